From an optimization exercise on the open Yosys and OpenROAD flow, aimed at small area; shortcuts taken in it are not production practice.
At most, simulation tests tie the RTL to the original design; equivalence was not proved.
Order is by start time. A run may have started before the one above it ended, and the first run may already hold edits.
The series may have gaps, and a smaller design here may also do less where the tests do not look.
For runs 4 and 5, only the layout was checked, not whether the RTL still works.
In runs 4 to 15 the design's own scripts or RTL, not TritonCTS, make the clock network.
The flow treats the clock pin as an ideal source. Dropping or thinning the clock tree relies on that and would not hold on a real chip.

**flow/run.sh**
```bash
#!/bin/bash
# synth_recipe.tcl (not shown) runs the flow's synth.tcl, then flattens the netlist and writes it again
# the make line also repeats each setting of config.mk as NAME=value (left out here)
make -C /OpenROAD-flow-scripts/flow DESIGN_CONFIG=/design/flow/config.mk WORK_HOME=/design/flow/orfs CLKGATE_MAP_FILE= SYNTH_SCRIPT=/design/flow/synth_recipe.tcl finish
```
**flow/config.mk**
```make
export PLATFORM = sky130hd
export DESIGN_NAME = ssd_top
export DESIGN_NICKNAME = ssd_top
export VERILOG_FILES = /design/flow/design.v
export SDC_FILE = /design/flow/constraint.sdc
export NUM_CORES = 4
export LEC_CHECK = 0
export CAP_MARGIN = 20
export CORE_MARGIN = 2
export CORE_UTILIZATION = 40
export PLACE_DENSITY = 0.6
export SLEW_MARGIN = 20
```
**flow/constraint.sdc**
```tcl
create_clock -name core_clock -period 5.0 [get_ports {clk}]
set_input_delay 1.0000 -clock core_clock [delete_from_list [all_inputs] [get_ports {clk}]]
set_output_delay 1.0000 -clock core_clock [all_outputs]
set_load 0.01 [all_outputs]
```
**flow/design.v**
```verilog
module debounce
    #(
        parameter clk_freq = 50_000_000,
        parameter stable_time = 10
    )
    (
        input logic clk,
        input logic rst,
        input logic button,
        output logic result
    );
    logic sig;
    logic [31:0] count;
    localparam max_delay = clk_freq*stable_time/1024;
    always_ff @( posedge clk, posedge rst ) begin
        if (rst) begin
            sig <= 1'b0;
            count <= 0;
        end
        else begin
            if (button) begin
                if (count == max_delay) begin
                    sig <= 1'b1;
                end
                count <= count + 1;
            end
            else begin
                sig <= 1'b0;
                count <= 0;
            end
        end
    end
    assign result = sig;
endmodule
module single_pulse_detector 
    #(
        parameter detect_type = 2'b0
    )
    (
        input logic clk,
        input logic rst,
        input logic input_signal,
        output logic output_pulse
    );
    logic ff0;
    logic ff1;
    always_ff@(posedge clk, posedge rst) begin
        if (rst) begin
            ff0 <= 1'b0;
            ff1 <= 1'b0;
        end
        else begin
            ff0 <= input_signal;
            ff1 <= ff0;
        end
    end
    always_comb begin
        if (detect_type == 2'b00)
            output_pulse = ~ff1 & ff0;
        else if (detect_type == 2'b01)
            output_pulse = ~ff0 & ff1;
        else if (detect_type == 2'b10)
            output_pulse = ff0 ^ ff1;
        else
            output_pulse = 1'b0;
    end
endmodule
module disp_ctrl (
    input logic clk,
    input logic rst,
    input logic [15:0] disp_val,
    output logic [6:0] seg_out
);
logic [6:0] seg_dec;
logic       seg_vld;
logic [6:0] seg_hold;
always_comb begin
    seg_vld = 1'b1;
    seg_dec = seg_hold;
    case (disp_val)
        16'b0000000000000001: seg_dec = 7'b1111110;  
        16'b0000000000000010: seg_dec = 7'b0110000;  
        16'b0000000000000100: seg_dec = 7'b1101101;  
        16'b0000000000001000: seg_dec = 7'b1111001;  
        16'b0000000000010000: seg_dec = 7'b0110011;  
        16'b0000000000100000: seg_dec = 7'b1011011;  
        16'b0000000001000000: seg_dec = 7'b1011111;  
        16'b0000000010000000: seg_dec = 7'b1110000;  
        16'b0000000100000000: seg_dec = 7'b1111111;  
        16'b0000001000000000: seg_dec = 7'b1110011;  
        16'b0000010000000000: seg_dec = 7'b1110111;  
        16'b0000100000000000: seg_dec = 7'b0011111;  
        16'b0001000000000000: seg_dec = 7'b1001110;  
        16'b0010000000000000: seg_dec = 7'b0111101;  
        16'b0100000000000000: seg_dec = 7'b1001111;  
        16'b1000000000000000: seg_dec = 7'b1000111;  
        default: seg_vld = 1'b0;
    endcase
end
always_ff @(posedge clk, posedge rst) begin
    if (rst)
        seg_hold <= 7'b0;
    else if (seg_vld)
        seg_hold <= seg_dec;
end
assign seg_out = seg_dec;
endmodule
module decoder 
#(
    parameter clk_freq = 50_000_000,
    parameter stable_time = 10
)
(
    input logic clk,
    input logic rst,
    input logic [3:0] row,
    output logic [3:0] col,
    output logic [15:0] keys
);
localparam keypad_size = 16;
localparam max_delay = 16;
logic [3:0] row_int;
logic [(keypad_size-1):0] keys_int;
logic [(keypad_size-1):0] keys_stored;
logic [(keypad_size-1):0] presses;
logic [31:0] count;
genvar i;
generate
    for (i = 0; i<keypad_size; i++) begin
       debounce
    #(
        .clk_freq(clk_freq),
        .stable_time(stable_time)
    )
    db_i
    (
        .clk(clk),
        .rst(rst),
        .button(keys_stored[i]),
        .result(keys[i])
    ); 
    end    
endgenerate
always_ff @(posedge clk) begin : synchronizer
    if (rst) begin
        row_int <= 0;
    end
    else begin
        row_int <= row;
    end
end
integer  j;
always_ff @( posedge rst, posedge clk ) begin : capture_keys 
    if (rst) begin
        col <= 4'b1111;
        keys_int <= 0;
        keys_stored <= 0;
        count <= 0;
        presses <= 0;
    end
    else begin
        presses <= 0;
        if (count < max_delay-1) begin  
            count <= count + 1;
        end
        else begin
            count <= 0;
            case (col)
                4'b1111: begin     
                    for (j = 0; j < keypad_size; j++) begin
                        if (keys_int[j] == 1) begin
                            presses <= presses + 1;
                        end
                    end
                    if (presses < 2) begin
                        keys_stored <= keys_int;
                    end
                    else begin
                        keys_stored <= 0;
                    end
                    keys_int <= 0;
                    col <= 4'b0111;
                end
                4'b0111: begin
                    keys_int[1] <= ~row_int[3];
                    keys_int[4] <= ~row_int[2];
                    keys_int[7] <= ~row_int[1];
                    keys_int[0] <= ~row_int[0];
                    col <= 4'b1011;
                end
                4'b1011: begin
                    keys_int[2] <= ~row_int[3];
                    keys_int[5] <= ~row_int[2];
                    keys_int[8] <= ~row_int[1];
                    keys_int[15] <= ~row_int[0];
                    col <= 4'b1101;
                end
                4'b1101: begin
                    keys_int[3] <= ~row_int[3];
                    keys_int[6] <= ~row_int[2];
                    keys_int[9] <= ~row_int[1];
                    keys_int[14] <= ~row_int[0];
                    col <= 4'b1110;
                end
                4'b1110: begin
                    keys_int[10] <= ~row_int[3];
                    keys_int[11] <= ~row_int[2];
                    keys_int[12] <= ~row_int[1];
                    keys_int[13] <= ~row_int[0];
                    col <= 4'b1111;
                end
            endcase
        end
    end
end
endmodule
module ssd_top
#(
    parameter clk_freq = 1_024_000,
    parameter stable_time = 5
)
(
    input logic clk, 
    input logic [1:0] btn,
    input logic sw,
    output logic led,
    output logic [6:0] seg,
    output logic chip_sel,
    input logic [3:0] row,
    output logic [3:0] col
);
localparam max_delay = clk_freq*stable_time/1024;
localparam keypad_size = 16;
localparam btn_size = 2;
logic rst;
logic c_sel;
logic [(keypad_size -1):0] keys;
logic [(keypad_size -1):0] keys_pulse;
logic btn1_debounce;
logic btn1_pulse;
logic [19:0] count_div;
logic [6:0] disp_ctrl_out;
logic [6:0] seg_reg;
logic [6:0] seg1_reg;
logic [6:0] seg2_reg;
logic btn_press_toggle;
decoder  
#(
    .clk_freq(clk_freq),
    .stable_time(stable_time)
)
decoder_i
(
    .clk(clk),
    .rst(rst),
    .row(row),
    .col(col),
    .keys(keys)
);
genvar n;
generate
    for (n = 0; n<keypad_size; n++) begin
        single_pulse_detector sp_i (
            .clk(clk),
            .rst(rst),
            .input_signal(keys[n]),
            .output_pulse(keys_pulse[n])
        );
    end    
endgenerate
disp_ctrl dc_i (
    .clk(clk),
    .rst(rst),
    .disp_val(keys),
    .seg_out(disp_ctrl_out)
);
debounce
#(
    .clk_freq(clk_freq),
    .stable_time(stable_time)
)
db_i
(
    .clk(clk),
    .rst(rst),
    .button(btn[1]),
    .result(btn1_debounce)
); 
single_pulse_detector sp_i (
    .clk(clk),
    .rst(rst),
    .input_signal(btn1_debounce),
    .output_pulse(btn1_pulse)
);
always_ff@(posedge rst, posedge clk) begin
    if (rst) begin
        c_sel <= 1'b0;
        count_div <= 'b0;
    end
    else begin
        if (sw == 0) begin
            if (btn1_pulse) begin
                c_sel <= ~c_sel;
            end
        end
        else begin
            count_div <= count_div + 'b1;
            if (count_div == max_delay) begin
                count_div <= 'b0;
                c_sel <= ~c_sel;
            end
        end
    end
end
always_ff@(posedge clk, posedge rst) begin
    if (rst) begin
        seg1_reg <= 7'b0;
        seg2_reg <= 7'b0;
        btn_press_toggle <= 1'b1;
    end
    else begin
        if (|keys_pulse) begin
            if (sw == 0) begin
                seg1_reg <= disp_ctrl_out;
            end
            else begin
                if (btn_press_toggle) begin
                    seg1_reg <= disp_ctrl_out;
                    seg2_reg <= 0;
                    btn_press_toggle <= 0;
                end
                else begin
                    seg2_reg <= disp_ctrl_out;
                    btn_press_toggle <= 1;
                end
            end
        end
    end
end
always_ff@(posedge clk, posedge rst) begin
    if (rst) begin
        seg_reg <= 0;
    end
    else begin
        if (sw == 0)
            seg_reg <= seg1_reg;
        else 
            if (chip_sel)
                seg_reg <= seg1_reg;
            else
                seg_reg <= seg2_reg;
    end
end
assign seg = seg_reg;
assign rst = btn[0];
assign led = sw;
assign chip_sel = c_sel;
endmodule
```
==> impl_metrics.yaml, run 1 <==
grt:
  overflow: 0
  grt_util_met1: 0.226
  grt_pass1_wl_mm: 118
  grt_max_degree: 111
  grt_busiest_layer: "met2"
  first_global_vias: 23700
  grt.total_usage: 0.152
  grt.met3_usage: 0.0263
  use_met2: 0.231
  antenna_found_initial: 2
die:
  die_y_microns: 302
  initial_core_util: 0.403
  row_count: 109
  core-area_sq_mm: 0.0884
  dieArea_sq_mm: 0.0915
  io_pins: 21
  chipWidth_microns: 302
clocking:
  cts_max_path_buffers: 3
  clk-insertion-delay-late_ns: 0.62
  cts_hold_buffers: 0
  clk_pin_slew_ns: 0.06
  cts_tree: "yes"
  cts_buffers: 84
  cts_root_buffer: "clkbuf_16"
  post_cts_buffers: 0
  clock-sinks: 733
  cts_resized: 0
  htreeDepth: 3
logic_synthesis:
  synth_area_per_cell_sq_um: 10.4
  post_synth_fa_ha_maj_area_fraction: 0.0133
  synth_area_leaders: "dfrtp_1 51%, xnor2_1 8.2%, and2_1 8.0%, xor2_1 3.6%, nand3_1 3.4%"
  yosys.area_share.simple: 0.286
  ys_ff_latch: 733
  synth.yosys.seq_area_share: 0.514
  yosys_warnings: 5
  synthXorXnorAreaFrac: 0.118
  ys_types: 70
  yosysTopAreaCell: "dfrtp_1"
  yosys-mux-area-fraction: 0.00404
  synth_edf_count: 0
  synth_top_family_by_area: "simple AND/OR/NAND/NOR gates"
  yosysTopAreaCellShare: 0.508
  syn_area_sq_mm: 0.0356
  synth_ff_type: "dfrtp_1"
  async_flop_share: 0.995
  synth_compound_area_frac: 0.0450
  syn_inst: 3442
detailed_routing:
  drc: 0
  dr.pass1.iters: 5
  ant_nets: 0
  first_iter_violations: 1444
  wl_per_cell_microns: 14.3
  vias: 24000
  viasPerCell: 5.07
  routed_wl_mm: 67.7
setup_path:
  r2r_cells: 7
  crit_buf_inv: 2
  worst_setup_path_start_kind: "input pin"
  path_cells: "clkdlybuf4s50_1, clkdlybuf4s50_1"
  cp.depth: 2
  worstPathRequired_ns: 4.00
  crit_path_end_kind: "output port"
  path_delay_family: "buffers and inverters"
  crit_type: "input pin to output port"
  critPathSlowestCell: "clkdlybuf4s50_1"
  path_max_fanout: 13
  max_stage_delay_ns: 0.77
  worstPathArrival_ns: 2.41
  crit_top_cell: "clkdlybuf4s50_1"
sta:
  slew_headroom: 0.315
  tightest_slew_ns: 1.03
  period_share: 0.681
  fin_crit_ns: 3.41
  slew_viol_final: 0
  fmax_mhz: 294
  hold_violations: 0
  rsz0062_at_grt: "no"
  final.setup.tns_ns: 0
  finalSetupViolCount: 0
  finClkSkew_ns: 0.0273
min_path:
  hold_path.class: "register to register"
  whs_path_depth: 0
cells_and_area:
  diodes: 0
  reg_top3: "decoder_i.genblk1.db_i.count: 512 flops, db_i.count: 32 flops, decoder_i.count: 32 flops"
  utilization: 0.455
  area_growth_pct: 12.8
  top_register: "decoder_i.genblk1.db_i.count"
  largest_reg_flops: 512
  fillers: 8352
  layoutNonFillerInstCount: 4732
  finalNetCount: 3550
  drive_above_1_share: 0.0611
placement:
  io_buffers: 20
  place_congestion: 0.783
  dpl.hpwl_mm: 43.9
  dp.cells: 4583
run_status:
  status: "timing/DRC/antenna clean"
run:
  maxCapViolations: 0
[Yosys cell counts, types with 5 or more instances]
library cell	instances
o21ai_0	103
nand3_1	241
and4_1	52
nor2_1	108
and2_1	454
nor3_1	59
and3_1	102
or3_1	78
nand2_1	258
xor2_1	147
nor2b_1	61
inv_1	79
nand2b_1	6
mux2_2	11
nor4bb_1	10
nor4_2	8
dfrtp_1	724
a21boi_0	71
clkbuf_1	82
buf_2	7
nor4b_1	32
ha_1	38
xnor2_1	332
nand4_1	145
nor3b_1	7
nor4_1	107
o21a_1	16
o31ai_1	21
dfstp_2	5
[per-stage QoR]
| stage | cell area (sq um) | hold WS (ns) | setup slack (ns) |
|---|---|---|---|
| after floorplan | 35700 | 0.346 | -5.98 |
| after global placement | 37300 | 0.349 | 1.60 |
| after detailed placement | 37300 | 0.351 | 1.59 |
| after CTS | 40200 | 0.363 | 1.58 |
| after global routing | 40200 | 0.374 | 1.51 |
| final | 40200 | 0.360 | 1.59 |
[layer usage]
| layer | share of wire | up-vias |
|---|---|---|
| met5 | 0 | - |
| li1 | - | 12000 |
| met2 | 0.43 | 219 |
| met1 | 0.52 | 11700 |
| met3 | 0.034 | 66 |
| met4 | 0.015 | 0 |
[layout make-up]
| cell class | instances | area, sq um | area share |
|---|---|---|---|
| clock buffers | 108 | 2340 | 0.0583 |
| multi-input cells | 2563 | 16700 | 0.416 |
| inverters | 79 | 300 | 0.00747 |
| repair buffers | 43 | 485 | 0.0121 |
| well taps | 1165 | 1460 | 0.0363 |
| clock inverters | 41 | 557 | 0.0138 |
| flip-flops and latches | 733 | 18300 | 0.456 |
[path summary, 6_finish.rpt]
kind                                            from                                   end  slack, ns
min in group asynchronous                     btn[0]                 decoder_i.presses[14]       1.04
worst max-delay path                              sw                                   led       1.59
worst min register to register  genblk1[11].sp_i.ff0                  genblk1[11].sp_i.ff1       0.36
max in group asynchronous                     btn[0]  decoder_i.genblk1[10].db_i.count[12]       2.88
worst max register to register   decoder_i.count[12]                  decoder_i.presses[3]       2.17
worst min-delay path            genblk1[11].sp_i.ff0                  genblk1[11].sp_i.ff1       0.36
[cell families (layout without fill, tap and decap cells)]
group / count (synthesis) / in the layout
AO/OA/AOI/OAI: 244 / 244
flip-flops: 733 / 733
buffers and inverters: 173 / 271
other: 1 / 28
adder cells (fa/ha/maj): 38 / 38
multiplexers: 13 / 13
AND/OR/NAND/NOR: 1761 / 1761
XOR/XNOR: 479 / 479
[cell usage in the layout, fill, tap and decap left out, types with 11 or more instances in the layout]
cell,instances
a21boi_0,71
and2_1,454
and3_1,102
and4_1,52
buf_4,14
bufinv_16,12
clkbuf_16,85
clkbuf_8,13
clkdlybuf4s50_1,20
clkinv_2,12
clkinvlp_4,11
conb_1,28
dfrtp_1,723
ha_1,38
inv_1,78
mux2_2,11
nand2_1,258
nand3_1,241
nand4_1,145
nor2_1,108
nor2b_1,61
nor3_1,59
nor4_1,106
nor4b_1,32
o21a_1,16
o21ai_0,103
o31ai_1,21
or3_1,78
xnor2_1,332
xor2_1,147
Power of run 1 is not shown: the default activity estimate is doubtful for this run.
==> run 2, diff against run 1 <==
==> flow/design.v (replaced) <==
module debounce (
    input  logic clk,
    input  logic rst,
    input  logic button,
    output logic rise
);
localparam logic [12:0] Z5000 = 13'd3344;
logic [12:0] count;
wire at_max = (count == Z5000);
always_ff @(posedge clk, posedge rst) begin
    if (rst) begin
        count <= 13'd0;
        rise  <= 1'b0;
    end else begin
        rise <= button & at_max;
        if (!button)
            count <= 13'd0;
        else if (at_max)
            count <= 13'h1fff;
        else
            count <= {count[11:0], ~(count[12] ^ count[5])};
    end
end
endmodule
module single_pulse_detector (
    input  logic clk,
    input  logic rst,
    input  logic input_signal,
    output logic output_pulse
);
always_ff @(posedge clk, posedge rst) begin
    if (rst)
        output_pulse <= 1'b0;
    else
        output_pulse <= input_signal;
end
endmodule
module disp_ctrl (
    input  logic [4:0] disp_val,
    output logic [6:0] seg_out
);
always_comb begin
    case (disp_val)
        5'h10: seg_out = 7'b1111110;  
        5'h11: seg_out = 7'b0110000;  
        5'h12: seg_out = 7'b1101101;  
        5'h13: seg_out = 7'b1111001;  
        5'h14: seg_out = 7'b0110011;  
        5'h15: seg_out = 7'b1011011;  
        5'h16: seg_out = 7'b1011111;  
        5'h17: seg_out = 7'b1110000;  
        5'h18: seg_out = 7'b1111111;  
        5'h19: seg_out = 7'b1110011;  
        5'h1a: seg_out = 7'b1110111;  
        5'h1b: seg_out = 7'b0011111;  
        5'h1c: seg_out = 7'b1001110;  
        5'h1d: seg_out = 7'b0111101;  
        5'h1e: seg_out = 7'b1001111;  
        5'h1f: seg_out = 7'b1000111;  
        default: seg_out = 7'b0000000;
    endcase
end
endmodule
module decoder (
    input  logic       clk,
    input  logic       rst,
    input  logic [3:0] row,
    output logic [3:0] col,
    output logic [4:0] hold,    
    output logic       cap
);
localparam logic [5:0] Z62 = 6'b100000;
localparam logic [5:0] SAT = 6'b111111;
logic [3:0]  cnt;
logic [15:0] kr;
logic [95:0] cr;      
logic        rmask;   
logic        a1, b1, a41, b41, rise;
wire pass_a = &col;
wire pass_b = ~col[3];
wire pass_c = ~col[2];
wire start  = (cnt == 4'd0);
wire       k_h   = kr[15] & ~rmask;
wire [5:0] c_h   = cr[95:90];
wire       h_sat = (c_h == SAT);
wire       h_z62 = (c_h == Z62);
wire       v1    = k_h & h_sat;
wire       v41   = k_h & (h_sat | h_z62);
wire       r_h   = k_h & h_z62;
wire [5:0] c_new = k_h ? (h_z62 ? SAT : {c_h[4:0], ~(c_h[5] ^ c_h[4])}) : 6'd0;
function automatic int colbit(input int k);
    case (k)
        1, 4, 7, 0:    colbit = 3;
        2, 5, 8, 15:   colbit = 2;
        3, 6, 9, 14:   colbit = 1;
        default:       colbit = 0;
    endcase
endfunction
function automatic int rowbit(input int k);
    case (k)
        1, 2, 3, 10:   rowbit = 3;
        4, 5, 6, 11:   rowbit = 2;
        7, 8, 9, 12:   rowbit = 1;
        default:       rowbit = 0;
    endcase
endfunction
logic [15:0] kr_next;
always_comb begin
    kr_next = {kr[14:0], kr[15]};
    for (int k = 0; k < 16; k++)
        if (cnt == 4'd14 && !col[colbit(k)])
            kr_next[(14 - k) & 15] = ~row[rowbit(k)];
end
always_ff @(posedge clk) begin
    kr <= kr_next;
    cr <= {cr[89:0], pass_b ? c_new : c_h};
end
always_ff @(posedge clk, posedge rst) begin
    if (rst) begin
        cnt   <= 4'd0;
        col   <= 4'b1111;
        rmask <= 1'b1;
        hold  <= 5'd0;
    end else begin
        cnt <= cnt + 4'd1;
        if (cnt == 4'd15)
            col <= {~&col, col[3:1]};
        if (pass_b && cnt == 4'd15)
            rmask <= 1'b0;
        if ((pass_b && a1 && !b1 && v1) || (pass_c && a41 && !b41 && h_sat))
            hold <= {1'b1, cnt};
    end
end
always_ff @(posedge clk) begin
    if (pass_a) begin
        a1  <= (start ? 1'b0 : a1) | v1;
        b1  <= (start ? 1'b0 : b1) | (a1 & v1 & !start);
        a41 <= (start ? 1'b0 : a41) | v41;
        b41 <= (start ? 1'b0 : b41) | (a41 & v41 & !start);
    end
    if (pass_b)
        rise <= (start ? 1'b0 : rise) | r_h;
end
assign cap = rise & ~col[1] & (cnt == 4'd10);
endmodule
module ssd_top
#(
    parameter clk_freq = 1_024_000,
    parameter stable_time = 5
)
(
    input logic clk,
    input logic [1:0] btn,
    input logic sw,
    output logic led,
    output logic [6:0] seg,
    output logic chip_sel,
    input logic [3:0] row,
    output logic [3:0] col
);
localparam max_delay = clk_freq*stable_time/1024;
logic rst;
logic c_sel;
logic [12:0] count_div;
logic [4:0] hold;
logic key_cap;
logic btn1_rise;
logic btn1_pulse;
logic [4:0] seg_reg;
logic [4:0] seg1_reg;
logic [4:0] seg2_reg;
logic btn_press_toggle;
decoder decoder_i (
    .clk(clk),
    .rst(rst),
    .row(row),
    .col(col),
    .hold(hold),
    .cap(key_cap)
);
debounce db_i (
    .clk(clk),
    .rst(rst),
    .button(btn[1]),
    .rise(btn1_rise)
);
single_pulse_detector sp_i (
    .clk(clk),
    .rst(rst),
    .input_signal(btn1_rise),
    .output_pulse(btn1_pulse)
);
always_ff @(posedge clk, posedge rst) begin
    if (rst) begin
        c_sel <= 1'b0;
        count_div <= 13'd0;
    end else begin
        if (sw == 0) begin
            if (btn1_pulse)
                c_sel <= ~c_sel;
        end else begin
            count_div <= count_div + 13'd1;
            if (count_div == 13'(max_delay)) begin
                count_div <= 13'd0;
                c_sel <= ~c_sel;
            end
        end
    end
end
always_ff @(posedge clk, posedge rst) begin
    if (rst) begin
        seg1_reg <= 5'd0;
        seg2_reg <= 5'd0;
        btn_press_toggle <= 1'b1;
    end else if (key_cap) begin
        if (sw == 0) begin
            seg1_reg <= hold;
        end else if (btn_press_toggle) begin
            seg1_reg <= hold;
            seg2_reg <= 5'd0;
            btn_press_toggle <= 1'b0;
        end else begin
            seg2_reg <= hold;
            btn_press_toggle <= 1'b1;
        end
    end
end
always_ff @(posedge clk, posedge rst) begin
    if (rst)
        seg_reg <= 5'd0;
    else if (sw == 0 || chip_sel)
        seg_reg <= seg1_reg;
    else
        seg_reg <= seg2_reg;
end
disp_ctrl dc_i (
    .disp_val(seg_reg),
    .seg_out(seg)
);
assign rst = btn[0];
assign led = sw;
assign chip_sel = c_sel;
endmodule
==> run 2 against run 1 <==
Compared with the run above:
- register-to-register slack improved by 0.78 ns
- global-route usage is 3.0 points lower
- sequential cell count down 557
- synthesized cell count is 88% lower
- routed wire length down 88%
- clock skew fell by 0.018 ns
- highest routed layer unchanged
- first-iteration DRC count shrank 93%
- still clean
- hold slack worse by 0.036 ns
- non-clock buffer count down 22
- critical path depth grew 4
==> impl_metrics.yaml, run 2 <==
die:
  row_count: 42
  initial_core_util: 0.411
  chipWidth_microns: 121
  core-area_sq_mm: 0.0133
  die_y_microns: 121
  io_pins: 21
  dieArea_sq_mm: 0.0146
cells_and_area:
  drive_above_1_share: 0.146
  multi_input_area_sq_mm: 0.00149
  final_common_cell: "dfxtp_1"
  seqCellArea_sq_mm: 0.00388
  fillers: 1187
  finalNetCount: 478
  reg_top3: "decoder_i.cr: 96 flops, decoder_i.kr: 16 flops"
  diodes: 0
  top_register: "decoder_i.cr"
  largest_reg_flops: 96
  area_growth_pct: 18.0
  most-common-layout-cells: "112 x dfxtp_1, 54 x nand2_1, 53 x dfrtp_1"
setup_path:
  crit_path_end_kind: "output port"
  path_max_fanout: 4
  worstPathRequired_ns: 4.00
  worstPathArrival_ns: 2.33
  worst_setup_path_start_kind: "register"
  r2r_slack_ns: 2.95
  crit_type: "register to output port"
logic_synthesis:
  async_flop_share: 0.335
  syn_area_sq_mm: 0.00546
  synth_area_leaders: "dfxtp_1 41%, dfrtp_1 24%, mux2_2 4.5%, nand2_1 3.7%, o21ai_0 3.1%"
  synth_ff_type: "dfxtp_1"
  yosysTopAreaCell: "dfxtp_1"
  yosys_warnings: 5
  syn_inst: 430
  ys_types: 47
  synth_area_per_cell_sq_um: 12.7
  yosysMostFrequentCell: "dfxtp_1"
  ys_ff_latch: 176
  synth_edf_count: 5
  yosysTopAreaCellShare: 0.411
  synth_common_cells: "112 x dfxtp_1, 54 x nand2_1, 53 x dfrtp_1, 34 x o21ai_0, 22 x mux2_2"
  synth.yosys.seq_area_share: 0.710
detailed_routing:
  dr.pass1.iters: 4
  first_iter_violations: 101
  vias: 3010
  wl_per_cell_microns: 12.0
  viasPerCell: 4.64
  drc: 0
  ant_nets: 0
  routed_wl_mm: 7.82
clocking:
  htreeDepth: 4
  cts_hold_buffers: 0
  cts_root_buffer: "clkbuf_16"
  post_cts_buffers: 0
  clock-sinks: 176
  cts_max_path_buffers: 2
  cts_tree: "yes"
  cts_resized: 0
  clk-insertion-delay-late_ns: 0.42
  cts_buffers: 17
  clk_pin_slew_ns: 0.07
sta:
  slew_viol_final: 0
  finClkSkew_ns: 0.00915
  period_share: 0.666
  hold_violations: 0
  fmax_mhz: 301
  slew_headroom: 0.541
  rsz0062_at_grt: "no"
  tightest_slew_ns: 0.687
  fin_crit_ns: 3.33
  final.setup.tns_ns: 0
  finalSetupViolCount: 0
grt:
  grt.total_usage: 0.122
  grt_busiest_layer: "met2"
  first_global_vias: 2997
  grt.met3_usage: 0.0489
  grt_pass1_wl_mm: 13.9
  grt_max_degree: 49
  antenna_found_initial: 0
  overflow: 0
  use_met2: 0.180
  grt_util_met1: 0.161
min_path:
  hold_path.class: "register to register"
run_status:
  status: "timing/DRC/antenna clean"
run:
  maxCapViolations: 0
placement:
  io_buffers: 20
  dpl.hpwl_mm: 5.02
  place_congestion: 0.791
-- run 2: final timing paths --
check / start / endpoint / cells past startpoint
setup / recovery: seg_reg[0] / seg[3] / 6
hold / removal: decoder_i.cr[42] / decoder_i.cr[48] / 0
setup reg to reg: decoder_i.rmask / decoder_i.hold[0] / 4
hold reg to reg: decoder_i.cr[42] / decoder_i.cr[48] / 0
max in group asynchronous: btn[0] / db_i.count[10] / 3
min in group asynchronous: btn[0] / count_div[0] / 2
-- run 2: layout make-up --
type	instances	share of cell area
multi-input combinational	229	0.231
timing repair buffer	21	0.0322
sequential	176	0.601
clock inverter	14	0.0262
inverter	15	0.00874
tap	176	0.0342
clock buffer	18	0.0666
-- run 2: metal layers --
metal  routed length [microns]  part of all wire
met1                      3990              0.51
met2                      3410              0.44
met3                       328             0.042
met5                         0                 0
met4                        92             0.012
-- run 2: stage by stage --
step                      hold slack [ns]  std cells  utilization  worst slack (ns)  area (sq um)
after floorplan                     0.310        430            -              2.55          5460
after global placement              0.312        617        0.440              1.82          5850
after detailed placement            0.312        617        0.440              1.77          5850
after CTS                           0.325        649        0.485              1.65          6440
after global routing                0.332        649        0.485              1.57          6440
final                               0.324        649        0.485              1.67          6440
-- run 2: critical path: stages, from the launching register on --
cell and delay (ns):
dfrtp_1 0.39, inv_1 0.11, ha_1 0.31, nor2b_1 0.15
or3_1 0.35, o311a_1 0.13, clkdlybuf4s50_1 0.48
-- run 2: kinds of logic (layout without fill, tap and decap cells) --
family | count (synthesis) | count (layout) | synth area share
compound gates | 57 | 57 | 0.0628
xor+xnor | 14 | 14 | 0.0225
fa+ha+maj | 10 | 10 | 0.0229
buf+inv | 25 | 68 | 0.0181
flops | 176 | 176 | 0.710
mux | 22 | 22 | 0.0454
simple gates | 126 | 126 | 0.119
Power of run 2 is not shown: the default activity estimate is doubtful for this run.
==> run 3, diff against run 2 <==
==> flow/flow/run.sh (new file) <==
#!/bin/bash
set -e
export CTS_ARGS="-sink_clustering_enable -repair_clock_nets -dont_use_dummy_load -buf_list sky130_fd_sc_hd__clkbuf_8"
export BUFFER_PORTS_ARGS="-buffer_cell sky130_fd_sc_hd__buf_1"
bash standard.sh > standard.log 2>&1
==> flow/standard.sh (new file) <==
#!/bin/bash
# synth_recipe.tcl (not shown) runs the flow's synth.tcl, then flattens the netlist and writes it again
# the make line also repeats each setting of config.mk as NAME=value (left out here)
make -C /OpenROAD-flow-scripts/flow DESIGN_CONFIG=/design/flow/config.mk WORK_HOME=/design/flow/orfs CLKGATE_MAP_FILE= SYNTH_SCRIPT=/design/flow/synth_recipe.tcl "${@:-finish}"
removed: flow/run.sh
==> run 3 against run 2 <==
Compared with the run above:
- still clean on timing, DRC and antenna
- setup slack improved by 0.31 ns
- area after synthesis did not move
- sequential cell count did not move
- global-route usage fell by 0.37 points
- synthesized cell count did not move
- via count rose by 0.27%
- maximum frequency rose by 10%
- final area fell by 7.6%
- non-clock buffer count did not move
- clock-buffer cell count fell by 1
==> impl_metrics.yaml, run 3 <==
run_status:
  status: "timing/DRC/antenna clean"
detailed_routing:
  dr.pass1.iters: 4
  routed_wl_mm: 7.74
  drc: 0
  first_iter_violations: 145
  viasPerCell: 4.76
  vias: 3018
  ant_nets: 0
  wl_per_cell_microns: 12.2
logic_synthesis:
  syn_inst: 430
  synth_top_family_by_area: "simple AND/OR/NAND/NOR gates"
  post_synth_fa_ha_maj_area_fraction: 0.0229
  yosysTopAreaCellShare: 0.411
  ys_types: 47
  synth_common_cells: "112 x dfxtp_1, 54 x nand2_1, 53 x dfrtp_1, 34 x o21ai_0, 22 x mux2_2"
  yosys-mux-area-fraction: 0.0454
  synthXorXnorAreaFrac: 0.0225
  syn_area_sq_mm: 0.00546
  yosys_warnings: 5
  ys_ff_latch: 176
  synth_area_leaders: "dfxtp_1 41%, dfrtp_1 24%, mux2_2 4.5%, nand2_1 3.7%, o21ai_0 3.1%"
  async_flop_share: 0.335
  yosysMostFrequentCell: "dfxtp_1"
  synth_ff_type: "dfxtp_1"
  yosys.area_share.simple: 0.119
  yosysTopAreaCell: "dfxtp_1"
  synth_area_per_cell_sq_um: 12.7
  synth_edf_count: 5
  synth_compound_area_frac: 0.0628
  synth.yosys.seq_area_share: 0.710
clocking:
  cts_root_buffer: "clkbuf_8"
  cts_max_path_buffers: 2
  cts_resized: 0
  cts_buffers: 17
  clk-insertion-delay-late_ns: 0.45
  htreeDepth: 4
  clk_pin_slew_ns: 0.09
  clock-sinks: 176
  cts_hold_buffers: 0
  post_cts_buffers: 0
  cts_tree: "yes"
cells_and_area:
  utilization: 0.448
  top_register: "decoder_i.cr"
  area_growth_pct: 9.05
  seqCellArea_sq_mm: 0.00388
  final_common_cell: "dfxtp_1"
  finalNetCount: 478
  fillers: 1214
  largest_reg_flops: 96
  multi_input_area_sq_mm: 0.00149
  diodes: 0
  drive_above_1_share: 0.120
  reg_top3: "decoder_i.cr: 96 flops, decoder_i.kr: 16 flops"
  most-common-layout-cells: "112 x dfxtp_1, 54 x nand2_1, 53 x dfrtp_1"
run:
  maxCapViolations: 0
setup_path:
  crit_type: "register to output port"
  worstPathRequired_ns: 4.00
  r2r-start: "decoder_i.rmask"
  r2r-end: "decoder_i.hold[1]"
  r2r_slack_ns: 2.96
  critPathSlowestCell: "dfrtp_1"
  path_max_fanout: 4
  crit_path_end_kind: "output port"
  r2r_cells: 4
  max_stage_delay_ns: 0.39
  worst_setup_path_start_kind: "register"
  path_cells: "inv_1, ha_1, nor2b_1, or3_1, o311a_1, buf_1"
  worstPathArrival_ns: 2.02
min_path:
  whs_path_depth: 0
  hold_path.class: "register to register"
  hold_start: "decoder_i.cr[31]"
  hold_end: "decoder_i.cr[37]"
die:
  io_pins: 21
  core-area_sq_mm: 0.0133
  initial_core_util: 0.411
  dieArea_sq_mm: 0.0146
  row_count: 42
  die_y_microns: 121
  chipWidth_microns: 121
grt:
  grt_pass1_wl_mm: 13.4
  overflow: 0
  antenna_found_initial: 0
  grt.total_usage: 0.118
  first_global_vias: 2912
  grt_max_degree: 60
sta:
  finClkSkew_ns: 0.0326
  finalSetupViolCount: 0
  rsz0062_at_grt: "no"
  slew_viol_final: 0
  slew_headroom: 0.511
  fmax_mhz: 331
  hold_violations: 0
  hold_slack_ns: 0.309
  period_share: 0.604
  tightest_slew_ns: 0.733
  final.setup.tns_ns: 0
  fin_crit_ns: 3.02
placement:
  io_buffers: 20
  dpl.hpwl_mm: 5.13
  place_congestion: 0.809
## run 3: cell counts after synthesis
No cell type changed its count.
## run 3: per-layer routing
metal,track usage,vias to the layer above,part of all wire
met2,0.165,56,0.43
li1,-,1487,-
met3,0.0461,8,0.045
met4,0.0567,0,0.016
met1,0.160,1467,0.51
met5,0,-,0
## run 3: final cells by class
type	instances	area share
Clock buffer	17	0.0393
Inverter	15	0.00945
Multi-Input combinational cell	229	0.250
Sequential cell	176	0.651
Tap cell	176	0.0370
Timing Repair Buffer	21	0.0139
## run 3: logic make-up after synthesis
group           after synthesis
mux                          22
buf+inv                      25
simple gates                126
flops                       176
xor+xnor                     14
compound gates               57
fa+ha+maj                    10
## run 3: critical path: cells and delay by family, from the launching register on
family / cells / cell delay [ns]
flops: 1 / 0.39
compound gates: 1 / 0.13
fa+ha+maj: 1 / 0.32
simple gates: 2 / 0.52
buf+inv: 2 / 0.24
## run 3: through the flow
step / instance area [sq um] / setup slack [ns] / std cells
final: 5960 / 1.98 / 634
after global routing: 5960 / 1.85 / 634
after CTS: 5960 / 1.95 / 634
after detailed placement: 5720 / 2.43 / 617
after global placement: 5720 / 2.49 / 617
after floorplan: 5460 / 2.55 / 430
## run 3: how the worst max path moves through the flow
| stage | from | to | slack (ns) | depth (start not counted) |
|---|---|---|---|---|
| after floorplan | btn[0] | c_sel | 2.55 | 1 |
| after CTS | seg_reg[0] | seg[3] | 1.95 | 6 |
| after detailed placement | seg_reg[0] | seg[3] | 2.43 | 6 |
| after global routing | seg_reg[0] | seg[3] | 1.85 | 6 |
| final | seg_reg[0] | seg[3] | 1.98 | 6 |
| after global placement | seg_reg[0] | seg[3] | 2.49 | 6 |
Power of run 3 is not shown: the default activity estimate is doubtful for this run.
==> run 4, diff against run 3 <==
==> flow/design.v (replaced) <==
module debounce (
    input  logic clk,
    input  logic rst,
    input  logic button,
    output logic rise
);
localparam logic [12:0] Z5000 = 13'd3344;
logic [12:0] count;
wire at_max = (count == Z5000);
always_ff @(posedge clk, posedge rst) begin
    if (rst) begin
        count <= 13'd0;
        rise  <= 1'b0;
    end else begin
        rise <= button & at_max;
        if (!button)
            count <= 13'd0;
        else if (at_max)
            count <= 13'h1fff;
        else
            count <= {count[11:0], ~(count[12] ^ count[5])};
    end
end
endmodule
module single_pulse_detector (
    input  logic clk,
    input  logic rst,
    input  logic input_signal,
    output logic output_pulse
);
always_ff @(posedge clk, posedge rst) begin
    if (rst)
        output_pulse <= 1'b0;
    else
        output_pulse <= input_signal;
end
endmodule
module disp_ctrl (
    input  logic [4:0] disp_val,
    output logic [6:0] seg_out
);
always_comb begin
    case (disp_val)
        5'h10: seg_out = 7'b1110000;  
        5'h11: seg_out = 7'b0110011;  
        5'h12: seg_out = 7'b0110000;  
        5'h13: seg_out = 7'b1000111;  
        5'h14: seg_out = 7'b1111111;  
        5'h15: seg_out = 7'b1011011;  
        5'h16: seg_out = 7'b1101101;  
        5'h17: seg_out = 7'b1001111;  
        5'h18: seg_out = 7'b1110011;  
        5'h19: seg_out = 7'b1011111;  
        5'h1a: seg_out = 7'b1111001;  
        5'h1b: seg_out = 7'b0111101;  
        5'h1c: seg_out = 7'b1001110;  
        5'h1d: seg_out = 7'b0011111;  
        5'h1e: seg_out = 7'b1110111;  
        5'h1f: seg_out = 7'b1111110;  
        default: seg_out = 7'b0000000;
    endcase
end
endmodule
module decoder (
    input  logic       clk,
    input  logic       rst,
    input  logic [3:0] row,
    output logic [3:0] col,
    output logic [4:0] hold,    
    output logic       cap
);
localparam logic [5:0] Z62 = 6'b100000;
localparam logic [5:0] SAT = 6'b111111;
logic [3:0]  cnt;
logic [3:0]  rbuf;
logic [95:0] cr;
logic        rmask;    
logic        a1, b1, a41, b41, rise_acc, rise;
logic [3:0]  idx1;
wire s0 = ~col[3];
wire s1 = ~col[2];
wire s2 = ~col[1];
wire s3 = ~col[0];
wire s4 = &col;
wire win = (s0 & cnt == 4'd15) | (s1 & cnt <= 4'd2) |
           (s2 & cnt >= 4'd3 & cnt <= 4'd6) | (s3 & cnt >= 4'd7 & cnt <= 4'd10) |
           (s4 & cnt >= 4'd11 & cnt <= 4'd14);
wire start   = s0 & (cnt == 4'd15);    
wire fr_end  = s4 & (cnt == 4'd15);    
wire       k_h   = win & rbuf[0];
wire [5:0] c_h   = cr[95:90];
wire       h_sat = (c_h == SAT);
wire       h_z62 = (c_h == Z62);
wire       v1    = k_h & h_sat;
wire       v41   = k_h & (h_sat | h_z62);
wire       r_h   = k_h & h_z62;
wire [5:0] c_new = rbuf[0] ? (h_z62 ? SAT : {c_h[4:0], ~(c_h[5] ^ c_h[4])}) : 6'd0;
wire [5:0] c_in  = rmask ? 6'd0 : (win ? c_new : c_h);
always_ff @(posedge clk) begin
    cr   <= {cr[89:0], c_in};
    rbuf <= (cnt == 4'd14) ? ~row : {rbuf[0], rbuf[3:1]};
    a1   <= (a1 & ~start) | v1;
    b1   <= (b1 & ~start) | (a1 & ~start & v1);
    a41  <= (a41 & ~start) | v41;
    b41  <= (b41 & ~start) | (a41 & ~start & v41);
    rise_acc <= (rise_acc & ~start) | r_h;
    if (v1 & (start | ~a1))
        idx1 <= cnt;
    if (fr_end)
        rise <= rise_acc & ~rmask;
end
always_ff @(posedge clk, posedge rst) begin
    if (rst) begin
        cnt   <= 4'd0;
        col   <= 4'b1111;
        rmask <= 1'b1;
        hold  <= 5'd0;
    end else begin
        cnt <= cnt + 4'd1;
        if (cnt == 4'd15)
            col <= {~&col, col[3:1]};
        if (fr_end)
            rmask <= 1'b0;
        if (fr_end & ~rmask & a1 & ~b1)
            hold <= {1'b1, idx1};
        else if (s0 & a41 & ~b41 & h_sat)
            hold <= {1'b1, cnt};
    end
end
assign cap = rise & s2 & (cnt == 4'd11);
endmodule
module ssd_top
#(
    parameter clk_freq = 1_024_000,
    parameter stable_time = 5
)
(
    input logic clk,
    input logic [1:0] btn,
    input logic sw,
    output logic led,
    output logic [6:0] seg,
    output logic chip_sel,
    input logic [3:0] row,
    output logic [3:0] col
);
localparam max_delay = clk_freq*stable_time/1024;
logic rst;
logic c_sel;
logic [12:0] count_div;
logic [4:0] hold;
logic key_cap;
logic btn1_rise;
logic btn1_pulse;
logic [4:0] seg1_d;
logic [4:0] seg2_d;
logic sel_d;
logic sw_d;
logic btn_press_toggle;
decoder decoder_i (
    .clk(clk),
    .rst(rst),
    .row(row),
    .col(col),
    .hold(hold),
    .cap(key_cap)
);
debounce db_i (
    .clk(clk),
    .rst(rst),
    .button(btn[1]),
    .rise(btn1_rise)
);
single_pulse_detector sp_i (
    .clk(clk),
    .rst(rst),
    .input_signal(btn1_rise),
    .output_pulse(btn1_pulse)
);
always_ff @(posedge clk, posedge rst) begin
    if (rst) begin
        c_sel <= 1'b0;
        count_div <= 13'd0;
    end else begin
        if (sw == 0) begin
            if (btn1_pulse)
                c_sel <= ~c_sel;
        end else begin
            count_div <= {count_div[11:0], ~(count_div[12] ^ count_div[5])};
            if (count_div == 13'd3344) begin  
                count_div <= 13'd0;
                c_sel <= ~c_sel;
            end
        end
    end
end
always_ff @(posedge clk, posedge rst) begin
    if (rst) begin
        seg1_d <= 5'd0;
        seg2_d <= 5'd0;
        btn_press_toggle <= 1'b1;
        sel_d <= 1'b0;
        sw_d <= 1'b0;
    end else begin
        sel_d <= ~sw | c_sel;
        sw_d <= sw;
        if (key_cap) begin
            if (sw_d == 0) begin
                seg1_d <= hold;
            end else if (btn_press_toggle) begin
                seg1_d <= hold;
                seg2_d <= 5'd0;
                btn_press_toggle <= 1'b0;
            end else begin
                seg2_d <= hold;
                btn_press_toggle <= 1'b1;
            end
        end
    end
end
disp_ctrl dc_i (
    .disp_val(sel_d ? seg1_d : seg2_d),
    .seg_out(seg)
);
assign rst = btn[0];
assign led = sw;
assign chip_sel = c_sel;
endmodule
==> flow/flow/run.sh (replaced) <==
#!/bin/bash
set -e
HERE=$(pwd)
export PRE_CTS_TCL=$HERE/flow/cts_pre.tcl
export FLOW_CLK=clk
export FLOW_CTS_LEVELS=${FLOW_CTS_LEVELS:-4}
export FLOW_CTS_LEAF=${FLOW_CTS_LEAF:-sky130_fd_sc_hd__clkbuf_4}
export FLOW_CTS_ROOT=${FLOW_CTS_ROOT:-sky130_fd_sc_hd__clkbuf_16}
export BUFFER_PORTS_ARGS="-buffer_cell sky130_fd_sc_hd__buf_1"
bash standard.sh > standard.log 2>&1
==> flow/flow/cts_pre.tcl (new file) <==
# Sourced by ORFS's cts.tcl before clock_tree_synthesis (PRE_CTS_TCL).
# Replaces TritonCTS with a plain two-level tree: the clock port drives one
# root buffer, which drives one leaf buffer per group of flip-flops; the
# groups come from splitting the flip-flops at the median, alternately in x
# and y, so that they are of equal size and compact.

proc my_split { items depth axis } {
  if { $depth == 0 || [llength $items] < 2 } { return [list $items] }
  set idx [expr { $axis == 0 ? 1 : 2 }]
  set sorted [lsort -integer -index $idx $items]
  set half [expr { [llength $sorted] / 2 }]
  set a [lrange $sorted 0 [expr { $half - 1 }]]
  set b [lrange $sorted $half end]
  return [concat [my_split $a [expr { $depth - 1 }] [expr { 1 - $axis }]] \
                 [my_split $b [expr { $depth - 1 }] [expr { 1 - $axis }]]]
}

rename clock_tree_synthesis my_orig_clock_tree_synthesis
proc clock_tree_synthesis { args } {
  set levels $::env(FLOW_CTS_LEVELS)
  set leaf_cell $::env(FLOW_CTS_LEAF)
  set root_cell $::env(FLOW_CTS_ROOT)
  set db [ord::get_db]
  set block [ord::get_db_block]
  set clk_net [$block findNet $::env(FLOW_CLK)]
  set sinks {}
  foreach it [$clk_net getITerms] {
    set inst [$it getInst]
    set bb [$inst getBBox]
    set x [expr { ([$bb xMin] + [$bb xMax]) / 2 }]
    set y [expr { ([$bb yMin] + [$bb yMax]) / 2 }]
    lappend sinks [list $it $x $y]
  }
  puts "bench cts: [llength $sinks] sinks on [$clk_net getName]"
  set groups [my_split $sinks $levels 0]
  set root_net [odb::dbNet_create $block clknet_root]
  $root_net setSigType CLOCK
  set rx 0; set ry 0; set n 0
  set i 0
  foreach g $groups {
    set sx 0; set sy 0
    foreach s $g { incr sx [lindex $s 1]; incr sy [lindex $s 2] }
    set cx [expr { $sx / [llength $g] }]
    set cy [expr { $sy / [llength $g] }]
    set buf [odb::dbInst_create $block [$db findMaster $leaf_cell] clkbuf_leaf_$i]
    set net [odb::dbNet_create $block clknet_leaf_$i]
    $net setSigType CLOCK
    foreach s $g {
      set it [lindex $s 0]
      $it disconnect
      $it connect $net
    }
    [$buf findITerm X] connect $net
    [$buf findITerm A] connect $root_net
    $buf setLocation $cx $cy
    $buf setPlacementStatus PLACED
    puts "bench cts: leaf $i [llength $g] sinks at $cx $cy"
    incr rx $cx; incr ry $cy; incr n
    incr i
  }
  set root [odb::dbInst_create $block [$db findMaster $root_cell] clkbuf_root]
  [$root findITerm A] connect $clk_net
  [$root findITerm X] connect $root_net
  $root setLocation [expr { $rx / $n }] [expr { $ry / $n }]
  $root setPlacementStatus PLACED
  set_propagated_clock [all_clocks]
}
==> run 4 against run 3 <==
Compared with the run above:
- critical path depth stayed put
- synthesized cell count is 7.0% lower
- cell count shrank 5.8%
- die area down 5.8%
- area after synthesis shrank 6.0%
- highest routed layer unchanged
- first-iteration DRC count is 39% lower
- maximum frequency fell by 14%
- final area down 7.3%
- still clean
- global-route usage is 1.5 points lower
- setup slack got worse by 0.51 ns
- routed wire length is 9.5% lower
==> impl_metrics.yaml, run 4 <==
setup_path:
  crit_buf_inv: 2
  worstPathRequired_ns: 4.00
  worst_setup_path_start_kind: "register"
  path_max_fanout: 6
  r2r-end: "decoder_i.idx1[2]"
  critPathSlowestCell: "dfrtp_1"
  path_cells: "mux2i_1, inv_1, ha_1, mux4_2, nor2_1, buf_1"
  r2r_cells: 6
  r2r-start: "decoder_i.cnt[1]"
  crit_path_end_kind: "output port"
  max_stage_delay_ns: 0.50
  r2r_slack_ns: 2.36
  crit_type: "register to output port"
  path_delay_family: "multiplexers"
  worstPathArrival_ns: 2.53
die:
  row_count: 41
  initial_core_util: 0.409
  chipWidth_microns: 117
  core-area_sq_mm: 0.0126
  dieArea_sq_mm: 0.0138
  io_pins: 21
  die_y_microns: 117
sta:
  hold_slack_ns: 0.320
  hold_violations: 0
  fin_crit_ns: 3.53
  slew_viol_final: 0
  period_share: 0.705
  slew_headroom: 0.404
  tightest_slew_ns: 0.869
  finClkSkew_ns: 0.0188
  fmax_mhz: 284
  finalSetupViolCount: 0
  rsz0062_at_grt: "no"
  final.setup.tns_ns: 0
grt:
  grt.total_usage: 0.104
  overflow: 0
  grt_max_degree: 57
  grt_pass1_wl_mm: 12.6
  antenna_found_initial: 0
  first_global_vias: 2732
clocking:
  post_cts_buffers: 0
  clk-insertion-delay-late_ns: 0.37
  cts_hold_buffers: 0
  cts_resized: 0
  clk_pin_slew_ns: 0.11
detailed_routing:
  first_iter_violations: 88
  wl_per_cell_microns: 11.7
  viasPerCell: 4.61
  dr.pass1.iters: 4
  vias: 2754
  ant_nets: 0
  drc: 0
  routed_wl_mm: 7.00
logic_synthesis:
  yosysMostFrequentCell: "dfxtp_1"
  async_flop_share: 0.337
  synth_ff_type: "dfxtp_1"
  synth.yosys.seq_area_share: 0.713
  syn_area_sq_mm: 0.00514
  yosys_warnings: 5
  ys_ff_latch: 166
  yosysTopAreaCell: "dfxtp_1"
  synth_area_per_cell_sq_um: 12.8
  ys_types: 54
  syn_inst: 400
  yosysTopAreaCellShare: 0.409
  synth_edf_count: 5
  synth_area_leaders: "dfxtp_1 41%, dfrtp_1 24%, nand2_1 3.4%, dfstp_2 3.1%, mux2_2 3.1%"
  synth_common_cells: "105 x dfxtp_1, 50 x dfrtp_1, 46 x nand2_1, 22 x o21ai_0"
cells_and_area:
  final_common_cell: "dfxtp_1"
  diodes: 0
  fillers: 1182
  reg_top3: "decoder_i.cr: 96 flops, count_div: 13 flops, db_i.count: 13 flops"
  top_register: "decoder_i.cr"
  multi_input_area_sq_mm: 0.00135
  finalNetCount: 442
  drive_above_1_share: 0.113
  largest_reg_flops: 96
  area_growth_pct: 7.53
  seqCellArea_sq_mm: 0.00366
  most-common-layout-cells: "105 x dfxtp_1, 50 x dfrtp_1, 46 x nand2_1"
min_path:
  whs_path_depth: 0
  hold_path.class: "register to register"
  hold_start: "decoder_i.cr[66]"
  hold_end: "decoder_i.cr[72]"
placement:
  place_congestion: 0.738
  io_buffers: 20
  dpl.hpwl_mm: 4.67
run_status:
  status: "timing/DRC/antenna clean"
run:
  maxCapViolations: 0
-- run 4: cell count changes after synthesis, sizes merged, moves of 5 or more --
| cell | delta |
|---|---|
| nand2 | -7 |
| nor2b | -7 |
| xnor2 | -7 |
| dfxtp | -7 |
| mux2 | -8 |
| mux2i | +11 |
| nand3 | -5 |
| o21ai | -9 |
| nand2b | +5 |
-- run 4: logic make-up after synthesis --
logic type / count (synthesis) / synth area share
adder cells (fa/ha/maj): 7 / 0.0171
multiplexers: 26 / 0.0565
XOR/XNOR: 6 / 0.0102
buffers and inverters: 32 / 0.0248
AND/OR/NAND/NOR: 107 / 0.109
flip-flops: 166 / 0.713
AO/OA/AOI/OAI: 56 / 0.0692
-- run 4: worst max path at each step --
stage	depth (start not counted)	to	from
6_report	6	seg[5]	sel_d
5_1_grt	6	seg[5]	sel_d
4_1_cts	6	seg[5]	sel_d
3_5_place_dp	6	seg[5]	sel_d
3_3_place_gp	6	seg[5]	sel_d
2_1_floorplan	6	seg[5]	sel_d
-- run 4: layout make-up --
class | instances | area share
Buffer | 17 | 0.0263
Timing Repair Buffer | 21 | 0.0150
Inverter | 19 | 0.0129
Multi-Input combinational cell | 202 | 0.244
Tap cell | 172 | 0.0390
Sequential cell | 166 | 0.663
-- run 4: layer usage --
| layer | global-route usage | vias up | part of all wire |
|---|---|---|---|
| li1 | - | 1385 | - |
| met1 | 0.150 | 1307 | 0.49 |
| met2 | 0.165 | 47 | 0.44 |
| met3 | 0.0161 | 15 | 0.046 |
| met4 | 0.0241 | 0 | 0.019 |
| met5 | 0 | - | 0 |
-- run 4: through the flow --
stage                     cells   util  instance area (sq um)  worst slack, ns
after floorplan             400      -                   5140             2.04
after global placement      580  0.428                   5380             1.98
after detailed placement    580  0.428                   5380             1.88
after CTS                   597  0.439                   5520             1.44
after global routing        597  0.439                   5520             1.24
final                       597  0.439                   5520             1.47
Power of run 4 is not shown: the default activity estimate is doubtful for this run.
==> run 5, diff against run 4 <==
==> flow/flow/run.sh (replaced) <==
#!/bin/bash
set -e
HERE=$(pwd)
export PRE_CTS_TCL=$HERE/flow/cts_pre.tcl
export FLOW_CLK=clk
export FLOW_CTS_LEVELS=${FLOW_CTS_LEVELS:-4}
export FLOW_CTS_LEAF=${FLOW_CTS_LEAF:-sky130_fd_sc_hd__clkbuf_4}
export FLOW_CTS_ROOT=${FLOW_CTS_ROOT:-sky130_fd_sc_hd__clkbuf_8}
export BUFFER_PORTS_ARGS="-buffer_cell sky130_fd_sc_hd__buf_1"
bash standard.sh > standard.log 2>&1
==> run 5 against run 4 <==
Compared with the run above:
- clock skew barely moved
- critical path type unchanged
- sequential share of layout area rose by 0.14 points
- area after synthesis did not move
- maximum frequency fell by 1.5%
- first-iteration DRC count did not move
- setup slack got worse by 0.054 ns
- via count barely moved
==> impl_metrics.yaml, run 5 <==
run_status:
  status: "timing/DRC/antenna clean"
setup_path:
  worst_setup_path_start_kind: "register"
  worstPathRequired_ns: 4.00
  r2r_cells: 6
  crit_type: "register to output port"
  crit_path_end_kind: "output port"
  path_max_fanout: 6
  endpoint: "seg[5]"
  worstPathArrival_ns: 2.58
  r2r_slack_ns: 2.36
  r2r-start: "decoder_i.cnt[1]"
  r2r-end: "decoder_i.idx1[2]"
  worstSetupStartpoint: "sel_d"
detailed_routing:
  routed_wl_mm: 7.01
  wl_met1_mm: 3.43
  highest_layer: "met4"
  drc: 0
  ant_nets: 0
  met3_length_microns: 325
  vias: 2755
  viasPerCell: 4.61
  dr.pass1.iters: 4
  met2_length_mm: 3.11
  first_iter_violations: 88
  wl_per_cell_microns: 11.7
die:
  die_y_microns: 117
  core-area_sq_mm: 0.0126
  initial_core_util: 0.409
  io_pins: 21
  dieArea_sq_mm: 0.0138
  chipWidth_microns: 117
  row_count: 41
cells_and_area:
  final_common_cell: "dfxtp_1"
  seqCellArea_sq_mm: 0.00366
  most-common-layout-cells: "105 x dfxtp_1, 50 x dfrtp_1, 46 x nand2_1"
  fillers: 1183
  drive_above_1_share: 0.113
  multi_input_area_sq_mm: 0.00135
  largest_reg_flops: 96
  reg_top3: "decoder_i.cr: 96 flops, count_div: 13 flops, db_i.count: 13 flops"
  layoutNonFillerInstCount: 597
  utilization: 0.439
  finalNetCount: 442
  top_register: "decoder_i.cr"
  diodes: 0
  area_growth_pct: 7.31
logic_synthesis:
  ys_types: 54
  synth_common_cells: "105 x dfxtp_1, 50 x dfrtp_1, 46 x nand2_1, 22 x o21ai_0"
  yosysMostFrequentCell: "dfxtp_1"
  syn_inst: 400
  synth.yosys.seq_area_share: 0.713
  syn_area_sq_mm: 0.00514
  synth_area_leaders: "dfxtp_1 41%, dfrtp_1 24%, nand2_1 3.4%, dfstp_2 3.1%, mux2_2 3.1%"
  yosysTopAreaCell: "dfxtp_1"
  synth_edf_count: 5
  synth_area_per_cell_sq_um: 12.8
  synth_ff_type: "dfxtp_1"
  async_flop_share: 0.337
  yosysTopAreaCellShare: 0.409
  yosys_warnings: 5
  ys_ff_latch: 166
run:
  maxCapViolations: 0
grt:
  grt.total_usage: 0.104
  antenna_found_initial: 0
  grt_max_degree: 57
  grt_pass1_wl_mm: 12.6
  overflow: 0
  first_global_vias: 2732
min_path:
  hold_path.class: "register to register"
  whs_path_depth: 0
clocking:
  cts_resized: 0
  cts_hold_buffers: 0
  clk-insertion-delay-late_ns: 0.42
  clk_pin_slew_ns: 0.11
  post_cts_buffers: 0
placement:
  place_congestion: 0.738
  dp.cells: 580
  dpl.hpwl_mm: 4.67
  io_buffers: 20
sta:
  finClkSkew_ns: 0.0185
  slew_headroom: 0.404
  period_share: 0.716
  hold_violations: 0
  rsz0062_at_grt: "no"
  fmax_mhz: 279
  tightest_slew_ns: 0.869
  slew_viol_final: 0
  hold_slack_ns: 0.320
  finalSetupViolCount: 0
  fin_crit_ns: 3.58
  final.setup.tns_ns: 0
[run 5: cell counts after synthesis]
No cell type changed its count.
[run 5: stage by stage]
| step | instance area, sq um | setup WS (ns) |
|---|---|---|
| 2_1_floorplan | 5140 | 2.04 |
| 3_3_place_gp | 5380 | 1.98 |
| 3_5_place_dp | 5380 | 1.88 |
| 4_1_cts | 5510 | 1.37 |
| 5_1_grt | 5510 | 1.17 |
| 6_report | 5510 | 1.42 |
[run 5: layout make-up]
class	instances	share of cell area
Timing Repair Buffer	21	0.0150
Sequential cell	166	0.664
Buffer	17	0.0243
Inverter	19	0.0129
Multi-Input combinational cell	202	0.244
Tap cell	172	0.0390
[run 5: routing by layer]
| layer | vias up | track usage |
|---|---|---|
| li1 | 1385 | - |
| met1 | 1307 | 0.150 |
| met5 | - | 0 |
| met3 | 15 | 0.0161 |
| met2 | 48 | 0.165 |
| met4 | 0 | 0.0241 |
[run 5: worst max-delay path: stages (launching register included)]
cell     delay, ns
dfrtp_1       0.50
mux2i_1       0.50
inv_1         0.18
ha_1          0.27
mux4_2        0.47
nor2_1        0.09
buf_1         0.15
[run 5: worst min path at each step]
| stage | start | endpoint | slack, ns |
|---|---|---|---|
| after detailed placement | decoder_i.cr[87] | decoder_i.cr[93] | 0.31 |
| after CTS | decoder_i.cr[66] | decoder_i.cr[72] | 0.32 |
| final | decoder_i.cr[66] | decoder_i.cr[72] | 0.32 |
| after global routing | decoder_i.cr[66] | decoder_i.cr[72] | 0.32 |
| after global placement | decoder_i.cr[58] | decoder_i.cr[64] | 0.31 |
| after floorplan | decoder_i.cr[4] | decoder_i.cr[10] | 0.31 |
[run 5: cell families after synthesis]
logic type / Yosys count / synth area share
and+or+nand+nor: 107 / 0.109
DFF: 166 / 0.713
adders and majority gates: 7 / 0.0171
muxes: 26 / 0.0565
AOI/OAI and AO/OA: 56 / 0.0692
buffers and inverters: 32 / 0.0248
xor gates and xnor gates: 6 / 0.0102
Power of run 5 is not shown: the default activity estimate is doubtful for this run.
==> run 6, diff against run 5 <==
--- a/flow/design.v
+++ b/flow/design.v
@@ -2,24 +2,20 @@
     input  logic clk,
     input  logic rst,
     input  logic button,
-    output logic rise
-);
-localparam logic [12:0] Z5000 = 13'd3344;
+    output logic at_s1
+);
+localparam logic [12:0] S1 = 13'd6689;
 logic [12:0] count;
-wire at_max = (count == Z5000);
-always_ff @(posedge clk, posedge rst) begin
-    if (rst) begin
+assign at_s1 = (count == S1);
+always_ff @(posedge clk, posedge rst) begin
+    if (rst)
         count <= 13'd0;
-        rise  <= 1'b0;
-    end else begin
-        rise <= button & at_max;
-        if (!button)
-            count <= 13'd0;
-        else if (at_max)
-            count <= 13'h1fff;
-        else
-            count <= {count[11:0], ~(count[12] ^ count[5])};
-    end
+    else if (!button)
+        count <= 13'd0;
+    else if (at_s1)
+        count <= 13'h1fff;
+    else
+        count <= {count[11:0], ~(count[12] ^ count[5])};
 end
 endmodule
 module single_pulse_detector (
@@ -169,7 +165,7 @@
     .clk(clk),
     .rst(rst),
     .button(btn[1]),
-    .rise(btn1_rise)
+    .at_s1(btn1_rise)
 );
 single_pulse_detector sp_i (
     .clk(clk),
==> run 6 against run 5 <==
Compared with the run above:
- cell count fell by 2.2%
- highest routed layer unchanged
- still clean on timing, DRC and antenna
- critical path depth did not move
- core utilization fell by 0.060 points
==> impl_metrics.yaml, run 6 <==
setup_path:
  r2r_slack_ns: 2.35
  crit_path_end_kind: "output port"
  r2r_cells: 6
  path_max_fanout: 6
  crit_type: "register to output port"
  worstPathRequired_ns: 4.00
  worstPathArrival_ns: 2.60
  worst_setup_path_start_kind: "register"
detailed_routing:
  viasPerCell: 4.62
  wl_per_cell_microns: 12.2
  drc: 0
  ant_nets: 0
  vias: 2697
  first_iter_violations: 83
  routed_wl_mm: 7.11
  dr.pass1.iters: 4
cells_and_area:
  final_common_cell: "dfxtp_1"
  top_register: "decoder_i.cr"
  reg_top3: "decoder_i.cr: 96 flops, count_div: 13 flops, db_i.count: 13 flops"
  finalNetCount: 429
  area_growth_pct: 7.35
  most-common-layout-cells: "105 x dfxtp_1, 49 x dfrtp_1, 28 x nand2_1"
  largest_reg_flops: 96
  diodes: 0
  drive_above_1_share: 0.121
run_status:
  status: "timing/DRC/antenna clean"
grt:
  grt.total_usage: 0.107
  grt_max_degree: 56
  overflow: 0
  grt_pass1_wl_mm: 12.3
  antenna_found_initial: 0
  first_global_vias: 2645
clocking:
  post_cts_buffers: 0
  clk_pin_slew_ns: 0.11
  cts_hold_buffers: 0
  cts_resized: 0
  clk-insertion-delay-late_ns: 0.42
sta:
  slew_headroom: 0.398
  final.setup.tns_ns: 0
  period_share: 0.720
  rsz0062_at_grt: "no"
  slew_viol_final: 0
  fin_crit_ns: 3.60
  tightest_slew_ns: 0.878
  finalSetupViolCount: 0
  finClkSkew_ns: 0.0156
  hold_violations: 0
  fmax_mhz: 278
logic_synthesis:
  yosysMostFrequentCell: "dfxtp_1"
  yosysTopAreaCellShare: 0.412
  synth_common_cells: "105 x dfxtp_1, 49 x dfrtp_1, 28 x nand2_1, 20 x nor2_1, 20 x o21ai_0"
  async_flop_share: 0.333
  yosysTopAreaCell: "dfxtp_1"
  synth_area_leaders: "dfxtp_1 41%, dfrtp_1 24%, mux2_2 3.5%, dfstp_2 3.1%, edfxtp_1 2.9%"
  ys_types: 53
  syn_area_sq_mm: 0.00511
  synth_ff_type: "dfxtp_1"
  ys_ff_latch: 165
  synth_edf_count: 5
  syn_inst: 387
  synth_area_per_cell_sq_um: 13.2
  synth.yosys.seq_area_share: 0.712
  yosys_warnings: 5
die:
  dieArea_sq_mm: 0.0137
  initial_core_util: 0.408
  row_count: 41
  core-area_sq_mm: 0.0125
  io_pins: 21
  die_y_microns: 117
  chipWidth_microns: 117
placement:
  io_buffers: 20
  place_congestion: 0.724
  dpl.hpwl_mm: 4.62
run:
  maxCapViolations: 0
min_path:
  hold_path.class: "register to register"
  whs_path_depth: 0
-- run 6: changes by cell type after synthesis --
cell / previous run / this run
mux2_2: 14 / 16
nand4_1: 2 / 1
nand2_1: 46 / 28
nand3_1: 5 / 6
nor4bb_1: 1 / 0
dfrtp_1: 50 / 49
nand4b_1: 2 / 3
o21a_1: 5 / 13
inv_1: 19 / 16
o21ai_0: 22 / 20
nor2_1: 19 / 20
-- run 6: logic make-up after synthesis --
family	share of synthesized area
muxes	0.0613
adders and majority gates	0.0172
AOI/OAI and AO/OA	0.0794
DFF	0.712
buffers and inverters	0.0228
xor gates and xnor gates	0.0103
and+or+nand+nor	0.0970
-- run 6: per-layer routing --
layer  global-route usage  vias to the layer above  part of all wire
li1                     -                     1364                 -
met1                0.155                     1284              0.50
met2                0.172                       36              0.44
met3               0.0165                       13             0.042
met4               0.0243                        0             0.018
met5                    0                        -                 0
-- run 6: final cells by class --
| class | instances | area (sq um) |
|---|---|---|
| tap | 172 | 215 |
| timing repair buffer | 21 | 82.6 |
| inverter | 16 | 60.1 |
| sequential | 165 | 3640 |
| fill | 1196 | 7040 |
| multi-input combinational | 193 | 1350 |
| buffer | 17 | 134 |
-- run 6: critical path, stage by stage (launching register included) --
cell	delay [ns]
dfrtp_1	0.49
mux2i_1	0.51
inv_1	0.18
ha_1	0.27
mux4_2	0.47
nor2_1	0.10
buf_1	0.16
-- run 6: path summary, 6_finish.rpt --
path	startpoint	to
min	decoder_i.cr[75]	decoder_i.cr[81]
min reg2reg	decoder_i.cr[75]	decoder_i.cr[81]
max	sel_d	seg[5]
max reg2reg	decoder_i.cnt[1]	decoder_i.idx1[2]
min in group asynchronous	btn[0]	db_i.count[12]
max in group asynchronous	btn[0]	decoder_i.cnt[0]
-- run 6: per-stage QoR --
step           hold WS (ns)   util  instances  setup slack (ns)  cell area (sq um)
4_1_cts               0.323  0.438        584              1.35               5480
6_report              0.323  0.438        584              1.40               5480
2_1_floorplan         0.310      -        387              2.04               5110
3_3_place_gp          0.311  0.427        567              1.97               5350
3_5_place_dp          0.312  0.427        567              1.85               5350
5_1_grt               0.327  0.438        584              1.22               5480
Power of run 6 is not shown: the default activity estimate is doubtful for this run.
==> run 7, diff against run 6 <==
--- a/flow/design.v
+++ b/flow/design.v
@@ -7,10 +7,8 @@
 localparam logic [12:0] S1 = 13'd6689;
 logic [12:0] count;
 assign at_s1 = (count == S1);
-always_ff @(posedge clk, posedge rst) begin
-    if (rst)
-        count <= 13'd0;
-    else if (!button)
+always_ff @(posedge clk) begin
+    if (rst || !button)
         count <= 13'd0;
     else if (at_s1)
         count <= 13'h1fff;
@@ -24,7 +22,7 @@
     input  logic input_signal,
     output logic output_pulse
 );
-always_ff @(posedge clk, posedge rst) begin
+always_ff @(posedge clk) begin
     if (rst)
         output_pulse <= 1'b0;
     else
@@ -106,15 +104,18 @@
         rise <= rise_acc & ~rmask;
 end
 always_ff @(posedge clk, posedge rst) begin
+    if (rst)
+        col <= 4'b1111;
+    else if (cnt == 4'd15)
+        col <= {~&col, col[3:1]};
+end
+always_ff @(posedge clk) begin
     if (rst) begin
         cnt   <= 4'd0;
-        col   <= 4'b1111;
         rmask <= 1'b1;
         hold  <= 5'd0;
     end else begin
         cnt <= cnt + 4'd1;
-        if (cnt == 4'd15)
-            col <= {~&col, col[3:1]};
         if (fr_end)
             rmask <= 1'b0;
         if (fr_end & ~rmask & a1 & ~b1)
@@ -173,46 +174,39 @@
     .input_signal(btn1_rise),
     .output_pulse(btn1_pulse)
 );
+wire cd_wrap = (count_div == 13'd3344);  
 always_ff @(posedge clk, posedge rst) begin
-    if (rst) begin
+    if (rst)
         c_sel <= 1'b0;
+    else if (sw == 0 ? btn1_pulse : cd_wrap)
+        c_sel <= ~c_sel;
+end
+always_ff @(posedge clk) begin
+    if (rst || (sw && cd_wrap))
         count_div <= 13'd0;
-    end else begin
-        if (sw == 0) begin
-            if (btn1_pulse)
-                c_sel <= ~c_sel;
-        end else begin
-            count_div <= {count_div[11:0], ~(count_div[12] ^ count_div[5])};
-            if (count_div == 13'd3344) begin  
-                count_div <= 13'd0;
-                c_sel <= ~c_sel;
-            end
-        end
-    end
+    else if (sw)
+        count_div <= {count_div[11:0], ~(count_div[12] ^ count_div[5])};
 end
 always_ff @(posedge clk, posedge rst) begin
     if (rst) begin
         seg1_d <= 5'd0;
         seg2_d <= 5'd0;
+    end else if (key_cap) begin
+        if (sw_d == 0 || btn_press_toggle)
+            seg1_d <= hold;
+        if (sw_d == 1)
+            seg2_d <= btn_press_toggle ? 5'd0 : hold;
+    end
+end
+always_ff @(posedge clk) begin
+    if (rst)
         btn_press_toggle <= 1'b1;
-        sel_d <= 1'b0;
-        sw_d <= 1'b0;
-    end else begin
-        sel_d <= ~sw | c_sel;
-        sw_d <= sw;
-        if (key_cap) begin
-            if (sw_d == 0) begin
-                seg1_d <= hold;
-            end else if (btn_press_toggle) begin
-                seg1_d <= hold;
-                seg2_d <= 5'd0;
-                btn_press_toggle <= 1'b0;
-            end else begin
-                seg2_d <= hold;
-                btn_press_toggle <= 1'b1;
-            end
-        end
-    end
+    else if (key_cap && sw_d)
+        btn_press_toggle <= ~btn_press_toggle;
+end
+always_ff @(posedge clk) begin
+    sel_d <= ~sw | c_sel;
+    sw_d <= sw;
 end
 disp_ctrl dc_i (
     .disp_val(sel_d ? seg1_d : seg2_d),
==> run 7 against run 6 <==
Compared with the run above:
- highest routed layer unchanged
- synthesized cell count rose by 4.1%
- register-to-register slack got worse by 0.18 ns
- area after synthesis fell by 2.4%
- die area fell by 2.3%
- still clean on timing, DRC and antenna
- core utilization rose by 0.57 points
- clock skew rose by 0.0026 ns
- via count rose by 2.7%
==> impl_metrics.yaml, run 7 <==
sta:
  setup_slack_ns: 1.44
  hold_violations: 0
  finClkSkew_ns: 0.0183
  slew_viol_final: 0
  slew_headroom: 0.297
  fmax_mhz: 281
  fin_crit_ns: 3.56
  finalSetupViolCount: 0
  period_share: 0.712
  tightest_slew_ns: 1.05
  rsz0062_at_grt: "no"
  final.setup.tns_ns: 0
logic_synthesis:
  yosysTopAreaCell: "dfxtp_1"
  synth_common_cells: "145 x dfxtp_1, 37 x nor2_1, 24 x mux2i_1, 19 x nand2_1, 17 x o21ai_0"
  yosysTopAreaCellShare: 0.583
  syn_inst: 403
  synth_ff_type: "dfxtp_1"
  syn_area_sq_mm: 0.00498
  yosysMostFrequentCell: "dfxtp_1"
  synth_edf_count: 5
  yosys_warnings: 5
  ys_types: 50
  synth.yosys.seq_area_share: 0.689
  async_flop_share: 0.0909
  synth_area_leaders: "dfxtp_1 58%, dfrtp_1 5.5%, mux2i_1 4.8%, edfxtp_1 3.0%, nor2_1 2.8%"
  ys_ff_latch: 165
  synth_area_per_cell_sq_um: 12.4
clocking:
  cts_hold_buffers: 0
  clk-insertion-delay-late_ns: 0.43
  clk_pin_slew_ns: 0.10
  post_cts_buffers: 0
  cts_resized: 0
die:
  die_y_microns: 116
  row_count: 40
  initial_core_util: 0.413
  chipWidth_microns: 116
  dieArea_sq_mm: 0.0134
  io_pins: 21
  core-area_sq_mm: 0.0121
cells_and_area:
  largest_reg_flops: 96
  reg_top3: "decoder_i.cr: 96 flops, count_div: 13 flops, db_i.count: 13 flops"
  drive_above_1_share: 0.0892
  multi_input_area_sq_mm: 0.00144
  finalNetCount: 443
  fillers: 1147
  most-common-layout-cells: "145 x dfxtp_1, 37 x nor2_1, 24 x mux2i_1"
  top_register: "decoder_i.cr"
  final_cell_area_sq_mm: 0.00535
  area_growth_pct: 7.41
  diodes: 0
  final_common_cell: "dfxtp_1"
  seqCellArea_sq_mm: 0.00343
detailed_routing:
  dr.pass1.iters: 4
  drc: 0
  ant_nets: 0
  viasPerCell: 4.66
  vias: 2769
  first_iter_violations: 108
  wl_per_cell_microns: 12.2
  routed_wl_mm: 7.24
grt:
  first_global_vias: 2820
  grt_max_degree: 20
  grt_pass1_wl_mm: 13.0
  overflow: 0
  grt.total_usage: 0.114
  antenna_found_initial: 0
placement:
  place_congestion: 0.774
  dpl_cell_area_sq_mm: 0.00521
  io_buffers: 20
  pre_cts_ws_ns: 1.89
  dpl.hpwl_mm: 4.81
setup_path:
  crit_path_end_kind: "output port"
  worst_setup_path_start_kind: "register"
  worstPathArrival_ns: 2.56
  r2r-start: "decoder_i.cnt[1]"
  crit_type: "register to output port"
  worstSetupStartpoint: "sel_d"
  path_max_fanout: 6
  worstPathRequired_ns: 4.00
run:
  maxCapViolations: 0
min_path:
  hold_path.class: "register to register"
  hold_start: "decoder_i.cr[33]"
run_status:
  status: "timing/DRC/antenna clean"
run 7: critical path, cell delays in order, from the launching register on:
cell and delay (ns):
dfxtp_1 0.47, mux2i_1 0.50, inv_1 0.18, ha_1 0.28, mux4_2 0.47, nor2_1 0.09, buf_1 0.15
run 7: cells by family (layout without fill, tap and decap cells):
kind of cell,count (synthesis),count (layout),share of synthesized area
mux,33,33,0.0708
simple gates,105,105,0.113
flops,165,165,0.689
fa+ha+maj,7,7,0.0176
buf+inv,30,53,0.0239
xor+xnor,6,6,0.0105
compound gates,57,57,0.0756
run 7: through the flow:
stage	util	hold slack (ns)	cells
4_1_cts	0.443	0.328	594
3_3_place_gp	0.432	0.312	577
5_1_grt	0.444	0.334	594
6_report	0.444	0.324	594
3_5_place_dp	0.432	0.312	577
2_1_floorplan	-	0.310	403
run 7: final timing paths:
path                                endpoint  cells after the start  slack, ns
hold / removal              decoder_i.cr[39]                      0       0.32
setup reg to reg           decoder_i.idx1[1]                      6       2.17
setup / recovery                      seg[5]                      6       1.44
min in group asynchronous          seg1_d[2]                      3       0.77
max in group asynchronous   decoder_i.col[3]                      3       3.96
hold reg to reg             decoder_i.cr[39]                      0       0.32
run 7: layer usage:
metal,vias up,global-route usage,part of all wire
li1,1407,-,-
met1,1304,0.160,0.50
met2,43,0.183,0.44
met3,15,0.0183,0.043
met4,0,0.0321,0.022
met5,-,0,0
run 7: area by class of cell:
| cell class | instances | share of cell area |
|---|---|---|
| plain buffers | 17 | 0.0250 |
| inverters | 15 | 0.0105 |
| multi-input cells | 208 | 0.268 |
| flip-flops and latches | 165 | 0.642 |
| well taps | 168 | 0.0393 |
| repair buffers | 21 | 0.0154 |
Power of run 7 is not shown: the default activity estimate is doubtful for this run.
==> run 8, diff against run 7 <==
--- a/flow/flow/run.sh
+++ b/flow/flow/run.sh
@@ -1,6 +1,10 @@
 #!/bin/bash
 set -e
 HERE=$(pwd)
+rm -rf "$HERE/orfs_scripts"
+cp -r "$FLOW_HOME/scripts" "$HERE/orfs_scripts"
+cp "$HERE/flow/abc_area.script" "$HERE/orfs_scripts/abc_area.script"
+export SCRIPTS_DIR=$HERE/orfs_scripts
 export PRE_CTS_TCL=$HERE/flow/cts_pre.tcl
 export FLOW_CLK=clk
 export FLOW_CTS_LEVELS=${FLOW_CTS_LEVELS:-4}
==> flow/flow/abc_area.script (new file) <==
strash
dch -f
map -a
mfs2
strash
dch -f
map -a
topo
--- a/flow/config.mk
+++ b/flow/config.mk
@@ -5,6 +5,7 @@
 export SDC_FILE = /design/flow/constraint.sdc
 export NUM_CORES = 4
 export LEC_CHECK = 0
+export ABC_AREA = 1
 export CAP_MARGIN = 20
 export CORE_MARGIN = 2
 export CORE_UTILIZATION = 40
==> run 8 against run 7 <==
Compared with the run above:
- die area fell by 3.7%
- setup slack improved by 0.053 ns
- maximum frequency rose by 1.5%
- hold slack got worse by 0.0042 ns
- global-route usage rose by 0.38 points
- critical path type unchanged
- still clean on timing, DRC and antenna
- largest cell class unchanged
- sequential share of layout area rose by 2.1 points
==> impl_metrics.yaml, run 8 <==
run_status:
  status: "timing/DRC/antenna clean"
grt:
  grt_max_degree: 21
  overflow: 0
  first_global_vias: 2848
  antenna_found_initial: 0
  grt_pass1_wl_mm: 13.0
  grt.total_usage: 0.118
die:
  die_y_microns: 113
  initial_core_util: 0.414
  row_count: 39
  io_pins: 21
  chipWidth_microns: 113
  dieArea_sq_mm: 0.0129
  core-area_sq_mm: 0.0116
setup_path:
  r2r-start: "decoder_i.cnt[2]"
  max_stage_delay_ns: 0.60
  worst_setup_path_start_kind: "register"
  path_cells: "o21ai_0, clkinv_1, nand2_1, o21ai_0, a311oi_1, buf_1"
  r2r-end: "decoder_i.idx1[1]"
  worstPathRequired_ns: 4.00
  r2r_slack_ns: 2.15
  critPathSlowestCell: "o21ai_0"
  path_max_fanout: 10
  crit_type: "register to output port"
  r2r_cells: 12
  worstPathArrival_ns: 2.51
  crit_top_cell: "o21ai_0"
  crit_path_end_kind: "output port"
min_path:
  hold_path.class: "register to register"
  whs_path_depth: 0
  hold_end: "decoder_i.cr[83]"
  hold_start: "decoder_i.cr[77]"
clocking:
  cts_hold_buffers: 0
  post_cts_buffers: 0
  clk_pin_slew_ns: 0.11
  cts_resized: 0
  clk-insertion-delay-late_ns: 0.43
cells_and_area:
  top_register: "decoder_i.cr"
  most-common-layout-cells: "145 x dfxtp_1, 67 x nand2_1, 59 x clkinv_1"
  drive_above_1_share: 0.0493
  reg_top3: "decoder_i.cr: 96 flops, count_div: 13 flops, db_i.count: 13 flops"
  fillers: 1108
  area_growth_pct: 8.09
  diodes: 0
  utilization: 0.448
  finalNetCount: 504
  final_common_cell: "dfxtp_1"
  layoutNonFillerInstCount: 630
  largest_reg_flops: 96
logic_synthesis:
  syn_inst: 450
  async_flop_share: 0.0909
  synth_edf_count: 5
  synth_ff_type: "dfxtp_1"
  ys_ff_latch: 165
  synth_area_per_cell_sq_um: 10.6
  yosysTopAreaCell: "dfxtp_1"
  synth.yosys.seq_area_share: 0.716
  synth_area_leaders: "dfxtp_1 61%, dfrtp_1 5.7%, nand2_1 5.2%, clkinv_1 4.6%, a21oi_1 4.1%"
  yosysMostFrequentCell: "dfxtp_1"
  yosysTopAreaCellShare: 0.606
  ys_types: 25
  yosys_warnings: 5
  synth_common_cells: "145 x dfxtp_1, 67 x nand2_1, 59 x clkinv_1, 39 x a21oi_1, 33 x o21ai_0"
  syn_area_sq_mm: 0.00479
sta:
  finalSetupViolCount: 0
  final.setup.tns_ns: 0
  period_share: 0.702
  slew_headroom: 0.403
  finClkSkew_ns: 0.0186
  slew_viol_final: 0
  hold_violations: 0
  rsz0062_at_grt: "no"
  tightest_slew_ns: 0.887
  fin_crit_ns: 3.51
  fmax_mhz: 285
detailed_routing:
  ant_nets: 0
  viasPerCell: 4.77
  drc: 0
  vias: 3004
  dr.pass1.iters: 4
  first_iter_violations: 162
  wl_per_cell_microns: 11.7
  routed_wl_mm: 7.38
placement:
  dpl.hpwl_mm: 4.95
  place_congestion: 0.807
  io_buffers: 20
  dp.cells: 613
run:
  maxCapViolations: 0
[run 8: worst max path at each step]
stage,startpoint,end,slack [ns],depth (start not counted)
floorplan,sel_d,seg[4],2.33,6
global placement,sw,count_div[1],2.03,7
detailed placement,sw,count_div[1],1.97,7
CTS,sel_d,seg[1],1.52,5
global route,sel_d,seg[1],1.18,5
finish,sel_d,seg[1],1.49,6
[run 8: through the flow]
stage	area, sq um	hold WS, ns	setup slack [ns]
after floorplan	4790	0.310	2.33
after global placement	5050	0.312	2.03
after detailed placement	5050	0.312	1.97
after CTS	5180	0.322	1.52
after global routing	5180	0.333	1.18
final	5180	0.320	1.49
[run 8: kinds of logic after synthesis]
| kind of cell | synth area share |
|---|---|
| AO/OA/AOI/OAI | 0.107 |
| AND/OR/NAND/NOR | 0.107 |
| buffers and inverters | 0.0478 |
| flip-flops | 0.716 |
| adder cells (fa/ha/maj) | 0.0183 |
| XOR/XNOR | 0.00366 |
[run 8: final cells by class]
| cell class | instances | area, sq um | share of cell area |
|---|---|---|---|
| repair buffers | 21 | 82.6 | 0.0159 |
| flip-flops and latches | 165 | 3430 | 0.663 |
| inverters | 59 | 221 | 0.0428 |
| well taps | 143 | 179 | 0.0345 |
| plain buffers | 17 | 134 | 0.0258 |
| multi-input cells | 225 | 1130 | 0.218 |
[run 8: per-layer routing]
metal  part of all wire  vias to the layer above  GRT usage
met5                  0                        -          0
met4              0.026                        0     0.0293
met3              0.038                       15     0.0149
met2               0.42                       48      0.188
met1               0.52                     1387      0.172
li1                   -                     1554          -
[run 8: critical path: cells and delay by family, from the launching register on]
kind / cells / cell delay [ns]
flip-flops: 1 / 0.40
AO/OA/AOI/OAI: 3 / 0.96
buffers and inverters: 2 / 0.54
AND/OR/NAND/NOR: 1 / 0.16
Power of run 8 is not shown: the default activity estimate is doubtful for this run.
==> run 9, diff against run 8 <==
--- a/flow/flow/run.sh
+++ b/flow/flow/run.sh
@@ -5,6 +5,7 @@
 cp -r "$FLOW_HOME/scripts" "$HERE/orfs_scripts"
 cp "$HERE/flow/abc_area.script" "$HERE/orfs_scripts/abc_area.script"
 export SCRIPTS_DIR=$HERE/orfs_scripts
+export ADDER_MAP_FILE=
 export PRE_CTS_TCL=$HERE/flow/cts_pre.tcl
 export FLOW_CLK=clk
 export FLOW_CTS_LEVELS=${FLOW_CTS_LEVELS:-4}
==> run 9 against run 8 <==
Compared with the run above:
- still clean on timing, DRC and antenna
- synthesized cell count shrank 3.3%
- routed wire length shrank 6.2%
- cell count shrank 2.4%
- area after synthesis shrank 2.7%
- final area shrank 2.5%
- first-iteration DRC count shrank 11%
- highest routed layer unchanged
- via count shrank 3.9%
- register-to-register slack is essentially flat
==> impl_metrics.yaml, run 9 <==
run_status:
  status: "timing/DRC/antenna clean"
setup_path:
  worstSetupStartpoint: "sel_d"
  max_stage_delay_ns: 0.63
  endpoint: "seg[1]"
  crit_path_end_kind: "output port"
  path_max_fanout: 10
  crit_buf_inv: 2
  path_cells: "o21ai_0, clkinv_1, a21oi_1, a21oi_1, a31oi_1, buf_1"
  r2r_slack_ns: 2.14
  crit_top_cell: "a21oi_1"
  path_delay_family: "compound AO/OA/AOI/OAI gates"
  worstPathRequired_ns: 4.00
  r2r-end: "decoder_i.idx1[2]"
  r2r_cells: 12
  r2r-start: "decoder_i.cnt[0]"
  critPathSlowestCell: "o21ai_0"
  worstPathArrival_ns: 2.42
  worst_setup_path_start_kind: "register"
  cp.depth: 6
  crit_type: "register to output port"
sta:
  fin_crit_ns: 3.42
  period_share: 0.684
  finalSetupViolCount: 0
  slew_viol_final: 0
  slew_headroom: 0.481
  tightest_slew_ns: 0.773
  rsz0062_at_grt: "no"
  fmax_mhz: 293
  hold_violations: 0
  final.setup.tns_ns: 0
  finClkSkew_ns: 0.0149
grt:
  grt_max_degree: 25
  overflow: 0
  grt.total_usage: 0.114
  antenna_found_initial: 0
  first_global_vias: 2797
  grt_pass1_wl_mm: 12.5
clocking:
  clk-insertion-delay-late_ns: 0.41
  cts_hold_buffers: 0
  clk_pin_slew_ns: 0.10
  cts_resized: 0
  post_cts_buffers: 0
logic_synthesis:
  ys_types: 24
  syn_area_sq_mm: 0.00466
  synth_area_leaders: "dfxtp_1 62%, dfrtp_1 5.9%, nand2_1 5.6%, clkinv_1 4.1%, a21oi_1 4.0%"
  synth_area_per_cell_sq_um: 10.7
  yosysMostFrequentCell: "dfxtp_1"
  synth_common_cells: "145 x dfxtp_1, 70 x nand2_1, 51 x clkinv_1, 37 x a21oi_1"
  synth.yosys.seq_area_share: 0.737
  async_flop_share: 0.0909
  yosysTopAreaCell: "dfxtp_1"
  ys_ff_latch: 165
  syn_inst: 435
  yosysTopAreaCellShare: 0.623
  yosys_warnings: 5
  synth_ff_type: "dfxtp_1"
  synth_edf_count: 5
detailed_routing:
  ant_nets: 0
  dr.pass1.iters: 6
  vias: 2887
  drc: 0
  wl_per_cell_microns: 11.3
  first_iter_violations: 144
  routed_wl_mm: 6.92
  viasPerCell: 4.69
die:
  die_y_microns: 112
  dieArea_sq_mm: 0.0125
  initial_core_util: 0.408
  core-area_sq_mm: 0.0114
  io_pins: 21
  chipWidth_microns: 112
  row_count: 39
cells_and_area:
  final_common_cell: "dfxtp_1"
  most-common-layout-cells: "145 x dfxtp_1, 70 x nand2_1, 51 x clkinv_1"
  seqCellArea_sq_mm: 0.00343
  finalNetCount: 482
  multi_input_area_sq_mm: 0.00103
  top_register: "decoder_i.cr"
  area_growth_pct: 8.32
  drive_above_1_share: 0.0551
  largest_reg_flops: 96
  fillers: 1144
  reg_top3: "decoder_i.cr: 96 flops, count_div: 13 flops, db_i.count: 13 flops"
  diodes: 0
min_path:
  hold_path.class: "register to register"
placement:
  place_congestion: 0.839
  io_buffers: 20
  dpl.hpwl_mm: 4.71
run:
  maxCapViolations: 0
run 9: layer usage:
metal,vias to the layer above,global-route usage,wire length (microns)
met5,-,0,0
met1,1332,0.154,3240
met3,12,0.0158,260
li1,1503,-,-
met2,40,0.196,3290
met4,0,0.0268,131
run 9: worst min path at each step:
stage / start / end / slack, ns / depth (start not counted)
CTS: decoder_i.cr[11] / decoder_i.cr[17] / 0.33 / 0
finish: decoder_i.cr[38] / decoder_i.cr[44] / 0.32 / 0
global placement: decoder_i.cr[34] / decoder_i.cr[40] / 0.31 / 0
floorplan: decoder_i.cr[4] / decoder_i.cr[10] / 0.31 / 0
detailed placement: decoder_i.cr[29] / decoder_i.cr[35] / 0.31 / 0
global route: decoder_i.cr[11] / decoder_i.cr[17] / 0.33 / 0
run 9: logic make-up after synthesis:
logic type,after synthesis,share of synthesized area
DFF,165,0.737
xor gates and xnor gates,2,0.00376
buffers and inverters,52,0.0427
AOI/OAI and AO/OA,88,0.103
and+or+nand+nor,128,0.114
run 9: stage by stage:
stage	hold slack, ns	utilization	setup WS, ns	std cells	cell area [sq um]
2_1_floorplan	0.310	-	2.43	435	4660
3_3_place_gp	0.311	0.430	2.06	598	4910
3_5_place_dp	0.312	0.430	1.98	598	4910
4_1_cts	0.326	0.442	1.57	615	5050
5_1_grt	0.325	0.442	1.29	615	5050
6_report	0.322	0.442	1.58	615	5050
run 9: cell type report:
| type | count | share of cell area |
|---|---|---|
| flip-flops and latches | 165 | 0.680 |
| multi-input cells | 218 | 0.204 |
| inverters | 51 | 0.0379 |
| well taps | 143 | 0.0354 |
| plain buffers | 17 | 0.0265 |
| repair buffers | 21 | 0.0164 |
run 9: worst register-to-register path, stage by stage, from the launching register on:
cell and delay, ns:
dfxtp_1 0.40, clkinv_1 0.12, nor2_1 0.22, clkinv_1 0.12
nor2_1 0.23, nand2_1 0.24, nor2_1 0.40, a31oi_1 0.08
nand3_1 0.15, nand2_1 0.08, clkinv_1 0.12, nand2_1 0.10
nor2_1 0.28
Power of run 9 is not shown: the default activity estimate is doubtful for this run.
==> run 10, diff against run 9 <==
==> flow/flow/abc_area.script (replaced) <==
strash
&get -n
&deepsyn -T 20
&put
dch -f
amap
topo
==> run 10 against run 9 <==
Compared with the run above:
- still clean
- clock skew is 0.0026 ns lower
- routed wire length is 0.72% lower
- synthesized cell count is 7.4% lower
- hold slack better by 0.0061 ns
- cell count is 5.4% lower
- maximum frequency is 0.40% higher
- sequential cell count stayed put
- critical path type unchanged
- highest routed layer unchanged
==> impl_metrics.yaml, run 10 <==
die:
  core-area_sq_mm: 0.0113
  row_count: 39
  die_y_microns: 111
  io_pins: 21
  dieArea_sq_mm: 0.0123
  initial_core_util: 0.405
  chipWidth_microns: 111
detailed_routing:
  routed_wl_mm: 6.87
  vias: 2806
  wl_per_cell_microns: 11.8
  drc: 0
  dr.pass1.iters: 4
  ant_nets: 0
  first_iter_violations: 121
  viasPerCell: 4.82
placement:
  place_congestion: 0.870
  dpl.hpwl_mm: 4.76
  io_buffers: 20
run:
  maxCapViolations: 0
sta:
  rsz0062_at_grt: "no"
  fin_crit_ns: 3.41
  period_share: 0.681
  fmax_mhz: 294
  tightest_slew_ns: 0.703
  hold_violations: 0
  slew_headroom: 0.531
  finalSetupViolCount: 0
  final.setup.tns_ns: 0
  slew_viol_final: 0
  finClkSkew_ns: 0.0123
grt:
  grt_pass1_wl_mm: 12.4
  overflow: 0
  grt_max_degree: 20
  grt.total_usage: 0.115
  first_global_vias: 2725
  antenna_found_initial: 0
cells_and_area:
  fillers: 1061
  final_common_cell: "dfxtp_1"
  diodes: 0
  most-common-layout-cells: "145 x dfxtp_1, 56 x nor2_1, 55 x clkinv_1"
  largest_reg_flops: 96
  multi_input_area_sq_um: 938
  seqCellArea_sq_mm: 0.00343
  reg_top3: "decoder_i.cr: 96 flops, count_div: 13 flops, db_i.count: 13 flops"
  area_growth_pct: 8.29
  drive_above_1_share: 0.0478
  top_register: "decoder_i.cr"
  finalNetCount: 449
logic_synthesis:
  synth_ff_type: "dfxtp_1"
  ys_types: 33
  syn_area_sq_mm: 0.00459
  post_synth_fa_ha_maj_area_fraction: 0
  syn_inst: 403
  async_flop_share: 0.0909
  synth_area_per_cell_sq_um: 11.4
  yosysMostFrequentCell: "dfxtp_1"
  yosys.area_share.simple: 0.0889
  synth_top_family_by_area: "compound AO/OA/AOI/OAI gates"
  yosys_warnings: 5
  synth_compound_area_frac: 0.116
  synth_common_cells: "145 x dfxtp_1, 56 x nor2_1, 55 x clkinv_1, 29 x o22ai_1, 22 x o21ai_0"
  synth_edf_count: 5
  yosysTopAreaCell: "dfxtp_1"
  yosysTopAreaCellShare: 0.633
  synthXorXnorAreaFrac: 0
  synth.yosys.seq_area_share: 0.749
  ys_ff_latch: 165
  synth_area_leaders: "dfxtp_1 63%, dfrtp_1 6.0%, nor2_1 4.6%, clkinv_1 4.5%, o22ai_1 4.0%"
  yosys-mux-area-fraction: 0
clocking:
  clk_pin_slew_ns: 0.10
  cts_resized: 0
  cts_hold_buffers: 0
  post_cts_buffers: 0
  clk-insertion-delay-late_ns: 0.42
setup_path:
  r2r_slack_ns: 2.19
  r2r-end: "decoder_i.idx1[1]"
  path_max_fanout: 6
  crit_type: "register to output port"
  r2r_cells: 10
  crit_path_end_kind: "output port"
  worstPathRequired_ns: 4.00
  worst_setup_path_start_kind: "register"
  r2r-start: "decoder_i.cnt[3]"
  worstPathArrival_ns: 2.40
run_status:
  status: "timing/DRC/antenna clean"
min_path:
  hold_path.class: "register to register"
  hold_end: "decoder_i.cr[41]"
  whs_path_depth: 0
  hold_start: "decoder_i.cr[35]"
[run 10: how the worst max path moves through the flow]
| stage | start | end | slack, ns | cells past startpoint |
|---|---|---|---|---|
| 2_1_floorplan | sel_d | seg[4] | 2.28 | 8 |
| 3_3_place_gp | btn[0] | db_i.count[0] | 2.21 | 4 |
| 3_5_place_dp | sel_d | seg[4] | 2.08 | 9 |
| 4_1_cts | sel_d | seg[4] | 1.57 | 9 |
| 5_1_grt | sel_d | seg[4] | 1.31 | 9 |
| 6_report | sel_d | seg[4] | 1.60 | 9 |
[run 10: layer usage]
layer / up-vias / track usage / routed length (microns)
li1: 1436 / - / -
met1: 1291 / 0.168 / 3430
met5: - / 0 / 0
met2: 62 / 0.178 / 2870
met4: 0 / 0.0296 / 197
met3: 17 / 0.0208 / 377
[run 10: layout make-up]
type / count / area share
plain buffers: 17 / 0.0270
inverters: 55 / 0.0416
multi-input cells: 182 / 0.189
repair buffers: 20 / 0.0151
well taps: 143 / 0.0360
flip-flops and latches: 165 / 0.691
[run 10: per-stage QoR]
step                      hold WS, ns  std cells  cell area (sq um)   util  setup WS, ns
after floorplan                 0.310        403               4590      -          2.28
after global placement          0.311        565               4830  0.427          2.21
after detailed placement        0.312        565               4830  0.427          2.08
after CTS                       0.327        582               4970  0.439          1.57
after global routing            0.332        582               4970  0.439          1.31
final                           0.328        582               4970  0.439          1.60
[run 10: kinds of logic (layout without fill, tap and decap cells)]
| kind of cell | count (synthesis) | after routing |
|---|---|---|
| AO/OA/AOI/OAI | 87 | 87 |
| buffers and inverters | 56 | 92 |
| flip-flops | 165 | 165 |
| AND/OR/NAND/NOR | 95 | 95 |
[run 10: critical path: stages, from the launching register on]
cell      delay, ns
dfxtp_1        0.43
clkinv_1       0.17
o22ai_1        0.29
clkinv_1       0.19
nor2_1         0.22
o21ai_0        0.12
o21a_1         0.12
nor2_1         0.14
o22a_1         0.16
buf_1          0.14
Power of run 10 is not shown: the default activity estimate is doubtful for this run.
==> run 11, diff against run 10 <==
--- a/flow/design.v
+++ b/flow/design.v
@@ -111,18 +111,22 @@
 end
 always_ff @(posedge clk) begin
     if (rst) begin
-        cnt   <= 4'd0;
-        rmask <= 1'b1;
-        hold  <= 5'd0;
+        cnt     <= 4'd0;
+        rmask   <= 1'b1;
+        hold[4] <= 1'b0;
     end else begin
         cnt <= cnt + 4'd1;
         if (fr_end)
             rmask <= 1'b0;
-        if (fr_end & ~rmask & a1 & ~b1)
-            hold <= {1'b1, idx1};
-        else if (s0 & a41 & ~b41 & h_sat)
-            hold <= {1'b1, cnt};
+        if ((fr_end & ~rmask & a1 & ~b1) | (s0 & a41 & ~b41 & h_sat))
+            hold[4] <= 1'b1;
     end
+end
+always_ff @(posedge clk) begin
+    if (fr_end & ~rmask & a1 & ~b1)
+        hold[3:0] <= idx1;
+    else if (s0 & a41 & ~b41 & h_sat)
+        hold[3:0] <= cnt;
 end
 assign cap = rise & s2 & (cnt == 4'd11);
 endmodule
@@ -187,15 +191,23 @@
     else if (sw)
         count_div <= {count_div[11:0], ~(count_div[12] ^ count_div[5])};
 end
-always_ff @(posedge clk, posedge rst) begin
+always_ff @(posedge clk) begin
     if (rst) begin
-        seg1_d <= 5'd0;
-        seg2_d <= 5'd0;
+        seg1_d[4] <= 1'b0;
+        seg2_d[4] <= 1'b0;
     end else if (key_cap) begin
         if (sw_d == 0 || btn_press_toggle)
-            seg1_d <= hold;
+            seg1_d[4] <= hold[4];
         if (sw_d == 1)
-            seg2_d <= btn_press_toggle ? 5'd0 : hold;
+            seg2_d[4] <= ~btn_press_toggle & hold[4];
+    end
+end
+always_ff @(posedge clk) begin
+    if (key_cap) begin
+        if (sw_d == 0 || btn_press_toggle)
+            seg1_d[3:0] <= hold[3:0];
+        if (sw_d == 1 && !btn_press_toggle)
+            seg2_d[3:0] <= hold[3:0];
     end
 end
 always_ff @(posedge clk) begin
@@ -208,8 +220,9 @@
     sel_d <= ~sw | c_sel;
     sw_d <= sw;
 end
+wire [4:0] shown = sel_d ? seg1_d : seg2_d;
 disp_ctrl dc_i (
-    .disp_val(sel_d ? seg1_d : seg2_d),
+    .disp_val({shown[4] & ~rst, shown[3:0]}),
     .seg_out(seg)
 );
 assign rst = btn[0];
==> run 11 against run 10 <==
Compared with the run above:
- maximum frequency is 10% lower
- global-route usage shrank 0.65 points
- register-to-register slack worse by 0.25 ns
- sequential share of layout area is 1.9 points higher
- area after synthesis fell by 0.93%
- still clean on timing, DRC and antenna
- die area down 0.90%
- core utilization rose by 1.1 points
- critical path depth fell by 1
- synthesized cell count decreased by 5.7%
- critical path type is now input pin to output port
==> impl_metrics.yaml, run 11 <==
run_status:
  status: "timing/DRC/antenna clean"
min_path:
  whs_path_depth: 0
  hold_start: "decoder_i.cr[73]"
  hold_end: "decoder_i.cr[79]"
  hold_path.class: "register to register"
setup_path:
  crit_path_end_kind: "output port"
  worst_setup_path_start_kind: "input pin"
  r2r_cells: 12
  crit_type: "input pin to output port"
  worstPathArrival_ns: 2.80
  path_max_fanout: 13
  r2r-start: "decoder_i.cnt[1]"
  worstPathRequired_ns: 4.00
  r2r-end: "decoder_i.idx1[1]"
  r2r_slack_ns: 1.94
logic_synthesis:
  yosys_warnings: 5
  synth_area_per_cell_sq_um: 12.0
  synth_area_leaders: "dfxtp_1 63%, edfxtp_1 11%, nor2_1 5.4%, clkinv_1 3.8%, o22ai_1 2.3%"
  syn_inst: 380
  synth.yosys.seq_area_share: 0.771
  synth_ff_type: "dfxtp_1"
  ys_types: 34
  synth_edf_count: 17
  yosysMostFrequentCell: "dfxtp_1"
  syn_area_sq_mm: 0.00454
  yosysTopAreaCellShare: 0.630
  synth_common_cells: "143 x dfxtp_1, 65 x nor2_1, 46 x clkinv_1"
  async_flop_share: 0.0303
  yosysTopAreaCell: "dfxtp_1"
  ys_ff_latch: 165
clocking:
  cts_resized: 0
  clk_pin_slew_ns: 0.10
  post_cts_buffers: 0
  cts_hold_buffers: 0
  clk-insertion-delay-late_ns: 0.42
cells_and_area:
  finalNetCount: 427
  largest_reg_flops: 96
  top_register: "decoder_i.cr"
  reg_top3: "decoder_i.cr: 96 flops, count_div: 13 flops, db_i.count: 13 flops"
  diodes: 0
  drive_above_1_share: 0.0552
  final_common_cell: "dfxtp_1"
  area_growth_pct: 8.62
  most-common-layout-cells: "143 x dfxtp_1, 65 x nor2_1, 46 x clkinv_1"
sta:
  finClkSkew_ns: 0.0146
  slew_viol_final: 0
  hold_violations: 0
  finalSetupViolCount: 0
  fin_crit_ns: 3.80
  final.setup.tns_ns: 0
  period_share: 0.760
  rsz0062_at_grt: "no"
  slew_headroom: 0.472
  fmax_mhz: 263
  tightest_slew_ns: 0.785
grt:
  grt.total_usage: 0.109
  overflow: 0
  grt_max_degree: 17
  grt_pass1_wl_mm: 11.7
  first_global_vias: 2628
  antenna_found_initial: 0
detailed_routing:
  ant_nets: 0
  viasPerCell: 4.71
  drc: 0
  vias: 2624
  wl_per_cell_microns: 11.8
  dr.pass1.iters: 4
  first_iter_violations: 164
  routed_wl_mm: 6.60
die:
  chipWidth_microns: 111
  initial_core_util: 0.414
  dieArea_sq_mm: 0.0122
  core-area_sq_mm: 0.0110
  io_pins: 21
  row_count: 38
  die_y_microns: 111
run:
  maxCapViolations: 0
placement:
  place_congestion: 0.952
  dpl.hpwl_mm: 4.42
  io_buffers: 20
run 11: cell types whose count changed in the layout (fill, tap and decap cells not counted), moves of 6 or more:
cell | previous run | this run
dfrtp_1 | 11 | 1
a21oi_1 | 16 | 10
clkinv_1 | 55 | 46
edfxtp_1 | 5 | 17
nor2_1 | 56 | 65
o22ai_1 | 29 | 17
run 11: cell families after synthesis:
family / synth area share
compound gates: 0.0923
buf+inv: 0.0397
flops: 0.771
simple gates: 0.0969
run 11: final cells by class:
class / instances / area (sq um)
well taps: 140 / 175
inverters: 46 / 173
fillers: 1026 / 6050
flip-flops and latches: 165 / 3500
plain buffers: 17 / 134
multi-input cells: 168 / 867
repair buffers: 21 / 82.6
run 11: per-stage QoR:
stage / cells / utilization / hold WS (ns) / setup slack (ns) / cell area, sq um
2_1_floorplan: 380 / - / 0.310 / 1.98 / 4540
3_3_place_gp: 540 / 0.436 / 0.313 / 1.33 / 4790
6_report: 557 / 0.449 / 0.324 / 1.20 / 4930
5_1_grt: 557 / 0.449 / 0.322 / 0.958 / 4930
3_5_place_dp: 540 / 0.436 / 0.312 / 1.14 / 4790
4_1_cts: 557 / 0.449 / 0.328 / 1.14 / 4930
run 11: worst max path at each step:
stage | depth (start not counted) | to | slack (ns) | start
after floorplan | 6 | seg[4] | 1.98 | btn[0]
after global placement | 8 | seg[4] | 1.33 | btn[0]
after detailed placement | 8 | seg[4] | 1.14 | btn[0]
after CTS | 8 | seg[4] | 1.14 | btn[0]
after global routing | 8 | seg[4] | 0.96 | btn[0]
final | 8 | seg[4] | 1.20 | btn[0]
run 11: routing by layer:
| metal | up-vias | track usage | wire length [microns] |
|---|---|---|---|
| met3 | 7 | 0.0209 | 268 |
| met1 | 1227 | 0.139 | 3080 |
| li1 | 1354 | - | - |
| met5 | - | 0 | 0 |
| met2 | 36 | 0.191 | 3160 |
| met4 | 0 | 0.0258 | 80 |
run 11: worst max-delay path, cell delays in order:
cell      delay, ns
buf_1          0.41
clkinv_1       0.44
o221ai_1       0.29
nor2_1         0.13
nor2_1         0.15
a31oi_1        0.07
o32a_1         0.18
buf_1          0.13
Power of run 11 is not shown: the default activity estimate is doubtful for this run.
==> run 12, diff against run 11 <==
--- a/flow/design.v
+++ b/flow/design.v
@@ -2,18 +2,17 @@
     input  logic clk,
     input  logic rst,
     input  logic button,
-    output logic at_s1
-);
-localparam logic [12:0] S1 = 13'd6689;
+    output logic at_t
+);
+localparam logic [12:0] P = 13'd1302;
 logic [12:0] count;
-assign at_s1 = (count == S1);
+wire low_ones = &count[11:0];
+assign at_t = low_ones & ~count[12];
 always_ff @(posedge clk) begin
     if (rst || !button)
-        count <= 13'd0;
-    else if (at_s1)
-        count <= 13'h1fff;
+        count <= P;
     else
-        count <= {count[11:0], ~(count[12] ^ count[5])};
+        count <= {count[11:0], ~(count[12] ^ count[5]) | low_ones};
 end
 endmodule
 module single_pulse_detector (
@@ -63,8 +62,7 @@
     output logic [4:0] hold,    
     output logic       cap
 );
-localparam logic [5:0] Z62 = 6'b100000;
-localparam logic [5:0] SAT = 6'b111111;
+localparam logic [5:0] P0  = 6'b111110;
 logic [3:0]  cnt;
 logic [3:0]  rbuf;
 logic [95:0] cr;
@@ -83,13 +81,15 @@
 wire fr_end  = s4 & (cnt == 4'd15);    
 wire       k_h   = win & rbuf[0];
 wire [5:0] c_h   = cr[95:90];
-wire       h_sat = (c_h == SAT);
-wire       h_z62 = (c_h == Z62);
+wire       h_low = &c_h[4:0];
+wire       h_sat = h_low & c_h[5];      
+wire       h_z62 = h_low & ~c_h[5];     
 wire       v1    = k_h & h_sat;
 wire       v41   = k_h & (h_sat | h_z62);
 wire       r_h   = k_h & h_z62;
-wire [5:0] c_new = rbuf[0] ? (h_z62 ? SAT : {c_h[4:0], ~(c_h[5] ^ c_h[4])}) : 6'd0;
-wire [5:0] c_in  = rmask ? 6'd0 : (win ? c_new : c_h);
+wire       k_in  = rbuf[0] & ~rmask;
+wire [5:0] c_new = k_in ? {c_h[4:0], ~(c_h[5] ^ c_h[4]) | h_low} : P0;
+wire [5:0] c_in  = (win | rmask) ? c_new : c_h;
 always_ff @(posedge clk) begin
     cr   <= {cr[89:0], c_in};
     rbuf <= (cnt == 4'd14) ? ~row : {rbuf[0], rbuf[3:1]};
@@ -170,7 +170,7 @@
     .clk(clk),
     .rst(rst),
     .button(btn[1]),
-    .at_s1(btn1_rise)
+    .at_t(btn1_rise)
 );
 single_pulse_detector sp_i (
     .clk(clk),
==> run 12 against run 11 <==
Compared with the run above:
- sequential share of layout area rose by 0.76 points
- cell count down 5.0%
- still clean
- critical path type unchanged
- maximum frequency is 2.7% higher
==> impl_metrics.yaml, run 12 <==
die:
  die_y_microns: 110
  chipWidth_microns: 110
  row_count: 38
  core-area_sq_mm: 0.0109
  dieArea_sq_mm: 0.0121
  io_pins: 21
  initial_core_util: 0.413
logic_synthesis:
  synth_common_cells: "143 x dfxtp_1, 36 x clkinv_1, 36 x nor2_1, 21 x o22ai_1, 17 x edfxtp_1"
  synth_area_leaders: "dfxtp_1 64%, edfxtp_1 11%, clkinv_1 3.0%, nor2_1 3.0%, o22ai_1 2.9%"
  synth_edf_count: 17
  ys_ff_latch: 165
  yosysTopAreaCell: "dfxtp_1"
  syn_inst: 353
  synth_area_per_cell_sq_um: 12.7
  syn_area_sq_mm: 0.00450
  ys_types: 36
  synth_ff_type: "dfxtp_1"
  synth.yosys.seq_area_share: 0.779
  yosys_warnings: 5
  yosysTopAreaCellShare: 0.636
  async_flop_share: 0.0303
  yosysMostFrequentCell: "dfxtp_1"
clocking:
  post_cts_buffers: 0
  clk_pin_slew_ns: 0.10
  clk-insertion-delay-late_ns: 0.41
  cts_hold_buffers: 0
  cts_resized: 0
setup_path:
  r2r_slack_ns: 1.89
  critPathSlowestCell: "clkinv_1"
  path_cells: "buf_1, clkinv_1, o221ai_1, o22a_1, nor3_1, buf_1"
  path_delay_family: "buffers and inverters"
  path_max_fanout: 12
  max_stage_delay_ns: 0.45
  crit_type: "input pin to output port"
  r2r_cells: 12
  worst_setup_path_start_kind: "input pin"
  r2r-start: "decoder_i.cnt[0]"
  r2r-end: "decoder_i.idx1[0]"
  crit_top_cell: "buf_1"
  worstPathRequired_ns: 4.00
  crit_path_end_kind: "output port"
  crit_buf_inv: 3
  worstPathArrival_ns: 2.70
grt:
  grt.met3_usage: 0.0165
  grt.total_usage: 0.106
  overflow: 0
  use_met2: 0.188
  grt_pass1_wl_mm: 10.7
  antenna_found_initial: 0
  grt_util_met1: 0.135
  first_global_vias: 2453
  grt_max_degree: 17
  grt_busiest_layer: "met2"
sta:
  finClkSkew_ns: 0.0135
  hold_violations: 0
  fin_crit_ns: 3.70
  rsz0062_at_grt: "no"
  period_share: 0.740
  setup_slack_ns: 1.30
  slew_headroom: 0.459
  tightest_slew_ns: 0.810
  fmax_mhz: 270
  final.setup.tns_ns: 0
  finalSetupViolCount: 0
  slew_viol_final: 0
run:
  maxCapViolations: 0
cells_and_area:
  area_growth_pct: 8.54
  drive_above_1_share: 0.0566
  reg_top3: "decoder_i.cr: 96 flops, count_div: 13 flops, db_i.count: 13 flops"
  largest_reg_flops: 96
  most-common-layout-cells: "143 x dfxtp_1, 36 x clkinv_1, 36 x nor2_1"
  final_cell_area_sq_mm: 0.00488
  top_register: "decoder_i.cr"
  finalNetCount: 399
  utilization: 0.448
  fillers: 1017
  diodes: 0
  final_common_cell: "dfxtp_1"
placement:
  io_buffers: 20
  dpl.hpwl_mm: 4.30
  dpl_cell_area_sq_mm: 0.00474
  place_congestion: 0.736
  pre_cts_ws_ns: 1.30
min_path:
  hold_path.class: "register to register"
  hold_start: "decoder_i.cr[7]"
  whs_path_depth: 0
  hold_end: "decoder_i.cr[13]"
detailed_routing:
  wl_per_cell_microns: 12.0
  vias: 2490
  ant_nets: 0
  first_iter_violations: 136
  viasPerCell: 4.71
  dr.pass1.iters: 4
  routed_wl_mm: 6.35
  drc: 0
run_status:
  status: "timing/DRC/antenna clean"
## run 12: through the flow
stage / hold slack (ns) / instances
3_5_place_dp: 0.312 / 512
4_1_cts: 0.327 / 529
2_1_floorplan: 0.310 / 353
6_report: 0.328 / 529
3_3_place_gp: 0.312 / 512
5_1_grt: 0.326 / 529
## run 12: logic make-up (layout without fill, tap and decap cells)
family,count (synthesis),in the layout,share of synthesized area
flops,165,165,0.779
simple gates,90,90,0.0979
compound gates,61,61,0.0915
buf+inv,37,73,0.0317
## run 12: worst max-delay path by stage
stage | from | cells after the start | to | slack [ns]
after detailed placement | btn[0] | 6 | seg[0] | 1.30
after floorplan | btn[0] | 4 | seg[0] | 2.07
after global routing | sel_d | 9 | seg[0] | 1.11
final | btn[0] | 6 | seg[0] | 1.30
after global placement | btn[0] | 6 | seg[0] | 1.44
after CTS | btn[0] | 6 | seg[0] | 1.30
## run 12: final cells by class
| cell class | count | area [sq um] | area share |
|---|---|---|---|
| buffer | 17 | 134 | 0.0274 |
| inverter | 36 | 135 | 0.0277 |
| multi-input combinational | 151 | 860 | 0.176 |
| sequential | 165 | 3500 | 0.718 |
| tap | 140 | 175 | 0.0359 |
| timing repair buffer | 20 | 75.1 | 0.0154 |
## run 12: per-layer routing
layer | vias to the layer above | wire, microns
li1 | 1277 | -
met2 | 40 | 2960
met4 | 0 | 145
met3 | 16 | 285
met1 | 1157 | 2960
met5 | - | 0
## run 12: worst reg2reg max path: stages, from the launching register on
cell      delay (ns)
dfxtp_1         0.42
nand2_1         0.10
nor2_1          0.13
clkinv_1        0.11
nor2_1          0.22
clkinv_1        0.21
nor2_1          0.28
a21oi_1         0.09
nand2b_1        0.15
a32oi_1         0.29
nand3b_1        0.18
or2_0           0.28
nor2b_1         0.33
Power of run 12 is not shown: the default activity estimate is doubtful for this run.
==> run 13, diff against run 12 <==
--- a/flow/flow/run.sh
+++ b/flow/flow/run.sh
@@ -8,8 +8,8 @@
 export ADDER_MAP_FILE=
 export PRE_CTS_TCL=$HERE/flow/cts_pre.tcl
 export FLOW_CLK=clk
-export FLOW_CTS_LEVELS=${FLOW_CTS_LEVELS:-4}
+export FLOW_CTS_GROUPS=${FLOW_CTS_GROUPS:-15}
 export FLOW_CTS_LEAF=${FLOW_CTS_LEAF:-sky130_fd_sc_hd__clkbuf_4}
-export FLOW_CTS_ROOT=${FLOW_CTS_ROOT:-sky130_fd_sc_hd__clkbuf_8}
+export FLOW_CTS_ROOT=${FLOW_CTS_ROOT:-sky130_fd_sc_hd__clkbuf_4}
 export BUFFER_PORTS_ARGS="-buffer_cell sky130_fd_sc_hd__buf_1"
 bash standard.sh > standard.log 2>&1
--- a/flow/flow/cts_pre.tcl
+++ b/flow/flow/cts_pre.tcl
@@ -1,23 +1,25 @@
 # Sourced by ORFS's cts.tcl before clock_tree_synthesis (PRE_CTS_TCL).
 # Replaces TritonCTS with a plain two-level tree: the clock port drives one
-# root buffer, which drives one leaf buffer per group of flip-flops; the
-# groups come from splitting the flip-flops at the median, alternately in x
-# and y, so that they are of equal size and compact.
+# root buffer, which drives one leaf buffer per group of flip-flops. The
+# groups come from splitting the flip-flops at a quantile, alternately in x
+# and y, into FLOW_CTS_GROUPS compact groups of (nearly) equal size.
 
-proc my_split { items depth axis } {
-  if { $depth == 0 || [llength $items] < 2 } { return [list $items] }
+proc my_split { items n axis } {
+  if { $n <= 1 || [llength $items] < 2 } { return [list $items] }
   set idx [expr { $axis == 0 ? 1 : 2 }]
   set sorted [lsort -integer -index $idx $items]
-  set half [expr { [llength $sorted] / 2 }]
-  set a [lrange $sorted 0 [expr { $half - 1 }]]
-  set b [lrange $sorted $half end]
-  return [concat [my_split $a [expr { $depth - 1 }] [expr { 1 - $axis }]] \
-                 [my_split $b [expr { $depth - 1 }] [expr { 1 - $axis }]]]
+  set na [expr { $n / 2 }]
+  set nb [expr { $n - $na }]
+  set cut [expr { ([llength $sorted] * $na + $n / 2) / $n }]
+  set a [lrange $sorted 0 [expr { $cut - 1 }]]
+  set b [lrange $sorted $cut end]
+  return [concat [my_split $a $na [expr { 1 - $axis }]] \
+                 [my_split $b $nb [expr { 1 - $axis }]]]
 }
 
 rename clock_tree_synthesis my_orig_clock_tree_synthesis
 proc clock_tree_synthesis { args } {
-  set levels $::env(FLOW_CTS_LEVELS)
+  set ngroups $::env(FLOW_CTS_GROUPS)
   set leaf_cell $::env(FLOW_CTS_LEAF)
   set root_cell $::env(FLOW_CTS_ROOT)
   set db [ord::get_db]
@@ -32,7 +34,11 @@
     lappend sinks [list $it $x $y]
   }
   puts "bench cts: [llength $sinks] sinks on [$clk_net getName]"
-  set groups [my_split $sinks $levels 0]
+  # split the longer side of the sink region first
+  set xs [lsort -integer [lmap s $sinks { lindex $s 1 }]]
+  set ys [lsort -integer [lmap s $sinks { lindex $s 2 }]]
+  set axis [expr { ([lindex $xs end] - [lindex $xs 0]) >= ([lindex $ys end] - [lindex $ys 0]) ? 0 : 1 }]
+  set groups [my_split $sinks $ngroups $axis]
   set root_net [odb::dbNet_create $block clknet_root]
   $root_net setSigType CLOCK
   set rx 0; set ry 0; set n 0
==> run 13 against run 12 <==
Compared with the run above:
- still clean on timing, DRC and antenna
- die area is the same
- area after synthesis is the same
- synthesized cell count is the same
- first-iteration DRC count shrank 4.4%
- sequential share of layout area grew 0.20 points
- critical path type is now register to output port
==> impl_metrics.yaml, run 13 <==
setup_path:
  path_max_fanout: 6
  worstPathArrival_ns: 2.77
  r2r-end: "decoder_i.idx1[1]"
  r2r-start: "decoder_i.cnt[0]"
  r2r_slack_ns: 1.87
  crit_type: "register to output port"
  crit_path_end_kind: "output port"
  r2r_cells: 12
  worst_setup_path_start_kind: "register"
  worstPathRequired_ns: 4.00
sta:
  fin_crit_ns: 3.77
  hold_violations: 0
  final.setup.tns_ns: 0
  slew_viol_final: 0
  finalSetupViolCount: 0
  rsz0062_at_grt: "no"
  finClkSkew_ns: 0.0138
  fmax_mhz: 265
  tightest_slew_ns: 0.805
  slew_headroom: 0.462
  period_share: 0.754
cells_and_area:
  multi_input_area_sq_um: 860
  fillers: 1017
  drive_above_1_share: 0.0541
  layoutNonFillerInstCount: 528
  top_register: "decoder_i.cr"
  largest_reg_flops: 96
  reg_top3: "decoder_i.cr: 96 flops, count_div: 13 flops, db_i.count: 13 flops"
  final_cell_area_sq_mm: 0.00487
  area_growth_pct: 8.23
  finalNetCount: 398
  diodes: 0
  final_common_cell: "dfxtp_1"
  seqCellArea_sq_mm: 0.00350
  utilization: 0.447
  most-common-layout-cells: "143 x dfxtp_1, 36 x clkinv_1, 36 x nor2_1"
logic_synthesis:
  synth_common_cells: "143 x dfxtp_1, 36 x clkinv_1, 36 x nor2_1, 21 x o22ai_1, 17 x edfxtp_1"
  synth_ff_type: "dfxtp_1"
  syn_area_sq_mm: 0.00450
  ys_ff_latch: 165
  ys_types: 36
  synth_area_per_cell_sq_um: 12.7
  syn_inst: 353
  synth_area_leaders: "dfxtp_1 64%, edfxtp_1 11%, clkinv_1 3.0%, nor2_1 3.0%, o22ai_1 2.9%"
  async_flop_share: 0.0303
  yosysTopAreaCellShare: 0.636
  yosysMostFrequentCell: "dfxtp_1"
  synth.yosys.seq_area_share: 0.779
  yosysTopAreaCell: "dfxtp_1"
  yosys_warnings: 5
  synth_edf_count: 17
min_path:
  whs_path_depth: 0
  hold_path.class: "register to register"
  hold_start: "decoder_i.cr[1]"
  hold_end: "decoder_i.cr[7]"
detailed_routing:
  viasPerCell: 4.69
  wl_per_cell_microns: 12.0
  drc: 0
  vias: 2474
  ant_nets: 0
  first_iter_violations: 130
  routed_wl_mm: 6.35
  dr.pass1.iters: 4
die:
  initial_core_util: 0.413
  row_count: 38
  dieArea_sq_mm: 0.0121
  core-area_sq_mm: 0.0109
  io_pins: 21
  chipWidth_microns: 110
  die_y_microns: 110
placement:
  dp.cells: 512
  dpl.hpwl_mm: 4.30
  io_buffers: 20
  place_congestion: 0.736
  dpl_cell_area_sq_mm: 0.00474
grt:
  grt_max_degree: 16
  antenna_found_initial: 0
  first_global_vias: 2458
  overflow: 0
  grt_pass1_wl_mm: 10.7
  grt.total_usage: 0.106
clocking:
  clk-insertion-delay-late_ns: 0.52
  clk_pin_slew_ns: 0.10
  cts_hold_buffers: 0
  cts_resized: 0
  post_cts_buffers: 0
run:
  maxCapViolations: 0
run_status:
  status: "timing/DRC/antenna clean"
## run 13: cell counts after synthesis
Identical to the previous run, type by type.
## run 13: per-stage QoR
step                hold WS, ns  worst slack, ns
detailed placement        0.312             1.30
global placement          0.312             1.44
finish                    0.329             1.23
global route              0.329            0.978
floorplan                 0.310             2.07
CTS                       0.336             1.23
## run 13: final cells by class
cell class                 instances  area share
sequential                       165       0.720
tap                              140      0.0360
inverter                          36      0.0278
multi-input combinational        151       0.177
buffer                            16      0.0247
timing repair buffer              20      0.0154
## run 13: cell families (layout without fill, tap and decap cells)
family	Yosys count	count (layout)	share of synthesized area
flip-flops	165	165	0.779
AND/OR/NAND/NOR	90	90	0.0979
AO/OA/AOI/OAI	61	61	0.0915
buffers and inverters	37	72	0.0317
## run 13: per-layer routing
metal / vias up / share of wire / track usage
met5: - / 0 / 0
met4: 0 / 0.027 / 0.0298
met3: 16 / 0.036 / 0.0165
met2: 32 / 0.46 / 0.189
met1: 1151 / 0.47 / 0.134
li1: 1275 / - / -
## run 13: how the worst max path moves through the flow
stage	from	to	slack [ns]	depth (start not counted)
floorplan	btn[0]	seg[0]	2.07	4
global placement	btn[0]	seg[0]	1.44	6
detailed placement	btn[0]	seg[0]	1.30	6
CTS	sel_d	seg[4]	1.23	9
global route	sel_d	seg[0]	0.98	9
finish	sel_d	seg[0]	1.23	9
## run 13: critical path, cell delays in order, from the launching register on
cell and delay [ns]:
dfxtp_1 0.45, clkinv_1 0.19, o22ai_1 0.41, clkinv_1 0.21, nor2_1 0.27, nand2_1 0.13
o211ai_1 0.13, nor2_1 0.08, nor3_1 0.20, buf_1 0.18
Power of run 13 is not shown: the default activity estimate is doubtful for this run.
==> run 14, diff against run 13 <==
--- a/flow/design.v
+++ b/flow/design.v
@@ -8,8 +8,10 @@
 logic [12:0] count;
 wire low_ones = &count[11:0];
 assign at_t = low_ones & ~count[12];
-always_ff @(posedge clk) begin
-    if (rst || !button)
+always_ff @(posedge clk, posedge rst) begin
+    if (rst)
+        count <= P;
+    else if (!button)
         count <= P;
     else
         count <= {count[11:0], ~(count[12] ^ count[5]) | low_ones};
@@ -21,7 +23,7 @@
     input  logic input_signal,
     output logic output_pulse
 );
-always_ff @(posedge clk) begin
+always_ff @(posedge clk, posedge rst) begin
     if (rst)
         output_pulse <= 1'b0;
     else
@@ -109,7 +111,7 @@
     else if (cnt == 4'd15)
         col <= {~&col, col[3:1]};
 end
-always_ff @(posedge clk) begin
+always_ff @(posedge clk, posedge rst) begin
     if (rst) begin
         cnt     <= 4'd0;
         rmask   <= 1'b1;
@@ -185,13 +187,15 @@
     else if (sw == 0 ? btn1_pulse : cd_wrap)
         c_sel <= ~c_sel;
 end
-always_ff @(posedge clk) begin
-    if (rst || (sw && cd_wrap))
+always_ff @(posedge clk, posedge rst) begin
+    if (rst)
+        count_div <= 13'd0;
+    else if (sw && cd_wrap)
         count_div <= 13'd0;
     else if (sw)
         count_div <= {count_div[11:0], ~(count_div[12] ^ count_div[5])};
 end
-always_ff @(posedge clk) begin
+always_ff @(posedge clk, posedge rst) begin
     if (rst) begin
         seg1_d[4] <= 1'b0;
         seg2_d[4] <= 1'b0;
@@ -210,7 +214,7 @@
             seg2_d[3:0] <= hold[3:0];
     end
 end
-always_ff @(posedge clk) begin
+always_ff @(posedge clk, posedge rst) begin
     if (rst)
         btn_press_toggle <= 1'b1;
     else if (key_cap && sw_d)
@@ -222,7 +226,7 @@
 end
 wire [4:0] shown = sel_d ? seg1_d : seg2_d;
 disp_ctrl dc_i (
-    .disp_val({shown[4] & ~rst, shown[3:0]}),
+    .disp_val(shown),
     .seg_out(seg)
 );
 assign rst = btn[0];
==> run 14 against run 13 <==
Compared with the run above:
- via count shrank 1.1%
- hold slack worse by 0.0034 ns
- die area rose by 3.3%
- sequential cell count unchanged
- cell count unchanged
- register-to-register slack better by 0.20 ns
- synthesized cell count is 1.4% lower
- core utilization is 0.43 points lower
- critical path depth shrank 2
- routed wire length grew 4.5%
- area after synthesis grew 3.4%
- global-route usage up 0.077 points
- largest cell class unchanged
==> impl_metrics.yaml, run 14 <==
logic_synthesis:
  yosysTopAreaCell: "dfxtp_1"
  synth_ff_type: "dfxtp_1"
  synth_area_per_cell_sq_um: 13.4
  yosysMostFrequentCell: "dfxtp_1"
  synth_area_leaders: "dfxtp_1 46%, dfrtp_1 16%, edfxtp_1 11%, dfstp_2 6.2%, nor2_1 3.3%"
  synth_edf_count: 17
  async_flop_share: 0.248
  syn_inst: 348
  ys_ff_latch: 165
  synth_common_cells: "107 x dfxtp_1, 41 x nor2_1, 32 x clkinv_1, 30 x dfrtp_1, 17 x edfxtp_1"
  yosys_warnings: 5
  yosysTopAreaCellShare: 0.460
  ys_types: 30
  synth.yosys.seq_area_share: 0.793
  syn_area_sq_mm: 0.00465
die:
  dieArea_sq_mm: 0.0125
  core-area_sq_mm: 0.0114
  io_pins: 21
  chipWidth_microns: 112
  row_count: 39
  die_y_microns: 112
  initial_core_util: 0.409
detailed_routing:
  drc: 0
  ant_nets: 0
  wl_met1_mm: 3.36
  viasPerCell: 4.63
  highest_layer: "met4"
  wl_per_cell_microns: 12.6
  routed_wl_mm: 6.64
  vias: 2446
  met2_length_mm: 2.80
  dr.pass1.iters: 4
  first_iter_violations: 206
  met3_length_microns: 338
run:
  maxCapViolations: 0
sta:
  rsz0062_at_grt: "no"
  tightest_slew_ns: 1.01
  slew_headroom: 0.318
  hold_violations: 0
  fmax_mhz: 275
  period_share: 0.728
  final.setup.tns_ns: 0
  fin_crit_ns: 3.64
  slew_viol_final: 0
  finalSetupViolCount: 0
  finClkSkew_ns: 0.0149
setup_path:
  r2r_slack_ns: 2.07
  critPathSlowestCell: "dfxtp_1"
  r2r-end: "decoder_i.idx1[0]"
  path_max_fanout: 6
  crit_buf_inv: 2
  path_delay_family: "compound AO/OA/AOI/OAI gates"
  crit_type: "register to output port"
  worstPathRequired_ns: 4.00
  worstPathArrival_ns: 2.64
  cp.depth: 7
  path_cells: "clkinv_1, o22ai_1, nor2_1, o21ai_0, nor2_1, a2111oi_0, buf_1"
  worstSetupStartpoint: "sel_d"
  r2r-start: "decoder_i.cnt[0]"
  worst_setup_path_start_kind: "register"
  crit_top_cell: "nor2_1"
  max_stage_delay_ns: 0.44
  crit_path_end_kind: "output port"
  endpoint: "seg[6]"
  r2r_cells: 12
clocking:
  clk_pin_slew_ns: 0.12
  post_cts_buffers: 0
  cts_hold_buffers: 0
  cts_resized: 0
  clk-insertion-delay-late_ns: 0.53
cells_and_area:
  most-common-layout-cells: "107 x dfxtp_1, 41 x nor2_1, 32 x clkinv_1"
  final_cell_area_sq_mm: 0.00503
  drive_above_1_share: 0.0753
  area_growth_pct: 8.20
  final_common_cell: "dfxtp_1"
  top_register: "decoder_i.cr"
  finalNetCount: 395
  reg_top3: "decoder_i.cr: 96 flops, count_div: 13 flops, db_i.count: 13 flops"
  largest_reg_flops: 96
  diodes: 0
min_path:
  whs_path_depth: 0
  hold_path.class: "register to register"
grt:
  antenna_found_initial: 0
  overflow: 0
  grt_pass1_wl_mm: 11.6
  grt_max_degree: 42
  grt.total_usage: 0.107
  first_global_vias: 2483
placement:
  place_congestion: 0.871
  io_buffers: 20
  dpl.hpwl_mm: 4.30
  dpl_cell_area_sq_mm: 0.00491
run_status:
  status: "timing/DRC/antenna clean"
## run 14: cell types whose count changed after synthesis, sizes merged, moves of 6 or more
cell,delta
a21oi,+6
dfrtp,+29
dfstp,+7
dfxtp,-36
o22a,+7
o22ai,-8
## run 14: cells by family after synthesis
family                 synth area share
flip-flops                        0.793
buffers and inverters            0.0274
AO/OA/AOI/OAI                    0.0858
AND/OR/NAND/NOR                  0.0933
## run 14: final cells by class
type	count	area [sq um]
Fill cell	1044	6330
Sequential cell	165	3690
Multi-Input combinational cell	150	833
Tap cell	143	179
Buffer	16	120
Inverter	32	120
Timing Repair Buffer	22	90.1
## run 14: per-stage QoR
step | utilization | cells | hold slack [ns] | setup WS, ns
final | 0.443 | 528 | 0.325 | 1.36
after detailed placement | 0.432 | 512 | 0.312 | 1.96
after CTS | 0.443 | 528 | 0.332 | 1.36
after floorplan | - | 348 | 0.310 | 2.17
after global placement | 0.432 | 512 | 0.310 | 2.14
after global routing | 0.443 | 528 | 0.331 | 1.03
## run 14: metal layers
metal / track usage / vias up
li1: - / 1252
met4: 0.0206 / 0
met5: 0 / -
met3: 0.0201 / 13
met2: 0.171 / 38
met1: 0.156 / 1143
## run 14: how the worst min path moves through the flow
| stage | from | slack, ns | to |
|---|---|---|---|
| 2_1_floorplan | decoder_i.cr[4] | 0.31 | decoder_i.cr[10] |
| 3_3_place_gp | decoder_i.cr[4] | 0.31 | decoder_i.cr[10] |
| 3_5_place_dp | decoder_i.cr[3] | 0.31 | decoder_i.cr[9] |
| 4_1_cts | decoder_i.cr[28] | 0.33 | decoder_i.cr[34] |
| 5_1_grt | decoder_i.cr[15] | 0.33 | decoder_i.cr[21] |
| 6_report | decoder_i.cr[65] | 0.33 | decoder_i.cr[71] |
Power of run 14 is not shown: the default activity estimate is doubtful for this run.
==> run 15, diff against run 14 <==
--- a/flow/design.v
+++ b/flow/design.v
@@ -8,10 +8,8 @@
 logic [12:0] count;
 wire low_ones = &count[11:0];
 assign at_t = low_ones & ~count[12];
-always_ff @(posedge clk, posedge rst) begin
-    if (rst)
-        count <= P;
-    else if (!button)
+always_ff @(posedge clk) begin
+    if (rst || !button)
         count <= P;
     else
         count <= {count[11:0], ~(count[12] ^ count[5]) | low_ones};
@@ -187,10 +185,8 @@
     else if (sw == 0 ? btn1_pulse : cd_wrap)
         c_sel <= ~c_sel;
 end
-always_ff @(posedge clk, posedge rst) begin
-    if (rst)
-        count_div <= 13'd0;
-    else if (sw && cd_wrap)
+always_ff @(posedge clk) begin
+    if (rst || (sw && cd_wrap))
         count_div <= 13'd0;
     else if (sw)
         count_div <= {count_div[11:0], ~(count_div[12] ^ count_div[5])};
==> run 15 against run 14 <==
Compared with the run above:
- register-to-register slack lost 0.52 ns
- die area is 2.4% lower
- still clean
- final area shrank 2.6%
- first-iteration DRC count shrank 26%
- synthesized cell count is 1.4% higher
- sequential share of layout area decreased by 0.85 points
- area after synthesis shrank 2.5%
- global-route usage decreased by 0.39 points
- setup slack improved by 0.17 ns
- critical path depth is 3 higher
- sequential cell count unchanged
- cell count stayed put
==> impl_metrics.yaml, run 15 <==
grt:
  antenna_found_initial: 0
  grt.total_usage: 0.103
  grt_max_degree: 17
  first_global_vias: 2405
  overflow: 0
  grt_pass1_wl_mm: 11.1
die:
  row_count: 38
  dieArea_sq_mm: 0.0122
  core-area_sq_mm: 0.0109
  initial_core_util: 0.415
  die_y_microns: 110
  io_pins: 21
  chipWidth_microns: 110
detailed_routing:
  drc: 0
  wl_per_cell_microns: 11.8
  routed_wl_mm: 6.23
  vias: 2439
  viasPerCell: 4.62
  dr.pass1.iters: 4
  ant_nets: 0
  first_iter_violations: 153
cells_and_area:
  area_growth_pct: 8.17
  final_common_cell: "dfxtp_1"
  diodes: 0
  top_register: "decoder_i.cr"
  final_cell_area_sq_mm: 0.00491
  largest_reg_flops: 96
  drive_above_1_share: 0.0593
  reg_top3: "decoder_i.cr: 96 flops, count_div: 13 flops, db_i.count: 13 flops"
  finalNetCount: 398
  most-common-layout-cells: "133 x dfxtp_1, 38 x nor2_1, 37 x clkinv_1"
logic_synthesis:
  yosys_warnings: 5
  yosysTopAreaCellShare: 0.587
  ys_types: 28
  syn_inst: 353
  synth.yosys.seq_area_share: 0.784
  synth_area_leaders: "dfxtp_1 59%, edfxtp_1 11%, dfrtp_1 5.0%, dfstp_2 3.5%, nor2_1 3.1%"
  yosysMostFrequentCell: "dfxtp_1"
  synth_area_per_cell_sq_um: 12.8
  syn_area_sq_mm: 0.00454
  async_flop_share: 0.0909
  ys_ff_latch: 165
  synth_common_cells: "133 x dfxtp_1, 38 x nor2_1, 37 x clkinv_1, 21 x o22ai_1, 17 x edfxtp_1"
  synth_ff_type: "dfxtp_1"
  yosysTopAreaCell: "dfxtp_1"
  synth_edf_count: 17
min_path:
  whs_path_depth: 0
  hold_path.class: "register to register"
setup_path:
  crit_type: "register to output port"
  crit_path_end_kind: "output port"
  path_max_fanout: 6
  worstPathRequired_ns: 4.00
  worstPathArrival_ns: 2.47
  worst_setup_path_start_kind: "register"
  r2r_cells: 12
placement:
  io_buffers: 20
  dpl_cell_area_sq_mm: 0.00478
  dpl.hpwl_mm: 4.13
  place_congestion: 0.840
run_status:
  status: "timing/DRC/antenna clean"
sta:
  fmax_mhz: 288
  finClkSkew_ns: 0.0134
  finalSetupViolCount: 0
  fin_crit_ns: 3.47
  period_share: 0.694
  slew_headroom: 0.358
  slew_viol_final: 0
  hold_violations: 0
  final.setup.tns_ns: 0
  rsz0062_at_grt: "no"
  tightest_slew_ns: 0.956
clocking:
  cts_hold_buffers: 0
  clk_pin_slew_ns: 0.11
  clk-insertion-delay-late_ns: 0.52
  cts_resized: 0
  post_cts_buffers: 0
run:
  maxCapViolations: 0
## run 15: cell types whose count changed after synthesis, sizes merged, moves of 5 or more
cell,change
dfstp,-5
or2,+6
o22a,-8
o22ai,+8
dfxtp,+26
clkinv,+5
dfrtp,-21
## run 15: cell families after synthesis
kind of cell / share of synthesized area
AO/OA/AOI/OAI: 0.0855
buffers and inverters: 0.0323
flip-flops: 0.784
AND/OR/NAND/NOR: 0.0982
## run 15: stage by stage
stage	hold slack (ns)	setup slack, ns	cells	utilization
2_1_floorplan	0.310	2.09	353	-
3_3_place_gp	0.310	1.77	512	0.437
4_1_cts	0.331	1.48	528	0.448
6_report	0.324	1.53	528	0.449
3_5_place_dp	0.312	1.61	512	0.437
5_1_grt	0.331	1.08	528	0.449
## run 15: final cells by class
type | instances | area (sq um)
multi-input combinational | 150 | 841
sequential | 165 | 3560
buffer | 16 | 120
inverter | 37 | 139
timing repair buffer | 20 | 75.1
tap | 140 | 175
fill | 1047 | 6030
## run 15: worst paths after layout
| check | from | to | slack (ns) |
|---|---|---|---|
| max reg2reg | decoder_i.cnt[1] | decoder_i.idx1[1] | 1.55 |
| max | sel_d | seg[5] | 1.53 |
| min in group asynchronous | btn[0] | c_sel | 0.43 |
| max in group asynchronous | btn[0] | decoder_i.col[2] | 4.24 |
| min | decoder_i.cr[68] | decoder_i.cr[74] | 0.32 |
| min reg2reg | decoder_i.cr[68] | decoder_i.cr[74] | 0.32 |
## run 15: critical path, stage by stage, from the launching register on
cell and delay (ns):
dfxtp_1 0.44, clkinv_1 0.18, o22ai_1 0.29, clkinv_1 0.14
or2_0 0.26, nor2_1 0.11, nor2_1 0.05, nor2_1 0.16
nor4_1 0.07, nor2_1 0.09, buf_1 0.16
## run 15: per-layer routing
layer,track usage,vias up,routed length [microns]
met1,0.154,1120,3240
met5,0,-,0
met4,0.0275,0,168
met3,0.0187,17,247
li1,-,1265,-
met2,0.156,37,2580
Power of run 15 is not shown: the default activity estimate is doubtful for this run.

port drivers added, routing unchanged:
In the flow no input, the clock included, has a driving cell. The finished layouts below were timed again as built, in two steps.
Step 1 (the two cells are an assumption about what drives the block):
set clk [get_ports {clk}]
set_driving_cell -lib_cell sky130_fd_sc_hd__clkbuf_16 $clk
set_driving_cell -lib_cell sky130_fd_sc_hd__buf_2 [delete_from_list [all_inputs] $clk]
Step 2 times the ports against the registers' clock, not the clock port: input delays grow and output delays shrink by t, the midpoint of the rising clock arrivals with the driver on.
Slacks: ideal / step 1 / step 2; pairs: ideal / step 1.
run | shift t [ns] | setup slack, ns | worst slew at a driven data input, ns | cell pins on the clock port's net
run 1 | 0.664 | 1.593 / 1.569 / 1.569 | 0.04 | 1
run 2 | 0.450 | 1.672 / 1.635 / 1.735 | 0.03 | 1
run 3 | 0.461 | 1.980 / 1.949 / 2.409 | 0.03 | 1
run 4 | 0.391 | 1.473 / 1.441 / 1.832 | 0.03 | 1
run 5 | 0.441 | 1.419 / 1.391 / 1.831 | 0.03 | 1
run 6 | 0.444 | 1.400 / 1.371 / 1.815 | 0.03 | 1
run 7 | 0.449 | 1.439 / 1.409 / 1.858 | 0.03 | 1
run 8 | 0.452 | 1.492 / 1.462 / 1.914 | 0.04 | 1
run 9 | 0.433 | 1.581 / 1.553 / 1.986 | 0.03 | 1
run 10 | 0.444 | 1.595 / 1.566 / 2.010 | 0.03 | 1
run 11 | 0.444 | 1.201 / 1.179 / 1.179 | 0.03 | 1
run 12 | 0.437 | 1.301 / 1.278 / 1.278 | 0.03 | 1
run 13 | 0.540 | 1.228 / 1.199 / 1.284 | 0.03 | 1
run 14 | 0.554 | 1.359 / 1.330 / 1.884 | 0.03 | 1
run 15 | 0.540 | 1.530 / 1.503 / 1.547 | 0.03 | 1
After both steps setup and hold are still met in every run listed. For run 1, which loses most, drivers alone change the setup slack by -0.024 ns; drivers and shift together by -0.024 ns.
